Context: an optimization exercise on an open-source flow, tuned for small area and a short achievable clock period. The choices shown serve that exercise and are no tape-out recipe. RTL that was checked went through simulation tests only; none was proved equivalent to the original. The runs stand in the order in which they began. Some may have run side by side, so a run need not build on the results above it, and the first need not be the original design. The series may have gaps, and a smaller design here may also do less where the tests do not look. No functional check of the RTL was part of run 3. Power figures rest on the tool's default switching activity, not on a simulated workload.

### design/flow/run.sh
#!/bin/bash
# synth_recipe.tcl (not shown) runs the flow's synth.tcl, then flattens the netlist and writes it again
# the make line also repeats each setting of config.mk as NAME=value (left out here)
make -C /OpenROAD-flow-scripts/flow DESIGN_CONFIG=/design/flow/config.mk WORK_HOME=/design/flow/orfs CLKGATE_MAP_FILE= SYNTH_SCRIPT=/design/flow/synth_recipe.tcl finish
### design/flow/config.mk
export PLATFORM = sky130hd
export DESIGN_NAME = cpu
export DESIGN_NICKNAME = cpu
export VERILOG_FILES = /design/flow/design.v
export SDC_FILE = /design/flow/constraint.sdc
export NUM_CORES = 4
export LEC_CHECK = 0
export CAP_MARGIN = 20
export CORE_MARGIN = 2
export CORE_UTILIZATION = 40
export SLEW_MARGIN = 20
### design/flow/constraint.sdc
create_clock -name core_clock -period 11.0 [get_ports {clk}]
set_input_delay 2.2000 -clock core_clock [delete_from_list [all_inputs] [get_ports {clk}]]
set_output_delay 2.2000 -clock core_clock [all_outputs]
set_load 0.01 [all_outputs]
### design/flow/design.v
`timescale 1ns / 1ps
module TwoToOneMux(a,b,sel_mux,out);
    input logic sel_mux;
    input logic [15:0] a;
    input logic [15:0] b;
    output logic [15:0] out;
    always_comb begin 
        case (sel_mux)
             1'b0 : out = a;
             1'b1 : out = b;
        endcase 
    end
endmodule
`timescale 1ns / 1ps
module alu(a, b, s, f, take_branch, ovf);
    input logic[15:0] a, b;
    input logic[3:0] s;
    output logic take_branch, ovf;
    output logic[15:0] f;
    always_comb begin
        case(s)
            4'b0000: begin
                f = a + b;
                ovf = (a[15] == b[15] && f[15] != a[15]);
                take_branch = 0;
            end
            4'b0001: begin
                f = ~b;
                ovf = 0;
                take_branch = 0;
            end
            4'b0010: begin
                f = a & b;
                ovf = 0;
                take_branch = 0;
            end                
            4'b0011: begin
                f = a | b;
                ovf = 0;
                take_branch = 0;
            end
            4'b0100: begin
                f = $signed (a) >>> b;
                ovf = 0;
                take_branch = 0;
            end
            4'b0101: begin
                f = a << b;
                ovf = 0;
                take_branch = 0;
            end 
            4'b0110: begin
                f = 0;
                ovf = 0;
                take_branch = (a == 0);
            end 
            4'b0111: begin
                f = 0;
                ovf = 0;
                take_branch = (a != 0);
            end  
            4'b1000: begin
                f = a ^ b;
                ovf = 0;
                take_branch = 0;
            end  
            default: begin
                f = 0;
                ovf = 0;
                take_branch = 0; 
            end
        endcase
    end
endmodule
`timescale 1ns / 1ps
module instruction_decoder(rs1, rs2, rd, immediate, nzimm, offset, opcode, RegWrite, RegDst, instr_i, ALUSrc1, ALUSrc2, ALUOp, MemWrite, MemToReg, Regsrc);
    input logic [2:0] rs1, rs2, rd;
    input logic [6:0] immediate;
    input logic [5:0] nzimm;
    input logic [8:0] offset;
    input logic [3:0] opcode;
    output logic RegWrite, RegDst, ALUSrc1, ALUSrc2, MemWrite, MemToReg, Regsrc;
    output logic [15:0] instr_i;
    output logic [3:0] ALUOp;
    always_comb begin
        case(opcode)
            4'b0000: begin  
                RegWrite = 1;
                RegDst = 1;
                instr_i = {{9{immediate[6]}}, immediate[6:0]};
                ALUSrc1 = 0;
                ALUSrc2 = 1;
                ALUOp = 4'b0000;
                MemWrite = 0;
                MemToReg = 1;
                Regsrc = 0;
            end
            4'b0001: begin  
                RegWrite = 0;
                RegDst = 0;
                instr_i = {{9{immediate[6]}}, immediate[6:0]};
                ALUSrc1 = 0;
                ALUSrc2 = 1;
                ALUOp = 4'b0000;
                MemWrite = 1;
                MemToReg = 0;
                Regsrc = 0;
            end 
            4'b0010: begin  
                RegWrite = 1;
                RegDst = 1;
                instr_i = 16'h0000;
                ALUSrc1 = 0;
                ALUSrc2 = 0;
                ALUOp = 4'b0000;
                MemWrite = 0;
                MemToReg = 0;
                Regsrc = 1;
            end                
            4'b0011: begin  
                RegWrite = 1;
                RegDst = 1;
                instr_i = {{10{nzimm[5]}}, nzimm};
                ALUSrc1 = 0;
                ALUSrc2 = 1;
                ALUOp = 4'b0000;
                MemWrite = 0;
                MemToReg = 0;
                Regsrc = 1; 
            end
            4'b0100: begin  
                RegWrite = 1;
                RegDst = 1;
                instr_i = 16'h0000;
                ALUSrc1 = 0;
                ALUSrc2 = 0;
                ALUOp = 4'b0010;
                MemWrite = 0;
                MemToReg = 0;
                Regsrc = 1; 
            end
            4'b0101: begin  
                RegWrite = 1;
                RegDst = 1;
                instr_i = {{9{immediate[6]}}, immediate[6:0]};
                ALUSrc1 = 0;
                ALUSrc2 = 1;
                ALUOp = 4'b0010;
                MemWrite = 0;
                MemToReg = 0;
                Regsrc = 1; 
            end 
            4'b0110: begin  
                RegWrite = 1;
                RegDst = 1;
                instr_i = 16'h0000; 
                ALUSrc1 = 0;
                ALUSrc2 = 0;
                ALUOp = 4'b0011; 
                MemWrite = 0;
                MemToReg = 0;
                Regsrc = 1;  
            end 
            4'b0111: begin  
                RegWrite = 1;
                RegDst = 1;
                instr_i = 16'h0000;
                ALUSrc1 = 0;
                ALUSrc2 = 0;
                ALUOp = 4'b1000; 
                MemWrite = 0;
                MemToReg = 0;
                Regsrc = 1;  
            end  
            4'b1000: begin  
                RegWrite = 1;
                RegDst = 1;
                instr_i = {{10{nzimm[5]}}, nzimm}; 
                ALUSrc1 = 0;
                ALUSrc2 = 1;
                ALUOp = 4'b0100; 
                MemWrite = 0;
                MemToReg = 0;
                Regsrc = 1;  
            end  
            4'b1001: begin  
                RegWrite = 1;
                RegDst = 1;
                instr_i = {{10{nzimm[5]}}, nzimm};
                ALUSrc1 = 0;
                ALUSrc2 = 1;
                ALUOp = 4'b0101;
                MemWrite = 0;
                MemToReg = 0;
                Regsrc = 1;  
            end  
            4'b1010: begin  
                RegWrite = 0;
                RegDst = 0;
                instr_i = {{7{offset[8]}}, offset}; 
                ALUSrc1 = 0;
                ALUSrc2 = 0;
                ALUOp = 4'b0110; 
                MemWrite = 0;
                MemToReg = 0;
                Regsrc = 0;  
            end  
            4'b1011: begin  
                RegWrite = 0;
                RegDst = 0;
                instr_i = {{7{offset[8]}}, offset}; 
                ALUSrc1 = 0; 
                ALUSrc2 = 0;
                ALUOp = 4'b0111; 
                MemWrite = 0;
                MemToReg = 0;
                Regsrc = 0;  
            end              
            default: begin
                RegWrite = 0;
                RegDst = 0;
                instr_i = 16'h0000;
                ALUSrc1 = 0;
                ALUSrc2 = 0;
                ALUOp = 4'b0000;
                MemWrite = 0;
                MemToReg = 0;
                Regsrc = 0;
            end
        endcase
    end
endmodule
`timescale 1ns / 1ps
module mapper(instruction, rs1, rs2, rd, immediate, nzimm, offset, opcode);
	input [15:0] instruction;
	output logic [2:0] rs1, rs2, rd;
	output logic [6:0] immediate;
	output logic [5:0] nzimm;
	output logic [8:0] offset;
	output logic [3:0] opcode;
  	always_comb begin
		nzimm = 0;
		offset = 0;
		immediate = 0;
		rs1 = 0;
		rs2 = 0;
		rd = 0;
		opcode = 4'b1111;  
		case(instruction[15:13])
			3'b110: begin 
				case(instruction[1:0])
					2'b00: begin  
						immediate = {instruction[5], instruction[12], instruction[11:10], instruction[6], 2'b00};
						rs1 = instruction[9:7];
						rs2 = instruction[4:2];
						opcode = 4'b0001;
					end
					2'b01: begin  
						offset = {instruction[12], instruction[12], instruction[6:5], instruction[2], instruction[11:10], instruction[4:3]};
						rs1 = instruction[9:7];
						opcode = 4'b1010;
					end
					default: ;
				endcase
			end
			3'b010: begin  
				immediate = {instruction[5], instruction[12], instruction[11:10], instruction[6], 2'b00};
				rs1 = instruction[9:7];
				rd = instruction[4:2];
				opcode = 4'b0000;
			end
			3'b100: begin
				case(instruction[11:10])
					2'b01: begin
						case(instruction[1:0])
							2'b10: begin  
								rd = instruction[9:7];
								rs2 = instruction[4:2];
								opcode = 4'b0010;
							end
							2'b01: begin  
								nzimm  = {instruction[12], instruction[6:5], instruction[4:2]};
								rd = instruction[9:7];
								rs1 = instruction[9:7];
								opcode = 4'b1000;
							end
							default: ;
						endcase
					end
					2'b11: begin
						case(instruction[6:5])
							2'b11: begin  
								rs1 = instruction[9:7];
								rd = instruction[9:7];
								rs2 = instruction[4:2];
								opcode = 4'b0100;
							end
							2'b10: begin  
								rs1 = instruction[9:7];
								rd = instruction[9:7];
								rs2 = instruction[4:2];
								opcode = 4'b0110;
							end
							2'b01: begin  
								rs1 = instruction[9:7];
								rd = instruction[9:7];
								rs2 = instruction[4:2];
								opcode = 4'b0111;
							end
							default: ;
						endcase
					end
					2'b10: begin  
						immediate = {1'b0, instruction[12], instruction[6:5], instruction[4:2]};
						rs1 = instruction[9:7];
						rd = instruction[9:7];
						opcode = 4'b0101;
					end
					default: ;
				endcase
			end
			3'b000: begin
				case(instruction[1:0])
					2'b01: begin  
						nzimm = {instruction[12], instruction[6:5], instruction[4:2]};
						rs1 = instruction[9:7];
						rd = instruction[9:7];
						opcode = 4'b0011;
					end
					2'b10: begin  
						nzimm = {instruction[12], instruction[6:5], instruction[4:2]};
						rd = instruction[9:7];
						opcode = 4'b1001;
					end
					default: ;
				endcase
			end
			3'b111: begin  
				offset = {instruction[12], instruction[12], instruction[6:5], instruction[2], instruction[11:10], instruction[4:3]};
				rs1 = instruction[9:7];
				opcode = 4'b1011;
			end
			default: ;
		endcase
    end
endmodule
`timescale 1ns / 1ps
module program_counter(clk, rst, pc, take_branch, offset);
    input logic clk, rst, take_branch;
    input logic signed [8:0] offset;
    output logic [8:0] pc;
    always_ff @(posedge clk or posedge rst) begin
        if (rst)
            pc <= 9'b0;  
        else if (take_branch)
            pc <= pc + offset;  
        else
            pc <= pc + 1;  
    end
endmodule
`timescale 1ns / 1ps
module regfile(rst, clk, wr_en, rd0_addr, rd1_addr, wr_addr, wr_data, rd0_data, rd1_data);
    input logic rst, clk, wr_en;
    input logic [2:0] rd0_addr;
    input logic [2:0] rd1_addr;
    input logic [2:0] wr_addr;
    input logic [15:0] wr_data;
    output logic [15:0] rd1_data;
    output logic [15:0] rd0_data;
    logic [15:0] REG [0:7];
    always_comb begin
        rd0_data = REG[rd0_addr];
        rd1_data = REG[rd1_addr];
    end
    always_ff @(posedge clk or posedge rst) begin
        if (rst == 1'b1) begin 
            for (int i = 0; i < 8; i = i + 1) 
                REG[i] <= 16'b0;
        end 
        else if (wr_en == 1) begin
            REG[wr_addr] <= wr_data;
        end
    end 
endmodule
`timescale 1ns / 1ps
module cpu(clk, reset, pc_out, alu_out, instruction, DataMemOut, MemWrite, MemWriteData);
    input logic clk;    
    input logic reset;   
    output logic [8:0] pc_out;
    output logic [15:0] alu_out;
    input logic [15:0] instruction;    
    input logic [15:0] DataMemOut;     
    output logic MemWrite;             
    output logic [15:0] MemWriteData;  
    logic [15:0] alu_input1, alu_input2, alu_input2_instr_src;
    logic [3:0] ALUOp;
    logic RegWrite;
    logic alu_ovf_flag, alu_take_branch;
    logic [2:0] regfile_ReadAddress1;
    logic [2:0] regfile_ReadAddress2;
    logic [2:0] regfile_WriteAddress;
    logic [15:0] regfile_ReadAddress1_full, regfile_WriteAddress_full;
    logic [15:0] regfile_WriteData;
    logic [15:0] regfile_ReadData1;
    logic [15:0] regfile_ReadData2;
    logic ALUSrc1, ALUSrc2;
    logic [15:0] zero_register;
    logic Regdst, Regsrc;
    logic [2:0] rs1, rs2, rd;
    logic [6:0] immediate;
    logic [8:0] offset;
    logic [3:0] opcode;
    logic [5:0] nzimm;
    logic MemToReg;
    assign zero_register = 16'h0000;
    program_counter prog_count(
        .clk(clk),
        .rst(reset),
        .pc(pc_out),
        .take_branch(alu_take_branch),
        .offset(offset)
    );
    mapper map_inst(
        .instruction(instruction),
        .rs1(rs1),
        .rs2(rs2),
        .rd(rd),
        .immediate(immediate),
        .nzimm(nzimm),
        .offset(offset),
        .opcode(opcode)
    );
    instruction_decoder inst_dec(
        .rs1(rs1),
        .rs2(rs2),
        .rd(rd),
        .nzimm(nzimm),
        .opcode(opcode),
        .immediate(immediate),
        .offset(offset),
        .RegWrite(RegWrite),
        .RegDst(Regdst),
        .ALUSrc1(ALUSrc1),
        .ALUSrc2(ALUSrc2),
        .MemWrite(MemWrite),
        .MemToReg(MemToReg),
        .Regsrc(Regsrc),
        .instr_i(alu_input2_instr_src),
        .ALUOp(ALUOp)
    );
    regfile reg1(
        .rst(reset),
        .clk(clk),
        .wr_en(RegWrite),
        .rd0_addr(regfile_ReadAddress1),
        .rd1_addr(regfile_ReadAddress2),
        .wr_addr(regfile_WriteAddress),
        .wr_data(regfile_WriteData),
        .rd0_data(regfile_ReadData1),
        .rd1_data(regfile_ReadData2)
    );
    TwoToOneMux mux1(.a(regfile_ReadData1), .b(zero_register), .sel_mux(ALUSrc1), .out(alu_input1));
    TwoToOneMux mux2(.a(regfile_ReadData2), .b(alu_input2_instr_src), .sel_mux(ALUSrc2), .out(alu_input2));
    TwoToOneMux mux3(.a(alu_out), .b(DataMemOut), .sel_mux(MemToReg), .out(regfile_WriteData));
    TwoToOneMux mux4(.a({13'b0, rs1}), .b({13'b0, rd}), .sel_mux(Regsrc), .out(regfile_ReadAddress1_full));
    TwoToOneMux mux5(.a({13'b0, rs2}), .b({13'b0, rd}), .sel_mux(Regdst), .out(regfile_WriteAddress_full));
    assign regfile_ReadAddress1 = regfile_ReadAddress1_full[2:0];
    assign regfile_WriteAddress = regfile_WriteAddress_full[2:0];
    assign regfile_ReadAddress2 = rs2;
    alu sixteenbit_alu(
        .s(ALUOp),
        .a(alu_input1),
        .b(alu_input2),
        .f(alu_out),
        .ovf(alu_ovf_flag),
        .take_branch(alu_take_branch)
    );
    assign MemWriteData = regfile_ReadData2;
endmodule
==> run summary, run 1 <==
* CP endpoint kind: output pin
* Max Slew Vio Count at 0
* PortBufs at 75
* Status: finished clean
* Minimum clock period at 10,750 ps
* Die W at 187 um
* Crit path max fanout at 33
* Post-Syn Nets at 1,762
* Hold buffers post-CTS at 0
* Vias in the first global route at 14.6k
* RSZ-0062 raised after global routing: no
* Clk sinks at 137
* Clock Skew at 12.2 ps
* Clock slew at reported path FFs at 60 ps
* Syn avg cell area at 7.96 sq um
* Cell count after synthesis at 1,681
* GR Util All Layers at 38.2%
* Post-CTS Setup Inserts at 0
* First-pass GRT wire length at 99,400 um
* Critical Path RT at 8800 ps
* Post-Route WL at 68,300 um
* Synth cell types at 102
* GRT overflow at 0
* Worst min path class: reg2reg
* Detailed-router iteration count before antenna repair at 7
* Clk root buf: clkbuf_16
* Fraction of layout cells with a size suffix above 1 at 18.4%
* Simple-gate share of the synthesized area at 20.9%
* # H-tree levels at 4
* Final core occ at 49.3%
* Main combinational cell family by area after synthesis: compound AO/OA/AOI/OAI gates
* Crit Path Class: in2out
* Diode count at 0
* Clk buf depth at 2
* # rows at 66
* Slew HR at 25.9%
* Max cap viols at 0
* I/O Pins at 76
* Tightest Pin Transition at 1110 ps
* HPWL Detailed at 53,100 um
* EDFF count, synth at 0
* Worst Path Buf+Inv at 6
* Synth Area in Compound Gates at 28.7%
* CP startpoint kind: primary input
* PwrDens at 256 nW/um^2
* Fin Setup TNS at 0 ps
* Remaining DRCs at 0
* Mux cell area share after synthesis at 13.4%
* Die height at 187 um
* Asr flop ratio synth at 100%
* Initial core utilization at 40.8%
* TritonCTS clock tree: built
* Dominant cell type by area after synthesis: dfrtp_1
* Largest net degree at the start of global routing at 73
* Sequential element share of the synthesized area at 25.6%
* R2R Setup Slk at 4970 ps
* GP Congestion at 1.04
* Mapped Area at 13,400 sq um
* Final setup vio count at 0
* Synth area leaders: dfrtp_1, mux2_2, mux2i_1
* Worst-Skew Late Latency at 450 ps
* Top-area cell type share of the netlist area at 25.6%
* Crit path max-delay family: compound AO/OA/AOI/OAI gates
* Slowest cell on crit path: clkdlybuf4s50_1
* Via Count at 15.4k
* XOR/XNOR share of the synthesized area at 1.51%
* Final nets at 1,903
* Period utilization at 97.7%
* Worst vdd ir at 0.000160 V
* Final hold vios at 0
* Adder-cell share of the synthesized area at 4.58%
* WL per Instance at 30.0 um
* DIE AREA at 34,900 sq um
* Initial antenna violation count at 0
* FF+latch count, synth at 137
* FMAX at 0.0931 GHz
* Drt via density at 6.78
* Crit-path max cell delay at 550 ps
* Ys Warns at 7
* Detail Route Antenna Nets at 0
* Pleak at 6.91 nW
* Area delta synth->final at 20.7%
* Prevailing post-synth register cell: dfrtp_1
* Iter 0 DRT Violations at 1,804
* CP Data Arrival Time at 8550 ps
* Clock buffer count from CTS at 17
* Placeable Area at 32,800 sq um
-- power by group --
| group | total, mW | switching [mW] | leakage, nW | internal [mW] |
|---|---|---|---|---|
| sequential | 0.912 | 0.228 | 1.80 | 0.683 |
| clock | 0.548 | 0.254 | 0.250 | 0.294 |
| combinational | 2.67 | 1.65 | 4.85 | 1.03 |
| total | 4.13 | 2.13 | 6.91 | 2.00 |
-- logic make-up after synthesis --
| kind of cell | Yosys count |
|---|---|
| simple gates | 596 |
| compound gates | 546 |
| buf+inv | 169 |
| mux | 165 |
| flops | 137 |
| fa+ha+maj | 48 |
| xor+xnor | 20 |
-- cell usage in the layout, fill, tap and decap left out, drive strengths merged, types with 21 or more instances in the layout --
cell type and instances:
a211oi 22, a21oi 108, a221oi 32, a31oi 21, and3 26, buf 155
clkdlybuf4s50 71, dfrtp 137, ha 45, inv 66, mux2 88, mux2i 74
nand2 182, nand3 76, nand4 22, nor2 164, nor3 40, o211ai 21
o21ai 118, o31ai 28
-- synthesized netlist by cell type (6+ instances only) --
cell / instances
mux2i_1: 74
and3_1: 26
o21ai_0: 114
nand4_1: 21
clkbuf_1: 71
xnor2_1: 15
nor3b_1: 6
nand2_1: 181
and2_1: 15
or3_1: 10
a21oi_1: 106
ha_1: 45
a311oi_1: 9
a2bb2oi_1: 6
buf_2: 20
a221o_1: 10
a2111oi_0: 13
o21a_1: 7
a21o_1: 12
buf_1: 10
nor2b_1: 8
o22ai_1: 17
a221oi_1: 31
nand3_1: 76
nor3_1: 40
nand2b_1: 16
a211oi_1: 21
dfrtp_1: 137
a22o_1: 15
nand3b_1: 6
a31oi_1: 18
o2111ai_1: 6
o21bai_1: 10
or2_2: 6
o211ai_1: 20
o31ai_1: 27
o221ai_1: 6
nor2_1: 164
a32oi_1: 13
mux2_2: 83
inv_1: 54
-- worst paths after layout --
path / startpoint / endpoint / cells past startpoint
worst max register to register: reg1.REG[7][0] / reg1.REG[6][15] / 25
min in group asynchronous: reset / reg1.REG[1][3] / 2
worst max-delay path: instruction[1] / alu_out[12] / 26
worst min-delay path: reg1.REG[4][15] / reg1.REG[4][15] / 2
max in group asynchronous: reset / reg1.REG[5][5] / 3
worst min register to register: reg1.REG[4][15] / reg1.REG[4][15] / 2
-- through the flow --
stage | std cells | hold slack (ps) | worst slack (ps) | area (sq um) | power, mW
after global routing | 2277 | 509 | 17.3 | 16100 | 4.31
final | 2277 | 496 | 254 | 16100 | 4.13
after floorplan | 1681 | 450 | 935 | 13400 | 2.26
after CTS | 2276 | 494 | 32.2 | 16000 | 4.03
after detailed placement | 2244 | 479 | 19.3 | 15500 | 3.47
after global placement | 2244 | 468 | 81.5 | 15500 | 3.47
-- worst register-to-register path, cell delays in order (launching register included) --
cell and delay, ps:
dfrtp_1 450, mux2_2 290, a221oi_1 300, nor2_1 150, o32a_1 460, nand2_1 90, a21boi_2 180, clkinv_1 100
ha_1 210, a21o_1 200, a21oi_2 170, o21bai_1 130, a2111oi_2 380, buf_4 170, o21bai_1 110, a2111oi_2 370
buf_4 160, o31ai_1 80, a31oi_1 270, xnor2_1 110, a21oi_1 160, buf_4 160, o21ai_0 110, buf_4 170
mux2i_1 680, o21ai_0 230
-- repair_timing --
item	CTS	global route
pin swaps	1	1
endpoints found under the hold margin	0	0
setup endpoints to repair	1	7
resized for setup	2	21
-- cell type report --
class                   count  area (sq um)
clock buffers              19           433
repair buffers            229          1980
flip-flops and latches    137          3430
inverters                  62           238
well taps                 442           553
clock inverters            13           110
fillers                  3268         16600
multi-input cells        1375          9410
-- flip-flops by register name (all words and copies together) (netlist names) --
| signal | count |
|---|---|
| prog_count.pc | 9 |
| reg1.REG | 128 |
-- layer usage --
| layer | GRT usage [%] | wire [um] | vias to the layer above |
|---|---|---|---|
| met1 | 49.4 | 27600 | 7513 |
| met3 | 5.95 | 5650 | 232 |
| met2 | 61.8 | 31100 | 1043 |
| li1 | - | - | 6651 |
| met5 | 0 | 0 | - |
| met4 | 19.9 | 3970 | 0 |
==> run 2: changes to the inputs <==
==> design/flow/design.v (replaced) <==
`timescale 1ns / 1ps
module cpu(clk, reset, pc_out, alu_out, instruction, DataMemOut, MemWrite, MemWriteData);
    input  logic        clk;
    input  logic        reset;
    output logic [8:0]  pc_out;
    output logic [15:0] alu_out;
    input  logic [15:0] instruction;
    input  logic [15:0] DataMemOut;
    output logic        MemWrite;
    output logic [15:0] MemWriteData;
    logic [15:0] i;
    assign i = instruction;
    logic op000, op010, op100, op110, op111;
    logic is_lw, is_sw, is_beqz, is_bnez, is_add, is_srai, is_and, is_or, is_xor;
    logic is_andi, is_addi, is_slli, is_nop;
    assign op000 = i[15:13] == 3'b000;
    assign op010 = i[15:13] == 3'b010;
    assign op100 = i[15:13] == 3'b100;
    assign op110 = i[15:13] == 3'b110;
    assign op111 = i[15:13] == 3'b111;
    assign is_lw   = op010;
    assign is_sw   = op110 & (i[1:0] == 2'b00);
    assign is_beqz = op110 & (i[1:0] == 2'b01);
    assign is_bnez = op111;
    assign is_add  = op100 & (i[11:10] == 2'b01) & (i[1:0] == 2'b10);
    assign is_srai = op100 & (i[11:10] == 2'b01) & (i[1:0] == 2'b01);
    assign is_and  = op100 & (i[11:10] == 2'b11) & (i[6:5] == 2'b11);
    assign is_or   = op100 & (i[11:10] == 2'b11) & (i[6:5] == 2'b10);
    assign is_xor  = op100 & (i[11:10] == 2'b11) & (i[6:5] == 2'b01);
    assign is_andi = op100 & (i[11:10] == 2'b10);
    assign is_addi = op000 & (i[1:0] == 2'b01);
    assign is_slli = op000 & (i[1:0] == 2'b10);
    assign is_nop  = ~(is_lw | is_sw | is_beqz | is_bnez | is_add | is_srai | is_and |
                       is_or | is_xor | is_andi | is_addi | is_slli);
    logic [15:0] R [0:7];
    logic [15:0] A, B;
    assign A = R[i[9:7]];
    assign B = R[i[4:2]];
    logic [15:0] imm, bop;
    always_comb begin
        if (is_lw | is_sw)
            imm = {{9{i[5]}}, i[5], i[12], i[11:10], i[6], 2'b00};
        else if (is_andi)
            imm = {10'b0, i[12], i[6:5], i[4:2]};
        else
            imm = {{10{i[12]}}, i[12], i[6:5], i[4:2]};
    end
    assign bop = (is_add | is_and | is_or | is_xor) ? B : imm;
    logic [15:0] sum, andr, orr, xorr;
    assign sum  = A + bop;
    assign andr = A & bop;
    assign orr  = A | bop;
    assign xorr = A ^ bop;
    logic [15:0] arev, sx, shr, shrrev;
    logic        fill, big;
    always_comb for (int k = 0; k < 16; k++) arev[k] = A[15-k];
    assign sx   = is_slli ? arev : A;
    assign fill = is_srai & A[15];
    assign shr  = 16'({{16{fill}}, sx} >> i[5:2]);
    always_comb for (int k = 0; k < 16; k++) shrrev[k] = shr[15-k];
    assign big  = i[12] | i[6];
    always_comb begin
        alu_out = 16'b0;
        if (is_lw | is_sw | is_add | is_addi) alu_out = sum;
        if (is_and | is_andi) alu_out = andr;
        if (is_or)  alu_out = orr;
        if (is_xor) alu_out = xorr;
        if (is_srai) alu_out = big ? {16{A[15]}} : shr;
        if (is_slli) alu_out = big ? 16'b0 : shrrev;
        if (is_nop) alu_out = {R[0][14:0], 1'b0};
    end
    logic        we;
    logic [2:0]  wa;
    logic [15:0] wd;
    assign we = is_lw | is_add | is_addi | is_and | is_andi | is_or | is_xor | is_srai | is_slli;
    assign wa = is_lw ? i[4:2] : i[9:7];
    assign wd = is_lw ? DataMemOut : alu_out;
    always_ff @(posedge clk or posedge reset) begin
        if (reset) begin
            for (int k = 0; k < 8; k++) R[k] <= 16'b0;
        end else if (we) begin
            R[wa] <= wd;
        end
    end
    logic       take;
    logic [8:0] off;
    assign off  = {i[12], i[12], i[6:5], i[2], i[11:10], i[4:3]};
    assign take = (is_beqz & (A == 16'b0)) | (is_bnez & (A != 16'b0));
    always_ff @(posedge clk or posedge reset) begin
        if (reset)
            pc_out <= 9'b0;
        else
            pc_out <= pc_out + (take ? off : 9'd1);
    end
    assign MemWrite     = is_sw;
    assign MemWriteData = B;
endmodule
==> run 2 against run 1 <==
  * Still clean on timing, DRC and antenna
  * Global-route usage decreased by 1.7 points
  * Count of clock-buffer cells in the layout increased by 2
  * Synthesized area decreased by 10%
  * Hold slack improved by 5.8 ps
  * Clock power increased by 8.8%
  * Via count decreased by 15%
  * Combinational power decreased by 55%
  * Setup slack improved by 540 ps
  * Routed wire length decreased by 16%
  * Critical path depth decreased by 10
  * Non-clock buffer count decreased by 95
  * Die area decreased by 10%
  * Highest routed layer unchanged
==> run summary, run 2 <==
* DIE AREA at 31,500 sq um (was 34,900 sq um)
* Critical Path RT at 8800 ps (about the same)
* Status: finished clean (unchanged)
* FMAX at 0.0980 GHz (was 0.0931 GHz)
* Max Slew Vio Count at 0 (unchanged)
* Synth cell types at 92 (was 102)
* CP Launch Point: instruction[8] (was instruction[1])
* Post-synth top cells: nand2_1, nor2_1, o21ai_0 (was nand2_1, nor2_1, dfrtp_1)
* Hold_ws at 502 ps (was 496 ps)
* Pleak at 5.68 nW (was 6.91 nW)
* # rows at 63 (was 66)
* Crit Path Class: in2out (unchanged)
* Reg-to-reg endpoint: R[2][15] (was reg1.REG[6][15])
* Syn avg cell area at 7.94 sq um (was 7.96 sq um)
* GRT overflow at 0 (unchanged)
* GR Util All Layers at 36.5% (was 38.2%)
* Post-Place Cells at 1,934 (was 2,244)
* Worst hold path endpoint: R[3][11] (was reg1.REG[4][15])
* RSZ-0062 raised after global routing: no (unchanged)
* Max reg flops at 128 (unchanged)
* CP Data Arrival Time at 8000 ps (was 8550 ps)
* First-pass GRT wire length at 84,100 um (was 99,400 um)
* Detailed-router iteration count before antenna repair at 6 (was 7)
* Asr flop ratio synth at 100% (unchanged)
* Initial antenna violation count at 1 (was 0)
* Clk root buf: clkbuf_16 (unchanged)
* Die height at 177 um (was 187 um)
* Fin Setup TNS at 0 ps (unchanged)
* Ys Warns at 2 (was 7)
* Clock buffer count from CTS at 17 (unchanged)
* Worst-Skew Late Latency at 450 ps (about the same)
* Worst min path class: reg2reg (unchanged)
* Final nets at 1,640 (was 1,903)
* HPWL Detailed at 43,000 um (was 53,100 um)
* Clk buf depth at 2 (unchanged)
* Vias in the first global route at 12.6k (was 14.6k)
* Clock slew at reported path FFs at 60 ps (about the same)
* Minimum clock period at 10,200 ps (was 10,750 ps)
* Dpl ws at 1000 ps (was 19.3 ps)
* Post-CTS Resized at 0 (was 2)
* Max cap viols at 0 (unchanged)
* Via Count at 13.2k (was 15.4k)
* Post-Syn Nets at 1,591 (was 1,762)
* Remaining DRCs at 0 (unchanged)
* Fraction of layout cells with a size suffix above 1 at 10.7% (was 18.4%)
* Final setup vio count at 0 (unchanged)
* Die W at 177 um (was 187 um)
* Area delta synth->final at 15.2% (was 20.7%)
* Hold depth at 2 (unchanged)
* Worst R2R Path Depth at 16 (was 25)
* Drt via density at 6.69 (was 6.78)
* Initial core utilization at 40.6% (was 40.8%)
* Mapped Area at 12,000 sq um (was 13,400 sq um)
* Pwr Total at 2.69 mW (was 4.13 mW)
* Final hold vios at 0 (unchanged)
* Tightest Pin Transition at 1110 ps (about the same)
* Most instantiated library cell after synthesis: nand2_1 (unchanged)
* Commonest non-fill, non-tap cell in the layout: nand2_1 (unchanged)
* Most frequent cells in the layout: nand2_1, nor2_1, o21ai_0 (was nand2_1, nor2_1, buf_4)
* FF+latch count, synth at 137 (unchanged)
* Beginning of the worst hold path: R[3][11] (was reg1.REG[4][15])
* Sequential element share of the synthesized area at 28.5% (was 25.6%)
* WL per Instance at 29.0 um (was 30.0 um)
* Largest net degree at the start of global routing at 74 (was 73)
* TritonCTS clock tree: built (unchanged)
* GP Congestion at 1.04 (about the same)
* Setup WS post-layout at 799 ps (was 254 ps)
* R2r startpoint: R[7][6] (was reg1.REG[7][0])
* Crit path max fanout at 16 (was 33)
* Slew HR at 25.8% (was 25.9%)
* Cell count after synthesis at 1,514 (was 1,681)
* PwrDens at 194 nW/um^2 (was 256 nW/um^2)
* Top-area cell type share of the netlist area at 28.5% (was 25.6%)
* PortBufs at 75 (unchanged)
* Detail Route Antenna Nets at 0 (unchanged)
* EDFF count, synth at 0 (unchanged)
* I/O Pins at 76 (unchanged)
* CP startpoint kind: primary input (unchanged)
* # H-tree levels at 4 (unchanged)
* Post-CTS Setup Inserts at 0 (unchanged)
* Filler-free cell count of the finished design at 1,967 (was 2,277)
* Period utilization at 92.7% (was 97.7%)
* Placeable Area at 29,600 sq um (was 32,800 sq um)
* Clk sinks at 137 (unchanged)
* R2R Setup Slk at 5820 ps (was 4970 ps)
* Biggest regs: R (128), pc_out (9) (was reg1.REG (128), prog_count.pc (9))
* Post-Route WL at 57,100 um (was 68,300 um)
* Prevailing post-synth register cell: dfrtp_1 (unchanged)
* Dominant cell type by area after synthesis: dfrtp_1 (unchanged)
* Hold buffers post-CTS at 0 (unchanged)
* Largest Register: R (was reg1.REG)
* Worst vdd ir at 0.000129 V (was 0.000160 V)
* CP endpoint kind: output pin (unchanged)
* Clock Skew at 19.6 ps (was 12.2 ps)
* Iter 0 DRT Violations at 1,620 (was 1,804)
* Synth area leaders: dfrtp_1, o21ai_0, nand2_1 (was dfrtp_1, mux2_2, mux2i_1)
## run 2: cell types whose count changed in the layout (fill, tap and decap cells not counted), moves of 16 or more
cell,change
buf_4,-87
mux2_2,-68
nand3_1,-62
o21ai_0,+35
a31oi_1,+32
nor3_1,-25
and3_1,-23
a21oi_1,-22
o21ai_1,+19
o22ai_1,+16
## run 2: layout make-up
type | count | area (sq um)
Inverter | 62 | 238
Clock inverter | 11 | 134
Timing Repair Buffer | 134 | 1170
Tap cell | 390 | 488
Fill cell | 3036 | 15800
Sequential cell | 137 | 3430
Antenna cell | 1 | 2.50
Clock buffer | 21 | 460
Multi-Input combinational cell | 1211 | 7930
## run 2: where the power goes
part / leakage [nW] / total, mW / internal, mW / switching, mW
sequential: 1.73 / 0.878 / 0.685 / 0.193
clock: 0.278 / 0.596 / 0.349 / 0.247
combinational: 3.67 / 1.21 / 0.495 / 0.719
## run 2: kinds of logic after synthesis
logic type      Yosys count  share of synthesized area, %
compound gates          589                          33.5
xor+xnor                 12                         0.874
fa+ha+maj                43                          4.60
buf+inv                 166                          5.69
flops                   137                          28.5
mux                      85                          8.42
simple gates            482                          18.4
## run 2: critical path, stage by stage
cell and delay (ps):
clkdlybuf4s50_1 980, nor2b_1 680, a221oi_1 200, o221a_2 390, nor2_1 450, ha_1 420
nand3_1 170, nor2_1 50, a2111oi_0 660, a21oi_1 210, mux2i_1 160, and3_1 230
o21ai_0 420, nor2_1 100, nor2_1 120, clkdlybuf4s50_1 540
## run 2: worst max-delay path by stage
stage / to / slack, ps / cells after the start
5_1_grt: alu_out[10] / 590 / 19
3_3_place_gp: alu_out[10] / 1010 / 19
6_report: alu_out[15] / 800 / 16
2_1_floorplan: alu_out[10] / 2200 / 21
4_1_cts: alu_out[10] / 990 / 19
3_5_place_dp: alu_out[10] / 1000 / 19
## run 2: layer usage
| layer | global-route usage, % | vias to the layer above | share of wire (%) |
|---|---|---|---|
| met5 | 0 | - | 0 |
| met4 | 19.5 | 0 | 5.8 |
| met3 | 7.35 | 195 | 9.0 |
| met2 | 56.0 | 801 | 44 |
| met1 | 48.5 | 6382 | 41 |
| li1 | - | 5772 | - |
## run 2: stage by stage
stage,cell area [sq um],utilization [%]
after floorplan,12000,-
after global placement,13200,44.7
after detailed placement,13300,44.7
after CTS,13900,46.7
after global routing,13900,46.7
final,13900,46.7
==> run 3: changes to the inputs <==
--- a/design/flow/design.v
+++ b/design/flow/design.v
@@ -1 +1,63 @@
+`timescale 1ns / 1ps
+module alu_add(a, b, p, g, sum);
+    input  logic [15:0] a, b;
+    output logic [15:0] p, g, sum;
+    logic [15:0] G1, P1, G2, P2, G3, P3, G4;
+    assign p = a ^ b;
+    assign g = a & b;
+    always_comb begin
+        for (int k = 0; k < 16; k++) begin
+            if (k % 2 == 1) begin G1[k] = g[k] | (p[k] & g[k-1]); P1[k] = p[k] & p[k-1]; end
+            else            begin G1[k] = g[k];                    P1[k] = p[k]; end
+        end
+        for (int k = 0; k < 16; k++) begin
+            if (k % 4 >= 2) begin G2[k] = G1[k] | (P1[k] & G1[(k/4)*4+1]); P2[k] = P1[k] & P1[(k/4)*4+1]; end
+            else            begin G2[k] = G1[k];                           P2[k] = P1[k]; end
+        end
+        for (int k = 0; k < 16; k++) begin
+            if (k % 8 >= 4) begin G3[k] = G2[k] | (P2[k] & G2[(k/8)*8+3]); P3[k] = P2[k] & P2[(k/8)*8+3]; end
+            else            begin G3[k] = G2[k];                           P3[k] = P2[k]; end
+        end
+        for (int k = 0; k < 16; k++) begin
+            if (k >= 8) G4[k] = G3[k] | (P3[k] & G3[7]);
+            else        G4[k] = G3[k];
+        end
+        sum[0] = p[0];
+        for (int k = 1; k < 16; k++) sum[k] = p[k] ^ G4[k-1];
+    end
+endmodule
+module alu_shift(x, fill, amt, y);
+    input  logic [15:0] x;
+    input  logic        fill;
+    input  logic [3:0]  amt;
+    output logic [15:0] y;
+    assign y = 16'({{16{fill}}, x} >> amt);
+endmodule
+`timescale 1ns / 1ps
+module dec3to8(a, y);
+    input  logic [2:0] a;
+    output logic [7:0] y;
+    always_comb for (int k = 0; k < 8; k++) y[k] = (a == 3'(k));
+endmodule
+`timescale 1ns / 1ps
+module pc_next(pc, take, off, nxt);
+    input  logic [8:0] pc, off;
+    input  logic       take;
+    output logic [8:0] nxt;
+    assign nxt = pc + (take ? off : 9'd1);
+endmodule
+`timescale 1ns / 1ps
+module rf_wmux(sel, nsel, wd, q, d);
+    input  logic        sel, nsel;
+    input  logic [15:0] wd, q;
+    output logic [15:0] d;
+    assign d = ({16{sel}} & wd) | ({16{nsel}} & q);
+endmodule
+module rf_rdport(s, r0, r1, r2, r3, r4, r5, r6, r7, y);
+    input  logic [7:0]  s;
+    input  logic [15:0] r0, r1, r2, r3, r4, r5, r6, r7;
+    output logic [15:0] y;
+    assign y = ({16{s[0]}} & r0) | ({16{s[1]}} & r1) | ({16{s[2]}} & r2) | ({16{s[3]}} & r3) |
+               ({16{s[4]}} & r4) | ({16{s[5]}} & r5) | ({16{s[6]}} & r6) | ({16{s[7]}} & r7);
+endmodule
 `timescale 1ns / 1ps
@@ -36,4 +98,9 @@
     logic [15:0] A, B;
-    assign A = R[i[9:7]];
-    assign B = R[i[4:2]];
+    logic [7:0]  sa, sb;
+    dec3to8 deca(.a(i[9:7]), .y(sa));
+    dec3to8 decb(.a(i[4:2]), .y(sb));
+    rf_rdport rpa(.s(sa), .r0(R[0]), .r1(R[1]), .r2(R[2]), .r3(R[3]),
+                  .r4(R[4]), .r5(R[5]), .r6(R[6]), .r7(R[7]), .y(A));
+    rf_rdport rpb(.s(sb), .r0(R[0]), .r1(R[1]), .r2(R[2]), .r3(R[3]),
+                  .r4(R[4]), .r5(R[5]), .r6(R[6]), .r7(R[7]), .y(B));
     logic [15:0] imm, bop;
@@ -48,27 +115,25 @@
     assign bop = (is_add | is_and | is_or | is_xor) ? B : imm;
-    logic [15:0] sum, andr, orr, xorr;
-    assign sum  = A + bop;
-    assign andr = A & bop;
-    assign orr  = A | bop;
-    assign xorr = A ^ bop;
+    logic [15:0] p, g, sum;
+    alu_add adder(.a(A), .b(bop), .p(p), .g(g), .sum(sum));
     logic [15:0] arev, sx, shr, shrrev;
-    logic        fill, big;
+    logic        big;
     always_comb for (int k = 0; k < 16; k++) arev[k] = A[15-k];
-    assign sx   = is_slli ? arev : A;
-    assign fill = is_srai & A[15];
-    assign shr  = 16'({{16{fill}}, sx} >> i[5:2]);
+    assign sx  = is_slli ? arev : A;
+    alu_shift shifter(.x(sx), .fill(is_srai & A[15]), .amt(i[5:2]), .y(shr));
     always_comb for (int k = 0; k < 16; k++) shrrev[k] = shr[15-k];
-    assign big  = i[12] | i[6];
-    always_comb begin
-        alu_out = 16'b0;
-        if (is_lw | is_sw | is_add | is_addi) alu_out = sum;
-        if (is_and | is_andi) alu_out = andr;
-        if (is_or)  alu_out = orr;
-        if (is_xor) alu_out = xorr;
-        if (is_srai) alu_out = big ? {16{A[15]}} : shr;
-        if (is_slli) alu_out = big ? 16'b0 : shrrev;
-        if (is_nop) alu_out = {R[0][14:0], 1'b0};
-    end
+    assign big = i[12] | i[6];
+    logic s_sum, s_g, s_p, s_shr, s_shl, s_nop, fbig;
+    assign s_sum = is_lw | is_sw | is_add | is_addi;
+    assign s_g   = is_and | is_andi | is_or;
+    assign s_p   = is_xor | is_or;
+    assign s_shr = is_srai & ~big;
+    assign s_shl = is_slli & ~big;
+    assign s_nop = is_nop;
+    assign fbig  = is_srai & big & A[15];
+    assign alu_out = ({16{s_sum}} & sum) | ({16{s_g}} & g) | ({16{s_p}} & p) |
+                     ({16{s_shr}} & shr) | ({16{s_shl}} & shrrev) |
+                     ({16{s_nop}} & {R[0][14:0], 1'b0}) | {16{fbig}};
     logic        we;
     logic [2:0]  wa;
+    logic [7:0]  ws;
     logic [15:0] wd;
@@ -76,3 +141,8 @@
     assign wa = is_lw ? i[4:2] : i[9:7];
+    dec3to8 decw(.a(wa), .y(ws));
     assign wd = is_lw ? DataMemOut : alu_out;
+    logic [15:0] D [0:7];
+    for (genvar k = 0; k < 8; k++) begin : g_wr
+        rf_wmux wm(.sel(we & ws[k]), .nsel(~(we & ws[k])), .wd(wd), .q(R[k]), .d(D[k]));
+    end
     always_ff @(posedge clk or posedge reset) begin
@@ -80,4 +150,4 @@
             for (int k = 0; k < 8; k++) R[k] <= 16'b0;
-        end else if (we) begin
-            R[wa] <= wd;
+        end else begin
+            for (int k = 0; k < 8; k++) R[k] <= D[k];
         end
@@ -85,5 +155,6 @@
     logic       take;
-    logic [8:0] off;
+    logic [8:0] off, pcn;
     assign off  = {i[12], i[12], i[6:5], i[2], i[11:10], i[4:3]};
     assign take = (is_beqz & (A == 16'b0)) | (is_bnez & (A != 16'b0));
+    pc_next pcu(.pc(pc_out), .take(take), .off(off), .nxt(pcn));
     always_ff @(posedge clk or posedge reset) begin
@@ -92,3 +163,3 @@
         else
-            pc_out <= pc_out + (take ? off : 9'd1);
+            pc_out <= pcn;
     end
==> design/flow/flow/run.sh (new file) <==
#!/bin/bash
# Own layout flow: the standard ORFS flow with two changes:
#  - synthesis maps logic with an area-oriented ABC script (flow/abc.script)
#  - ports are buffered with a plain buffer cell instead of a delay buffer
set -euo pipefail
W=$PWD
rm -rf "$W/scripts_local"
cp -r "$FLOW_HOME/scripts" "$W/scripts_local"
cp "$W/flow/abc.script" "$W/scripts_local/abc_area.script"
cp "$W/flow/abc.script" "$W/scripts_local/abc_speed.script"
export BUFFER_PORTS_ARGS="-buffer_cell sky130_fd_sc_hd__buf_2"
bash "$W/standard.sh" SCRIPTS_DIR="$W/scripts_local" finish > "$W/make_finish.log" 2>&1
==> design/flow/flow/abc.script (new file) <==
strash
dch -f
map -a
topo
==> design/flow/standard.sh (new file) <==
#!/bin/bash
# synth_recipe.tcl (not shown) runs the flow's synth.tcl, then flattens the netlist and writes it again
# the make line also repeats each setting of config.mk as NAME=value (left out here)
make -C /OpenROAD-flow-scripts/flow DESIGN_CONFIG=/design/flow/config.mk WORK_HOME=/design/flow/orfs CLKGATE_MAP_FILE= SYNTH_SCRIPT=/design/flow/synth_recipe.tcl "${@:-finish}"
--- a/design/flow/config.mk
+++ b/design/flow/config.mk
@@ -7,2 +7,3 @@
 export LEC_CHECK = 0
+export ABC_AREA = 1
 export CAP_MARGIN = 20
removed: design/flow/run.sh
==> run 3 against run 2 <==
  * Sequential share of layout area increased by 7.6 points
  * Critical path type unchanged
  * Non-clock buffer count decreased by 22
  * Critical endpoint is now alu_out[10]
  * Largest cell class unchanged
  * Clock power decreased by 4.4%
==> run summary, run 3 <==
* Status: finished clean (unchanged)
* Top-area cell type share of the netlist area at 38.2% (was 28.5%)
* Critical Path RT at 8800 ps (about the same)
* Clk root buf: clkbuf_16 (unchanged)
* GRT overflow at 0 (unchanged)
* WL per Instance at 23.0 um (was 29.0 um)
* Clk buf depth at 2 (unchanged)
* TritonCTS clock tree: built (unchanged)
* PwrDens at 208 nW/um^2 (was 194 nW/um^2)
* GR Util All Layers at 32.0% (was 36.5%)
* Most frequent cells in the layout: nand2_1, o21ai_0, clkinv_1 (was nand2_1, nor2_1, o21ai_0)
* Clock slew at reported path FFs at 60 ps (about the same)
* Largest net degree at the start of global routing at 72 (was 74)
* Final hold vios at 0 (unchanged)
* Detail Route Antenna Nets at 0 (unchanged)
* Tightest Pin Transition at 1070 ps (was 1110 ps)
* Filler-free cell count of the finished design at 1,626 (was 1,967)
* DIE AREA at 23,700 sq um (was 31,500 sq um)
* Slowest cell on crit path: a221oi_1 (was clkdlybuf4s50_1)
* Placeable Area at 22,000 sq um (was 29,600 sq um)
* Crit-path max cell delay at 640 ps (was 980 ps)
* Synth cell types at 35 (was 92)
* Vias in the first global route at 9,252 (was 12.6k)
* M1 WL at 15,700 um (was 23,500 um)
* Prevailing post-synth register cell: dfrtp_1 (unchanged)
* Dominant cell type by area after synthesis: dfrtp_1 (unchanged)
* EDFF count, synth at 0 (unchanged)
* Initial antenna violation count at 0 (was 1)
* Reg power frac at 36.8% (was 32.7%)
* Detailed-router iteration count before antenna repair at 6 (unchanged)
* Clock network power share at 25.8% (was 22.2%)
* First-pass GRT wire length at 57,100 um (was 84,100 um)
* Max cap viols at 0 (unchanged)
* Post-Route WL at 37,300 um (was 57,100 um)
* Synth area leaders: dfrtp_1, nand2_1, o21ai_0 (was dfrtp_1, o21ai_0, nand2_1)
* PortBufs at 75 (unchanged)
* Die height at 154 um (was 177 um)
* Remaining DRCs at 0 (unchanged)
* GP Congestion at 1.01 (was 1.04)
* # rows at 54 (was 63)
* Post-CTS Resized at 0 (unchanged)
* HPWL Detailed at 26,900 um (was 43,000 um)
* Slew HR at 28.0% (was 25.8%)
* Asr flop ratio synth at 100% (unchanged)
* Crit-path most repeated cell: clkinv_1 (was nor2_1)
* Period utilization at 88.3% (was 92.7%)
* Crit Path Class: in2out (unchanged)
* Iter 0 DRT Violations at 1,103 (was 1,620)
* Fraction of layout cells with a size suffix above 1 at 12.1% (was 10.7%)
* FF+latch count, synth at 137 (unchanged)
* Area delta synth->final at 18.2% (was 15.2%)
* CP Data Arrival Time at 7510 ps (was 8000 ps)
* # H-tree levels at 4 (unchanged)
* FMAX at 0.103 GHz (was 0.0980 GHz)
* Top Metal Used: met4 (unchanged)
* CP startpoint kind: primary input (unchanged)
* Syn avg cell area at 7.47 sq um (was 7.94 sq um)
* Fin area at 10,600 sq um (was 13,900 sq um)
* Via Count at 9,909 (was 13.2k)
* Hold buffers post-CTS at 0 (unchanged)
* Drt via density at 6.09 (was 6.69)
* Post-CTS Setup Inserts at 0 (unchanged)
* RSZ-0062 raised after global routing: no (unchanged)
* Worst vdd ir at 0.000105 V (was 0.000129 V)
* Comb power frac at 37.4% (was 45.2%)
* CP endpoint kind: output pin (unchanged)
* Sw power at 0.945 mW (was 1.16 mW)
* Crit path max fanout at 18 (was 16)
* Clk sinks at 137 (unchanged)
* Post-Syn Nets at 1,265 (was 1,591)
* Fin Setup TNS at 0 ps (unchanged)
* Die W at 154 um (was 177 um)
* Commonest non-fill, non-tap cell in the layout: nand2_1 (unchanged)
* Clock Skew at 12.6 ps (was 19.6 ps)
* Diode count at 0 (was 1)
* Internal Pwr Total at 1.26 mW (was 1.53 mW)
* Post-synth top cells: nand2_1, o21ai_0, clkinv_1 (was nand2_1, nor2_1, o21ai_0)
* Post-DP Area at 10,000 sq um (was 13,300 sq um)
* Sequential element share of the synthesized area at 38.2% (was 28.5%)
* Final core occ at 48.3% (was 46.7%)
* Post-Place Cells at 1,594 (was 1,934)
* Minimum clock period at 9710 ps (was 10,200 ps)
* Met2 routed wirelength at 16,100 um (was 25,200 um)
* Mapped Area at 8980 sq um (was 12,000 sq um)
* I/O Pins at 76 (unchanged)
* Initial core utilization at 40.9% (was 40.6%)
* Pleak at 4.51 nW (was 5.68 nW)
* Switching share of power at 42.8% (was 43.1%)
* Cell count after synthesis at 1,202 (was 1,514)
* Ys Warns at 6 (was 2)
* Clock buffer count from CTS at 17 (unchanged)
* Max Slew Vio Count at 0 (unchanged)
* Final nets at 1,396 (was 1,640)
* Most instantiated library cell after synthesis: nand2_1 (unchanged)
* Worst-Skew Late Latency at 440 ps (was 450 ps)
* Worst min path class: reg2reg (unchanged)
* Final setup vio count at 0 (unchanged)
* Routed wl met3 at 3630 um (was 5150 um)
==> run 3: cell count changes in the layout (fill, tap and decap cells not counted), sizes merged, moves of 32 or more <==
cell / before / now
a22oi: 12 / 58
inv: 67 / 9
buf: 63 / 112
clkinv: 0 / 155
o21ai: 171 / 206
mux2i: 58 / 22
nand2: 182 / 279
a31oi: 48 / 3
nor2: 153 / 90
a21oi: 82 / 50
clkdlybuf4s50: 71 / 0
==> run 3: final cells by class <==
type,count,area [sq um]
Clock inverter,14,131
Fill cell,2219,11300
Sequential cell,137,3430
Clock buffer,18,439
Multi-Input combinational cell,912,5030
Tap cell,280,350
Inverter,153,579
Timing Repair Buffer,112,657
==> run 3: kinds of logic (layout without fill, tap and decap cells) <==
family / after synthesis / after routing / synth area share, %
AO/OA/AOI/OAI: 402 / 402 / 26.9
adder cells (fa/ha/maj): 29 / 29 / 4.46
multiplexers: 22 / 22 / 2.45
AND/OR/NAND/NOR: 448 / 448 / 20.5
buffers and inverters: 153 / 297 / 6.39
flip-flops: 137 / 137 / 38.2
XOR/XNOR: 11 / 11 / 1.07
==> run 3: power groups by stage <==
stage | combinational, mW | sequential [mW] | clock (mW)
2_1_floorplan | 0.523 | 0.781 | 0
3_3_place_gp | 0.815 | 0.814 | 0
3_5_place_dp | 0.815 | 0.816 | 0
4_1_cts | 0.818 | 0.810 | 0.575
5_1_grt | 0.922 | 0.833 | 0.595
6_report | 0.827 | 0.812 | 0.570
==> run 3: routing by layer <==
layer	vias up	global-route usage, %
li1	4523	-
met4	0	16.1
met5	-	0
met2	608	48.1
met3	114	7.38
met1	4664	43.5
==> run 3: metrics by stage <==
step	total power, mW	hold slack (ps)	worst slack [ps]
finish	2.21	494	1290
global route	2.35	517	903
CTS	2.20	498	1490
detailed placement	1.63	483	1540
global placement	1.63	475	1540
floorplan	1.30	461	2440
==> run 3: worst paths after layout <==
kind,depth (start not counted),slack (ps),to,from
max,25,1290,alu_out[10],instruction[3]
min,2,490,flop,flop
max reg2reg,24,6150,flop,flop
min reg2reg,2,490,flop,flop
max in group asynchronous,3,7780,async pin,reset
min in group asynchronous,2,1860,async pin,reset
==> run 3: worst max-delay path: cells and delay by family <==
kind | cells | cell delay [ps]
compound gates | 8 | 2020
buf+inv | 7 | 1420
simple gates | 8 | 1380
fa+ha+maj | 2 | 460
==> run 4: changes to the inputs <==
--- a/design/flow/design.v
+++ b/design/flow/design.v
@@ -28,8 +28,15 @@
 endmodule
-module alu_shift(x, fill, amt, y);
+module alu_shift(x, fill, l, h, y);
     input  logic [15:0] x;
     input  logic        fill;
-    input  logic [3:0]  amt;
+    input  logic [3:0]  l, h;
     output logic [15:0] y;
-    assign y = 16'({{16{fill}}, x} >> amt);
+    logic [31:0] xe, te;
+    logic [15:0] t;
+    assign xe = {{16{fill}}, x};
+    always_comb for (int k = 0; k < 16; k++)
+        t[k] = (l[0] & xe[k]) | (l[1] & xe[k+1]) | (l[2] & xe[k+2]) | (l[3] & xe[k+3]);
+    assign te = {{16{fill}}, t};
+    always_comb for (int k = 0; k < 16; k++)
+        y[k] = (h[0] & te[k]) | (h[1] & te[k+4]) | (h[2] & te[k+8]) | (h[3] & te[k+12]);
 endmodule
@@ -40,2 +47,7 @@
     always_comb for (int k = 0; k < 8; k++) y[k] = (a == 3'(k));
+endmodule
+module dec2to4(a, y);
+    input  logic [1:0] a;
+    output logic [3:0] y;
+    always_comb for (int k = 0; k < 4; k++) y[k] = (a == 2'(k));
 endmodule
@@ -121,3 +133,6 @@
     assign sx  = is_slli ? arev : A;
-    alu_shift shifter(.x(sx), .fill(is_srai & A[15]), .amt(i[5:2]), .y(shr));
+    logic [3:0] shl4, shh4;
+    dec2to4 dsl(.a(i[3:2]), .y(shl4));
+    dec2to4 dsh(.a(i[5:4]), .y(shh4));
+    alu_shift shifter(.x(sx), .fill(is_srai & A[15]), .l(shl4), .h(shh4), .y(shr));
     always_comb for (int k = 0; k < 16; k++) shrrev[k] = shr[15-k];
==> design/flow/flow/run.sh (replaced) <==
#!/bin/bash
# Own layout flow: the standard ORFS flow with these changes:
#  - synthesis maps logic with flow/abc.script, and does not pull out full/half adders
#  - ports are buffered with a plain buffer cell instead of a delay buffer
set -euo pipefail
W=$PWD
rm -rf "$W/scripts_local"
cp -r "$FLOW_HOME/scripts" "$W/scripts_local"
cp "$W/flow/abc.script" "$W/scripts_local/abc_area.script"
cp "$W/flow/abc.script" "$W/scripts_local/abc_speed.script"
export BUFFER_PORTS_ARGS="-buffer_cell sky130_fd_sc_hd__buf_2"
bash "$W/standard.sh" SCRIPTS_DIR="$W/scripts_local" ADDER_MAP_FILE= ${LFLOW_TARGET:-finish} > "$W/make_finish.log" 2>&1
==> design/flow/flow/abc.script (replaced) <==
strash
&get -n
&nf
&put
topo
--- a/design/flow/config.mk
+++ b/design/flow/config.mk
@@ -11,2 +11,5 @@
 export CORE_UTILIZATION = 40
+export SETUP_SLACK_MARGIN = 3
 export SLEW_MARGIN = 20
+export SYNTH_HIERARCHICAL = 1
+export SYNTH_MINIMUM_KEEP_SIZE = 0
==> run 4 against run 3 <==
  * Global-route usage is 2.2 points lower
  * Die area increased by 0.64%
  * Count of clock-buffer cells in the layout unchanged
  * Routed wire length fell by 3.8%
  * Design area increased by 5.8%
  * Critical endpoint is now alu_out[6]
==> run summary, run 4 <==
* Via Count at 9,592 (was 9,909)
* Most instantiated library cell after synthesis: nand2_1 (unchanged)
* Dpl ws at 1890 ps (was 1540 ps)
* Largest Register: R
* Ys Warns at 14 (was 6)
* Final hold vios at 0 (unchanged)
* Area delta synth->final at 24.3% (was 18.2%)
* Clk root buf: clkbuf_16 (unchanged)
* Synth cell types at 45 (was 35)
* Die height at 154 um (about the same)
* Crit Path Class: in2out (unchanged)
* Worst R2R Path Depth at 17 (was 24)
* Final setup vio count at 0 (unchanged)
* Top-area cell type share of the netlist area at 37.9% (was 38.2%)
* Comb power frac at 42.0% (was 37.4%)
* Filler-free cell count of the finished design at 1,389 (was 1,626)
* Hold buffers post-CTS at 0 (unchanged)
* Fraction of layout cells with a size suffix above 1 at 21.8% (was 12.1%)
* Status: finished clean (unchanged)
* Final core occ at 50.1% (was 48.3%)
* TritonCTS clock tree: built (unchanged)
* Sequential Area at 3430 sq um (unchanged)
* CP Cell Sequence: buf_12 > nor3b_4 > clkbuf_4 > a222oi_1 > nand4_1 > a221o_1 > nand2_1 > o21ai_2 > a31o_1 > a311oi_4 > buf_6 > nor2_4 > nor2_2 > xnor2_1 > a222oi_1 > nand3_1 > a211o_1 > buf_2
* R2r startpoint: R[0][3]
* # fillers at 2,053 (was 2,219)
* Worst hold path endpoint: R[4][6]
* Drt via density at 6.91 (was 6.09)
* Max reg flops at 128
* Dominant cell type by area after synthesis: dfrtp_1 (unchanged)
* RSZ-0062 raised after global routing: yes (was no)
* Met2 Usage GRT at 49.2% (was 48.1%)
* Pleak at 5.28 nW (was 4.51 nW)
* DIE AREA at 23,800 sq um (was 23,700 sq um)
* Vias in the first global route at 8,942 (was 9,252)
* Clk sinks at 137 (unchanged)
* Clock buffer count from CTS at 17 (unchanged)
* Minimum clock period at 8170 ps (was 9710 ps)
* Slowest cell on crit path: a311oi_4 (was a221oi_1)
* Biggest regs: R (128), pc_out (9)
* Initial antenna violation count at 0 (unchanged)
* Hold_ws at 522 ps (was 494 ps)
* GR Util All Layers at 29.8% (was 32.0%)
* Crit-path max cell delay at 470 ps (was 640 ps)
* Post-synth top cells: nand2_1, dfrtp_1, a22o_1 (was nand2_1, o21ai_0, clkinv_1)
* Diode count at 0 (unchanged)
* HPWL Detailed at 23,600 um (was 26,900 um)
* Slew HR at 26.2% (was 28.0%)
* Crit path max-delay family: compound AO/OA/AOI/OAI gates (unchanged)
* Worst vdd ir at 0.000102 V (was 0.000105 V)
* Crit-path most repeated cell: a222oi_1 (was clkinv_1)
* Beginning of the worst hold path: R[4][6]
* Post-DP Area at 9920 sq um (was 10,000 sq um)
* Largest net degree at the start of global routing at 73 (was 72)
* Internal Pwr Total at 1.39 mW (was 1.26 mW)
* Worst Path Buf+Inv at 4 (was 7)
* Detail Route Antenna Nets at 0 (unchanged)
* Placeable Area at 22,400 sq um (was 22,000 sq um)
* # rows at 55 (was 54)
* CP startpoint kind: primary input (unchanged)
* Reg power frac at 35.5% (was 36.8%)
* Post-Syn Nets at 967 (was 1,265)
* FMAX at 0.122 GHz (was 0.103 GHz)
* Clock slew at reported path FFs at 60 ps (about the same)
* Clk buf depth at 2 (unchanged)
* Sequential element share of the synthesized area at 37.9% (was 38.2%)
* Worst-Skew Late Latency at 430 ps (was 440 ps)
* Global-route track usage on met3 at 5.07% (was 7.38%)
* Remaining DRCs at 0 (unchanged)
* First-pass GRT wire length at 54,700 um (was 57,100 um)
* Iter 0 DRT Violations at 1,604 (was 1,103)
* Synth area leaders: dfrtp_1, a22o_1, nand2_1 (was dfrtp_1, nand2_1, o21ai_0)
* Most frequent cells in the layout: nand2_1, dfrtp_1, a22o_1 (was nand2_1, o21ai_0, clkinv_1)
* Setup WS post-layout at 2830 ps (was 1290 ps)
* Clock network power share at 22.5% (was 25.8%)
* Syn avg cell area at 9.69 sq um (was 7.47 sq um)
* R2R Setup Slk at 6390 ps (was 6150 ps)
* Crit path max fanout at 15 (was 18)
* # H-tree levels at 4 (unchanged)
* FF+latch count, synth at 137 (unchanged)
* Switching share of power at 40.6% (was 42.8%)
* I/O Pins at 76 (unchanged)
* CP endpoint kind: output pin (unchanged)
* Reg-to-reg endpoint: R[7][6]
* Met1 Use GR at 39.4% (was 43.5%)
* Post-Route WL at 35,900 um (was 37,300 um)
* EDFF count, synth at 0 (unchanged)
* Asr flop ratio synth at 100% (unchanged)
* Die W at 154 um (about the same)
* Final nets at 1,126 (was 1,396)
* Critical Path RT at 8800 ps (about the same)
* Max Slew Vio Count at 0 (unchanged)
* Worst min path class: reg2reg (unchanged)
* Fin area at 11,200 sq um (was 10,600 sq um)
* Pwr Total at 2.34 mW (was 2.21 mW)
* Max cap viols at 0 (unchanged)
* Fin Setup TNS at 0 ps (unchanged)
* Initial core utilization at 40.3% (was 40.9%)
* Commonest non-fill, non-tap cell in the layout: nand2_1 (unchanged)
* CP Data Arrival Time at 5970 ps (was 7510 ps)
* Most used routing layer: met2 (unchanged)
* GRT overflow at 0 (unchanged)
* Area of the multi-input gates at 5900 sq um (was 5030 sq um)
* Period utilization at 74.3% (was 88.3%)
* Cell count after synthesis at 933 (was 1,202)
* Sw power at 0.949 mW (was 0.945 mW)
* Hold depth at 1 (was 2)
* PortBufs at 75 (unchanged)
* Post-Place Cells at 1,306 (was 1,594)
* Clock Skew at 16.0 ps (was 12.6 ps)
* Detailed-router iteration count before antenna repair at 12 (was 6)
* Prevailing post-synth register cell: dfrtp_1 (unchanged)
* PwrDens at 208 nW/um^2 (about the same)
* GP Congestion at 0.939 (was 1.01)
* WL per Instance at 25.9 um (was 23.0 um)
* Mapped Area at 9040 sq um (was 8980 sq um)
* Tightest Pin Transition at 1100 ps (was 1070 ps)
-- run 4: kinds of logic (layout without fill, tap and decap cells) --
logic type / after synthesis / after routing / synth area share, %
AO/OA/AOI/OAI: 343 / 346 / 33.2
AND/OR/NAND/NOR: 354 / 354 / 19.2
multiplexers: 37 / 37 / 4.55
XOR/XNOR: 40 / 40 / 3.87
buffers and inverters: 17 / 185 / 0.747
adder cells (fa/ha/maj): 5 / 5 / 0.554
flip-flops: 137 / 137 / 37.9
-- run 4: power groups by stage --
stage / Combinational (mW) / Sequential (mW) / Clock, mW
global placement: 0.829 / 0.829 / 0
detailed placement: 0.837 / 0.832 / 0
finish: 0.983 / 0.830 / 0.527
CTS: 0.912 / 0.825 / 0.533
global route: 1.05 / 0.853 / 0.558
floorplan: 0.578 / 0.789 / 0
-- run 4: how the worst max path moves through the flow --
stage / startpoint / end / cells after the start
floorplan: instruction[9] / alu_out[14] / 13
finish: instruction[3] / alu_out[6] / 18
global route: instruction[3] / alu_out[11] / 17
CTS: instruction[2] / alu_out[14] / 18
detailed placement: instruction[13] / alu_out[14] / 16
global placement: instruction[13] / alu_out[14] / 16
-- run 4: modules after synthesis, one instance, submodules excluded --
module / flops+latches / times used / cell area [sq um]
cpu: 137 / 1 / 4850
alu_add: 0 / 1 / 617
alu_shift: 0 / 1 / 608
pc_next: 0 / 1 / 417
rf_rdport: 0 / 2 / 601
dec3to8: 0 / 3 / 60.1
dec2to4: 0 / 2 / 22.5
rf_wmux: 0 / 8 / 140
-- run 4: metal layers --
metal  wire length [um]  part of all wire, %
met5                  0                    0
met3               3010                  8.4
met2              16800                   47
met4               1690                  4.7
met1              14400                   40
-- run 4: final cells by class --
type,count,area share (%)
inverters,16,0.579
multi-input cells,782,52.5
flip-flops and latches,137,30.5
well taps,285,3.17
clock inverters,13,0.869
clock buffers,18,3.91
repair buffers,138,8.41
-- run 4: what timing repair did --
action | 4_1_cts | 5_1_grt
setup endpoints to repair | 15 | 16
setup buffers | 29 | 16
gates resized for setup | 73 | 61
cloned | 5 | 2
pin swaps | 43 | 74
==> run 5: changes to the inputs <==
--- a/design/flow/design.v
+++ b/design/flow/design.v
@@ -1,12 +1,15 @@
 `timescale 1ns / 1ps
-module alu_add(a, b, p, g, sum);
+module alu_add(a, b, arith, selp, selg, y);
     input  logic [15:0] a, b;
-    output logic [15:0] p, g, sum;
-    logic [15:0] G1, P1, G2, P2, G3, P3, G4;
-    assign p = a ^ b;
-    assign g = a & b;
+    input  logic        arith, selp, selg;
+    output logic [15:0] y;
+    logic [15:0] p, g, ga, x, G1, P1, G2, P2, G3, P3, G4;
+    assign p  = a ^ b;
+    assign g  = a & b;
+    assign ga = g & {16{arith}};
+    assign x  = (p & {16{selp}}) | (g & {16{selg}});
     always_comb begin
         for (int k = 0; k < 16; k++) begin
-            if (k % 2 == 1) begin G1[k] = g[k] | (p[k] & g[k-1]); P1[k] = p[k] & p[k-1]; end
-            else            begin G1[k] = g[k];                    P1[k] = p[k]; end
+            if (k % 2 == 1) begin G1[k] = ga[k] | (p[k] & ga[k-1]); P1[k] = p[k] & p[k-1]; end
+            else            begin G1[k] = ga[k];                     P1[k] = p[k]; end
         end
@@ -24,7 +27,7 @@
         end
-        sum[0] = p[0];
-        for (int k = 1; k < 16; k++) sum[k] = p[k] ^ G4[k-1];
+        y[0] = x[0];
+        for (int k = 1; k < 16; k++) y[k] = x[k] ^ G4[k-1];
     end
 endmodule
-module alu_shift(x, fill, l, h, y);
+module alu_shift(x, fill, l, h, hbig, y);
     input  logic [15:0] x;
@@ -32,2 +35,3 @@
     input  logic [3:0]  l, h;
+    input  logic        hbig;
     output logic [15:0] y;
@@ -40,3 +44,12 @@
     always_comb for (int k = 0; k < 16; k++)
-        y[k] = (h[0] & te[k]) | (h[1] & te[k+4]) | (h[2] & te[k+8]) | (h[3] & te[k+12]);
+        y[k] = (h[0] & te[k]) | (h[1] & te[k+4]) | (h[2] & te[k+8]) | (h[3] & te[k+12]) | (hbig & fill);
+endmodule
+module alu_result(alin, salu, shr, srai, slli, r0, nop, y);
+    input  logic [15:0] alin, shr, r0;
+    input  logic        salu, srai, slli, nop;
+    output logic [15:0] y;
+    logic [15:0] shrrev;
+    always_comb for (int k = 0; k < 16; k++) shrrev[k] = shr[15-k];
+    assign y = ({16{salu}} & alin) | ({16{srai}} & shr) | ({16{slli}} & shrrev) |
+               ({16{nop}} & {r0[14:0], 1'b0});
 endmodule
@@ -117,35 +130,28 @@
                   .r4(R[4]), .r5(R[5]), .r6(R[6]), .r7(R[7]), .y(B));
+    logic        regb, arith, selp, selg, ext;
     logic [15:0] imm, bop;
-    always_comb begin
-        if (is_lw | is_sw)
-            imm = {{9{i[5]}}, i[5], i[12], i[11:10], i[6], 2'b00};
-        else if (is_andi)
-            imm = {10'b0, i[12], i[6:5], i[4:2]};
-        else
-            imm = {{10{i[12]}}, i[12], i[6:5], i[4:2]};
-    end
-    assign bop = (is_add | is_and | is_or | is_xor) ? B : imm;
-    logic [15:0] p, g, sum;
-    alu_add adder(.a(A), .b(bop), .p(p), .g(g), .sum(sum));
-    logic [15:0] arev, sx, shr, shrrev;
-    logic        big;
+    assign regb  = i[15] & ~i[14] & i[10];         
+    assign arith = ~(i[15] & ~i[14] & i[11]);      
+    assign selp  = arith | (i[10] & (i[6] ^ i[5]));
+    assign selg  = ~arith & (~i[10] | i[6]);
+    assign ext   = i[12] & ~i[15];                 
+    assign imm   = i[14] ? {{9{i[5]}}, i[5], i[12], i[11:10], i[6], 2'b00}
+                         : {{10{ext}}, i[12], i[6:5], i[4:2]};
+    assign bop   = regb ? B : imm;
+    logic [15:0] alin;
+    alu_add adder(.a(A), .b(bop), .arith(arith), .selp(selp), .selg(selg), .y(alin));
+    logic [15:0] arev, sx, shr;
+    logic [3:0]  shl4, shh4;
+    logic        big, fill;
     always_comb for (int k = 0; k < 16; k++) arev[k] = A[15-k];
-    assign sx  = is_slli ? arev : A;
-    logic [3:0] shl4, shh4;
+    assign sx   = i[15] ? A : arev;                 
+    assign big  = i[12] | i[6];
+    assign fill = i[15] & A[15];
     dec2to4 dsl(.a(i[3:2]), .y(shl4));
     dec2to4 dsh(.a(i[5:4]), .y(shh4));
-    alu_shift shifter(.x(sx), .fill(is_srai & A[15]), .l(shl4), .h(shh4), .y(shr));
-    always_comb for (int k = 0; k < 16; k++) shrrev[k] = shr[15-k];
-    assign big = i[12] | i[6];
-    logic s_sum, s_g, s_p, s_shr, s_shl, s_nop, fbig;
-    assign s_sum = is_lw | is_sw | is_add | is_addi;
-    assign s_g   = is_and | is_andi | is_or;
-    assign s_p   = is_xor | is_or;
-    assign s_shr = is_srai & ~big;
-    assign s_shl = is_slli & ~big;
-    assign s_nop = is_nop;
-    assign fbig  = is_srai & big & A[15];
-    assign alu_out = ({16{s_sum}} & sum) | ({16{s_g}} & g) | ({16{s_p}} & p) |
-                     ({16{s_shr}} & shr) | ({16{s_shl}} & shrrev) |
-                     ({16{s_nop}} & {R[0][14:0], 1'b0}) | {16{fbig}};
+    alu_shift shifter(.x(sx), .fill(fill), .l(shl4), .h(shh4 & {4{~big}}), .hbig(big), .y(shr));
+    logic s_alu;
+    assign s_alu = is_lw | is_sw | is_add | is_addi | is_and | is_andi | is_or | is_xor;
+    alu_result resmux(.alin(alin), .salu(s_alu), .shr(shr), .srai(is_srai), .slli(is_slli),
+                      .r0(R[0]), .nop(is_nop), .y(alu_out));
     logic        we;
==> design/flow/flow/abc.script (replaced) <==
strash
&get -n
&st
&dch
&nf
&put
topo
==> run 5 against run 4 <==
  * Power shrank 5.7%
  * Critical path depth shrank 4
  * Synthesized cell count shrank 3.1%
  * Sequential power shrank 4.5%
  * Routed wire length grew 5.4%
  * Synthesized area shrank 2.8%
==> run summary, run 5 <==
* Largest Register: R (unchanged)
* Worst-Skew Late Latency at 430 ps (about the same)
* Most frequent cells in the layout: dfrtp_1, a22oi_1, a22o_1 (was nand2_1, dfrtp_1, a22o_1)
* Top-area cell type share of the netlist area at 39.0% (was 37.9%)
* Beginning of the worst hold path: R[4][15] (was R[4][6])
* Critical Path RT at 8800 ps (about the same)
* Remaining DRCs at 0 (unchanged)
* RSZ-0062 raised after global routing: yes (unchanged)
* Initial antenna violation count at 0 (unchanged)
* Clock slew at reported path FFs at 60 ps (about the same)
* Period utilization at 72.5% (was 74.3%)
* Die W at 152 um (was 154 um)
* Initial core utilization at 40.5% (was 40.3%)
* Fin Setup TNS at 0 ps (unchanged)
* Final setup vio count at 0 (unchanged)
* Final hold vios at 0 (unchanged)
* Dominant cell type by area after synthesis: dfrtp_1 (unchanged)
* Max Slew Vio Count at 0 (unchanged)
* Die height at 152 um (was 154 um)
* Pwr Total at 2.21 mW (was 2.34 mW)
* Crit-path most repeated cell: a222oi_1 (unchanged)
* CP Cell Sequence: buf_6 > and3_4 > buf_8 > a22oi_2 > nand4_1 > buf_4 > mux2_2 > a222oi_1 > nand2_1 > a222oi_1 > nand3_1 > a222oi_1 > nand2_1 > buf_2 (was buf_12 > nor3b_4 > clkbuf_4 > a222oi_1 > nand4_1 > a221o_1 > nand2_1 > o21ai_2 > a31o_1 > a311oi_4 > buf_6 > nor2_4 > nor2_2 > xnor2_1 > a222oi_1 > nand3_1 > a211o_1 > buf_2)
* Switching share of power at 38.9% (was 40.6%)
* Worst vdd ir at 0.000130 V (was 0.000102 V)
* Slew HR at 24.0% (was 26.2%)
* Drt via density at 7.12 (was 6.91)
* Crit-path max cell delay at 680 ps (was 470 ps)
* Worst min path class: reg2reg (unchanged)
* Clock network power share at 26.6% (was 22.5%)
* # rows at 54 (was 55)
* CP Launch Point: instruction[7] (was instruction[3])
* CP Data Arrival Time at 5780 ps (was 5970 ps)
* Post-DP Area at 9810 sq um (was 9920 sq um)
* Post-Place Cells at 1,284 (was 1,306)
* Mapped Area at 8790 sq um (was 9040 sq um)
* CP endpoint kind: output pin (unchanged)
* TritonCTS clock tree: built (unchanged)
* Post-Route WL at 37,900 um (was 35,900 um)
* Crit Path Class: in2out (unchanged)
* PwrDens at 199 nW/um^2 (was 208 nW/um^2)
* Max reg flops at 128 (unchanged)
* FF+latch count, synth at 137 (unchanged)
* Iter 0 DRT Violations at 1,363 (was 1,604)
* Detailed-router iteration count before antenna repair at 10 (was 12)
* Tightest Pin Transition at 1140 ps (was 1100 ps)
* Filler-free cell count of the finished design at 1,363 (was 1,389)
* Most instantiated library cell after synthesis: a22oi_1 (was nand2_1)
* GP Congestion at 0.902 (was 0.939)
* Syn avg cell area at 9.72 sq um (was 9.69 sq um)
* Comb power frac at 37.5% (was 42.0%)
* First-pass GRT wire length at 53,500 um (was 54,700 um)
* Fin area at 11,100 sq um (was 11,200 sq um)
* Status: finished clean (unchanged)
* Synth area leaders: dfrtp_1, a22o_1, a22oi_1 (was dfrtp_1, a22o_1, nand2_1)
* Slowest cell on crit path: a222oi_1 (was a311oi_4)
* # fillers at 2,002 (was 2,053)
* CP startpoint kind: primary input (unchanged)
* Synth cell types at 41 (was 45)
* Prevailing post-synth register cell: dfrtp_1 (unchanged)
* Clk buf depth at 2 (unchanged)
* DIE AREA at 23,200 sq um (was 23,800 sq um)
* PortBufs at 75 (unchanged)
* Clk sinks at 137 (unchanged)
* Post-Syn Nets at 938 (was 967)
* FMAX at 0.125 GHz (was 0.122 GHz)
* Reg power frac at 35.9% (was 35.5%)
* Minimum clock period at 7980 ps (was 8170 ps)
* GR Util All Layers at 29.8% (about the same)
* Diode count at 0 (unchanged)
* EDFF count, synth at 0 (unchanged)
* Crit path max fanout at 16 (was 15)
* Max cap viols at 0 (unchanged)
* WL per Instance at 27.8 um (was 25.9 um)
* Cell count after synthesis at 904 (was 933)
* # H-tree levels at 4 (unchanged)
* Final nets at 1,105 (was 1,126)
* Largest net degree at the start of global routing at 74 (was 73)
* GRT overflow at 0 (unchanged)
* Internal Pwr Total at 1.35 mW (was 1.39 mW)
* Pleak at 4.97 nW (was 5.28 nW)
* Clock buffer count from CTS at 17 (unchanged)
* Post-synth top cells: a22oi_1, dfrtp_1, a22o_1 (was nand2_1, dfrtp_1, a22o_1)
* Clock Skew at 8.68 ps (was 16.0 ps)
* Sw power at 0.857 mW (was 0.949 mW)
* Area delta synth->final at 26.2% (was 24.3%)
* Fraction of layout cells with a size suffix above 1 at 21.8% (about the same)
* Placeable Area at 21,700 sq um (was 22,400 sq um)
* Sequential element share of the synthesized area at 39.0% (was 37.9%)
* Asr flop ratio synth at 100% (unchanged)
* Via Count at 9,711 (was 9,592)
* Commonest non-fill, non-tap cell in the layout: dfrtp_1 (was nand2_1)
* Detail Route Antenna Nets at 0 (unchanged)
* R2r startpoint: R[6][2] (was R[0][3])
* Ys Warns at 15 (was 14)
* Biggest regs: R (128), pc_out (9) (unchanged)
* I/O Pins at 76 (unchanged)
* Clk root buf: clkbuf_16 (unchanged)
* Vias in the first global route at 8,788 (was 8,942)
* HPWL Detailed at 23,000 um (was 23,600 um)
run 5: cell count changes after synthesis, sizes merged, moves of 9 or more:
cell    before  now
a2111o      16    0
a211o       16    0
a21boi      26    0
a21oi       11   20
a221o       32    0
a222oi      62   35
a22oi        2  143
nand2      181  108
nor2        20   31
o21ai       14   23
o31ai        0   11
run 5: power by group through the flow:
stage | Sequential, mW | Clock (mW) | Combinational [mW]
4_1_cts | 0.783 | 0.590 | 0.748
2_1_floorplan | 0.761 | 0 | 0.481
6_report | 0.793 | 0.587 | 0.827
5_1_grt | 0.812 | 0.609 | 0.883
3_3_place_gp | 0.790 | 0 | 0.716
3_5_place_dp | 0.789 | 0 | 0.722
run 5: worst max-delay path, delay by kind of cell:
kind,cells,cell delay [ps]
AOI/OAI and AO/OA,4,1450
buffers and inverters,4,740
and+or+nand+nor,5,1070
muxes,1,290
run 5: area by class of cell:
| class | instances | area (sq um) | share of cell area, % |
|---|---|---|---|
| tap | 280 | 350 | 3.16 |
| clock inverter | 11 | 149 | 1.34 |
| clock buffer | 20 | 437 | 3.94 |
| timing repair buffer | 143 | 992 | 8.94 |
| sequential | 137 | 3430 | 30.9 |
| inverter | 9 | 38.8 | 0.350 |
| multi-input combinational | 763 | 5700 | 51.4 |
run 5: routing by layer:
metal | up-vias | share of wire, % | global-route usage (%)
li1 | 4114 | - | -
met3 | 186 | 12 | 8.65
met2 | 745 | 43 | 45.0
met5 | - | 0 | 0
met4 | 0 | 6.3 | 16.0
met1 | 4666 | 38 | 38.8
run 5: what timing repair did:
action | CTS | global route
pin swaps | 13 | 48
buffers inserted | 11 | 28
hold endpoints to repair | 0 | 0
hold buffers | 0 | 0
gates cloned | 0 | 8
gates resized for setup | 16 | 85
setup endpoints to repair | 14 | 11
run 5: final timing paths:
check / end / slack [ps] / cells past startpoint
hold reg to reg: R[4][15] / 520 / 1
max in group asynchronous: pc_out[1] / 7800 / 3
hold / removal: R[4][15] / 520 / 1
setup / recovery: alu_out[3] / 3020 / 14
min in group asynchronous: R[0][7] / 1870 / 2
setup reg to reg: R[3][3] / 6800 / 12
run 5: cells by family after synthesis:
logic type / share of synthesized area [%]
xor+xnor: 3.09
flops: 39.0
fa+ha+maj: 0.114
mux: 4.94
buf+inv: 0.384
simple gates: 16.8
compound gates: 35.7
run 5: per-stage QoR:
| stage | hold WS, ps | util (%) | worst slack, ps |
|---|---|---|---|
| 2_1_floorplan | 487 | - | 3310 |
| 3_3_place_gp | 504 | 45.2 | 2500 |
| 3_5_place_dp | 506 | 45.2 | 2430 |
| 4_1_cts | 525 | 48.5 | 3000 |
| 5_1_grt | 541 | 51.2 | 2970 |
| 6_report | 523 | 51.2 | 3020 |
run 5: Yosys stat by module (local to each module, per instance):
module,cells,flip-flops and latches,area [sq um]
cpu,263,137,4400
alu_add,122,0,742
rf_rdport,80,0,581
alu_shift,95,0,518
pc_next,57,0,345
alu_result,47,0,277
rf_wmux,16,0,140
dec3to8,8,0,60.1
dec2to4,4,0,22.5
==> run 6: changes to the inputs <==
--- a/design/flow/design.v
+++ b/design/flow/design.v
@@ -31,3 +31,3 @@
 endmodule
-module alu_shift(x, fill, l, h, hbig, y);
+module alu_shift(x, fill, l, h, hbig, r, lf, dir, y);
     input  logic [15:0] x;
@@ -35,21 +35,28 @@
     input  logic [3:0]  l, h;
-    input  logic        hbig;
+    input  logic        hbig, r, lf, dir;
     output logic [15:0] y;
-    logic [31:0] xe, te;
+    logic [3:0]  sr, sl;
     logic [15:0] t;
-    assign xe = {{16{fill}}, x};
-    always_comb for (int k = 0; k < 16; k++)
-        t[k] = (l[0] & xe[k]) | (l[1] & xe[k+1]) | (l[2] & xe[k+2]) | (l[3] & xe[k+3]);
-    assign te = {{16{fill}}, t};
-    always_comb for (int k = 0; k < 16; k++)
-        y[k] = (h[0] & te[k]) | (h[1] & te[k+4]) | (h[2] & te[k+8]) | (h[3] & te[k+12]) | (hbig & fill);
+    assign sr = l & {4{r}};
+    assign sl = l & {4{lf}};
+    always_comb for (int k = 0; k < 16; k++) begin
+        t[k] = (sr[0] | sl[0]) & x[k];
+        for (int j = 1; j < 4; j++) begin
+            t[k] = t[k] | (sr[j] & ((k + j <= 15) ? x[(k + j) % 16] : fill));
+            if (k - j >= 0) t[k] = t[k] | (sl[j] & x[(k - j + 16) % 16]);
+        end
+    end
+    always_comb for (int k = 0; k < 16; k++) begin
+        y[k] = (h[0] & t[k]) | (hbig & fill);
+        for (int j = 1; j < 4; j++) begin
+            y[k] = y[k] | (h[j] & dir & ((k + 4*j <= 15) ? t[(k + 4*j) % 16] : fill));
+            if (k - 4*j >= 0) y[k] = y[k] | (h[j] & ~dir & t[(k - 4*j + 16) % 16]);
+        end
+    end
 endmodule
-module alu_result(alin, salu, shr, srai, slli, r0, nop, y);
-    input  logic [15:0] alin, shr, r0;
-    input  logic        salu, srai, slli, nop;
+module alu_result(alin, salu, shout, r0, nop, y);
+    input  logic [15:0] alin, shout, r0;
+    input  logic        salu, nop;
     output logic [15:0] y;
-    logic [15:0] shrrev;
-    always_comb for (int k = 0; k < 16; k++) shrrev[k] = shr[15-k];
-    assign y = ({16{salu}} & alin) | ({16{srai}} & shr) | ({16{slli}} & shrrev) |
-               ({16{nop}} & {r0[14:0], 1'b0});
+    assign y = ({16{salu}} & alin) | shout | ({16{nop}} & {r0[14:0], 1'b0});
 endmodule
@@ -142,16 +149,15 @@
     alu_add adder(.a(A), .b(bop), .arith(arith), .selp(selp), .selg(selg), .y(alin));
-    logic [15:0] arev, sx, shr;
+    logic [15:0] shout;
     logic [3:0]  shl4, shh4;
     logic        big, fill;
-    always_comb for (int k = 0; k < 16; k++) arev[k] = A[15-k];
-    assign sx   = i[15] ? A : arev;                 
     assign big  = i[12] | i[6];
-    assign fill = i[15] & A[15];
+    assign fill = is_srai & A[15];
     dec2to4 dsl(.a(i[3:2]), .y(shl4));
     dec2to4 dsh(.a(i[5:4]), .y(shh4));
-    alu_shift shifter(.x(sx), .fill(fill), .l(shl4), .h(shh4 & {4{~big}}), .hbig(big), .y(shr));
+    alu_shift shifter(.x(A), .fill(fill), .l(shl4), .h(shh4 & {4{~big}}), .hbig(big),
+                      .r(is_srai), .lf(is_slli), .dir(i[15]), .y(shout));
     logic s_alu;
     assign s_alu = is_lw | is_sw | is_add | is_addi | is_and | is_andi | is_or | is_xor;
-    alu_result resmux(.alin(alin), .salu(s_alu), .shr(shr), .srai(is_srai), .slli(is_slli),
-                      .r0(R[0]), .nop(is_nop), .y(alu_out));
+    alu_result resmux(.alin(alin), .salu(s_alu), .shout(shout), .r0(R[0]), .nop(is_nop),
+                      .y(alu_out));
     logic        we;
==> design/flow/flow/abc.script (replaced) <==
strash
&get -n
&st
&dch
&nf
&put
topo
stime -c
upsize -c
dnsize -c
--- a/design/flow/config.mk
+++ b/design/flow/config.mk
@@ -8,2 +8,3 @@
 export ABC_AREA = 1
+export ABC_CLOCK_PERIOD_IN_PS = 700
 export CAP_MARGIN = 20
@@ -11,3 +12,4 @@
 export CORE_UTILIZATION = 40
-export SETUP_SLACK_MARGIN = 3
+export CTS_BUF_LIST = sky130_fd_sc_hd__clkbuf_8
+export SETUP_SLACK_MARGIN = 3.5
 export SLEW_MARGIN = 20
==> run 6 against run 5 <==
  * Still clean on timing, DRC and antenna
  * Combinational power down 8.1%
  * Sequential power down 0.6%
  * Maximum frequency up 7.3%
  * Largest cell class unchanged
==> run summary, run 6 <==
* GP Congestion at 0.906 (was 0.902)
* Top-area cell type share of the netlist area at 38.4% (was 39.0%)
* Slowest cell on crit path: a221o_1 (was a222oi_1)
* Remaining DRCs at 0 (unchanged)
* Clock Skew at 17.1 ps (was 8.68 ps)
* GRT overflow at 0 (unchanged)
* FMAX at 0.135 GHz (was 0.125 GHz)
* Period utilization at 67.6% (was 72.5%)
* Final nets at 1,088 (was 1,105)
* Biggest regs: R (128), pc_out (9) (unchanged)
* Cell count after synthesis at 890 (was 904)
* Mux cell area share after synthesis at 2.73% (was 4.94%)
* Synth Area in Compound Gates at 39.9% (was 35.7%)
* FF+latch count, synth at 137 (unchanged)
* Syn avg cell area at 10.0 sq um (was 9.72 sq um)
* Ys Warns at 14 (was 15)
* Sequential element share of the synthesized area at 38.4% (was 39.0%)
* Mapped Area at 8930 sq um (was 8790 sq um)
* Post-Syn Nets at 924 (was 938)
* Largest net degree at the start of global routing at 78 (was 74)
* Vias in the first global route at 9,119 (was 8,788)
* Max cap viols at 0 (unchanged)
* # H-tree levels at 4 (unchanged)
* TritonCTS clock tree: built (unchanged)
* Clk root buf: clkbuf_8 (was clkbuf_16)
* Slew HR at 34.1% (was 24.0%)
* Most instantiated library cell after synthesis: a22oi_1 (unchanged)
* Critical Path RT at 8800 ps (about the same)
* Commonest non-fill, non-tap cell in the layout: a22oi_1 (was dfrtp_1)
* Clock buffer count from CTS at 17 (unchanged)
* Detail Route Antenna Nets at 0 (unchanged)
* Final setup vio count at 0 (unchanged)
* Most frequent cells in the layout: a22oi_1, dfrtp_1, a22o_1 (was dfrtp_1, a22oi_1, a22o_1)
* WL per Instance at 28.4 um (was 27.8 um)
* CP endpoint kind: output pin (unchanged)
* HPWL Detailed at 23,900 um (was 23,000 um)
* Adder-cell share of the synthesized area at 0.126% (was 0.114%)
* Detailed-router iteration count before antenna repair at 8 (was 10)
* Prevailing post-synth register cell: dfrtp_1 (unchanged)
* First-pass GRT wire length at 56,200 um (was 53,500 um)
* Initial core utilization at 40.8% (was 40.5%)
* GR Util All Layers at 31.1% (was 29.8%)
* CP Cell Sequence: buf_6 > and3b_4 > a22oi_1 > nand4_1 > nand2_1 > o21ai_0 > and2_4 > maj3_2 > o2bb2ai_1 > o2bb2ai_4 > a221oi_2 > xnor2_1 > a221o_1 > buf_2 (was buf_6 > and3_4 > buf_8 > a22oi_2 > nand4_1 > buf_4 > mux2_2 > a222oi_1 > nand2_1 > a222oi_1 > nand3_1 > a222oi_1 > nand2_1 > buf_2)
* Post-Route WL at 38,300 um (was 37,900 um)
* Area delta synth->final at 21.2% (was 26.2%)
* Tightest Pin Transition at 980 ps (was 1140 ps)
* Simple-gate share of the synthesized area at 15.6% (was 16.8%)
* Synth area leaders: dfrtp_1, a22oi_1, a22o_1 (was dfrtp_1, a22o_1, a22oi_1)
* Crit path max fanout at 16 (unchanged)
* Worst vdd ir at 0.0000764 V (was 0.000130 V)
* Final hold vios at 0 (unchanged)
* Post-synth top cells: a22oi_1, dfrtp_1, a22o_1 (unchanged)
* Initial antenna violation count at 2 (was 0)
* Pleak at 4.76 nW (was 4.97 nW)
* Minimum clock period at 7430 ps (was 7980 ps)
* Dominant cell type by area after synthesis: dfrtp_1 (unchanged)
* # rows at 54 (unchanged)
* Clk sinks at 137 (unchanged)
* Fin Setup TNS at 0 ps (unchanged)
* Clock slew at reported path FFs at 80 ps (was 60 ps)
* Main combinational cell family by area after synthesis: compound AO/OA/AOI/OAI gates (unchanged)
* I/O Pins at 76 (unchanged)
* Fraction of layout cells with a size suffix above 1 at 21.5% (was 21.8%)
* EDFF count, synth at 0 (unchanged)
* CP startpoint kind: primary input (unchanged)
* CP Data Arrival Time at 5230 ps (was 5780 ps)
* Largest Register: R (unchanged)
* XOR/XNOR share of the synthesized area at 2.94% (was 3.09%)
* Asr flop ratio synth at 100% (unchanged)
* PortBufs at 75 (unchanged)
* Die height at 153 um (was 152 um)
* Max Slew Vio Count at 0 (unchanged)
* Crit-path max cell delay at 420 ps (was 680 ps)
* PwrDens at 181 nW/um^2 (was 199 nW/um^2)
* Crit path max-delay family: compound AO/OA/AOI/OAI gates (unchanged)
* Worst Path Buf+Inv at 2 (was 4)
* Worst-Skew Late Latency at 470 ps (was 430 ps)
* RSZ-0062 raised after global routing: no (was yes)
* Iter 0 DRT Violations at 1,764 (was 1,363)
* DIE AREA at 23,500 sq um (was 23,200 sq um)
* Fin area at 10,800 sq um (was 11,100 sq um)
* Synth cell types at 57 (was 41)
* Placeable Area at 21,900 sq um (was 21,700 sq um)
* Die W at 153 um (was 152 um)
* Clk buf depth at 2 (unchanged)
* Hold buffers post-CTS at 0 (unchanged)
* Worst min path class: reg2reg (unchanged)
* Drt via density at 7.27 (was 7.12)
* Crit Path Class: in2out (unchanged)
* Via Count at 9,791 (was 9,711)
* Max reg flops at 128 (unchanged)
* Status: finished clean (unchanged)
* Post-DP Area at 9930 sq um (was 9810 sq um)
## run 6: cell types whose count changed in the layout (fill, tap and decap cells not counted), sizes merged, moves of 5 or more
cell,previous run,this run
a21oi,20,32
o31ai,11,2
mux2,35,19
a22oi,143,163
o21ai,23,30
o31a,9,0
and2,17,27
nand3,27,32
a21boi,0,8
nand2,108,47
a221o,0,15
nor4,8,13
## run 6: worst register-to-register path: stages (launching register included)
cell     delay (ps)
dfrtp_1         430
a22oi_1         240
nand4_1         230
buf_4           240
buf_4           150
nor4_1          350
nand2_1         130
or4_1           480
nand2_1         460
a21oi_2         190
nor4_1          310
a21oi_1         200
o21ai_0         260
xor2_1          170
## run 6: Yosys stat by module, one instance, submodules excluded
module	cells	area, sq um	flops+latches
dec3to8	8	60.1	0
cpu	247	4210	137
alu_result	16	158	0
dec2to4	4	22.5	0
rf_rdport	80	581	0
alu_shift	127	882	0
alu_add	122	787	0
pc_next	58	382	0
rf_wmux	16	140	0
## run 6: kinds of logic (layout without fill, tap and decap cells)
kind of cell	Yosys count	count (layout)
adders and majority gates	1	1
and+or+nand+nor	247	248
DFF	137	137
AOI/OAI and AO/OA	446	446
buffers and inverters	7	181
muxes	22	22
xor gates and xnor gates	30	30
other	0	1
## run 6: where the power goes
group          internal (mW)  total [mW]  switching (mW)
registers              0.648       0.788           0.140
clock network          0.204       0.417           0.214
logic                  0.317       0.760           0.443
total                   1.17        1.96           0.796
## run 6: per-stage QoR
step | util, % | power (mW) | setup WS [ps] | cells | hold slack, ps
after CTS | 48.0 | 1.91 | 3520 | 1326 | 526
after floorplan | - | 1.21 | 3550 | 890 | 487
final | 49.5 | 1.96 | 3570 | 1346 | 530
after global routing | 49.4 | 2.06 | 3510 | 1345 | 541
after detailed placement | 45.3 | 1.46 | 3030 | 1275 | 506
after global placement | 45.3 | 1.45 | 3050 | 1275 | 498
## run 6: worst paths after layout
check	start	to	slack, ps	cells after the start
max in group asynchronous	reset	R[7][12]	8020	4
worst min register to register	R[5][11]	R[5][11]	530	1
worst max register to register	R[0][8]	pc_out[7]	7110	13
worst max-delay path	instruction[3]	alu_out[15]	3570	14
min in group asynchronous	reset	R[7][5]	1800	2
worst min-delay path	R[5][11]	R[5][11]	530	1
## run 6: layout make-up
type	count	area [sq um]
diodes	1	2.50
clock buffers	18	248
clock inverters	12	128
fillers	2047	11100
inverters	7	31.3
multi-input cells	747	5690
flip-flops and latches	137	3430
well taps	280	350
repair buffers	144	953
## run 6: routing by layer
metal / wire, um / part of all wire [%] / global-route usage (%)
met4: 1480 / 3.9 / 12.6
met2: 16800 / 44 / 45.4
met3: 4680 / 12 / 9.72
met5: 0 / 0 / 0
met1: 15300 / 40 / 42.8
## run 6: what timing repair did
item,in CTS,in global routing
setup endpoints to repair,15,15
buffers inserted,21,16
pin swaps,14,15
gates cloned,0,2
resized for setup,22,33
==> run 7: changes to the inputs <==
--- a/design/flow/flow/run.sh
+++ b/design/flow/flow/run.sh
@@ -11,2 +11,3 @@
 export BUFFER_PORTS_ARGS="-buffer_cell sky130_fd_sc_hd__buf_2"
+export CTS_ARGS="-sink_clustering_enable -repair_clock_nets -buf_list sky130_fd_sc_hd__clkbuf_8 -dont_use_dummy_load"
 bash "$W/standard.sh" SCRIPTS_DIR="$W/scripts_local" ADDER_MAP_FILE= ${LFLOW_TARGET:-finish} > "$W/make_finish.log" 2>&1
==> run 7 against run 6 <==
  * Combinational power down 0.7%
  * Count of clock-buffer cells in the layout down 1
  * Clock power down 24%
  * Via count up 0.28%
  * Power down 5.2%
  * Final cell count down 0.97%
  * Highest routed layer unchanged
  * Hold slack worse by 5.5 ps
  * Largest cell class unchanged
  * Critical path depth unchanged
==> run summary, run 7 <==
* Sequential Area at 3430 sq um (unchanged)
* Worst R2R Path Depth at 13 (unchanged)
* Clock buffer count from CTS at 17 (unchanged)
* EDFF count, synth at 0 (unchanged)
* Prevailing post-synth register cell: dfrtp_1 (unchanged)
* Detail Route Antenna Nets at 0 (unchanged)
* CP Launch Point: instruction[2] (was instruction[3])
* DIE AREA at 23,500 sq um (unchanged)
* Asr flop ratio synth at 100% (unchanged)
* Worst vdd ir at 0.0000736 V (was 0.0000764 V)
* GR Util All Layers at 31.1% (about the same)
* WL per Instance at 28.7 um (was 28.4 um)
* Final nets at 1,087 (was 1,088)
* Commonest non-fill, non-tap cell in the layout: a22oi_1 (unchanged)
* Hold depth at 1 (unchanged)
* Post-synth top cells: a22oi_1, dfrtp_1, a22o_1 (unchanged)
* Dpl ws at 3030 ps (unchanged)
* PortBufs at 75 (unchanged)
* Drt via density at 7.37 (was 7.27)
* Max cap viols at 0 (unchanged)
* Most instantiated library cell after synthesis: a22oi_1 (unchanged)
* R2r startpoint: R[0][8] (unchanged)
* Vias in the first global route at 9,088 (was 9,119)
* Period utilization at 67.7% (was 67.6%)
* Worst-Skew Late Latency at 480 ps (was 470 ps)
* Ys Warns at 14 (unchanged)
* Cell count after synthesis at 890 (unchanged)
* Clock slew at reported path FFs at 60 ps (was 80 ps)
* Hold buffers post-CTS at 0 (unchanged)
* Setup WS post-layout at 3550 ps (was 3570 ps)
* Pleak at 4.68 nW (was 4.76 nW)
* Synth area leaders: dfrtp_1, a22oi_1, a22o_1 (unchanged)
* Minimum clock period at 7450 ps (was 7430 ps)
* Area of the multi-input gates at 5670 sq um (was 5690 sq um)
* CP startpoint kind: primary input (unchanged)
* FF+latch count, synth at 137 (unchanged)
* Critical Path RT at 8800 ps (about the same)
* Most frequent cells in the layout: a22oi_1, dfrtp_1, a22o_1 (unchanged)
* Detailed-router iteration count before antenna repair at 14 (was 8)
* Die W at 153 um (unchanged)
* Biggest regs: R (128), pc_out (9) (unchanged)
* # rows at 54 (unchanged)
* Max Slew Vio Count at 0 (unchanged)
* Remaining DRCs at 0 (unchanged)
* # H-tree levels at 4 (unchanged)
* GRT overflow at 0 (unchanged)
* Hold_ws at 525 ps (was 530 ps)
* Initial antenna violation count at 1 (was 2)
* Final setup vio count at 0 (unchanged)
* Synth cell types at 57 (unchanged)
* # fillers at 2,066 (was 2,047)
* Clk sinks at 137 (unchanged)
* Slew HR at 31.3% (was 34.1%)
* Tightest Pin Transition at 1020 ps (was 980 ps)
* Max reg flops at 128 (unchanged)
* Clock Skew at 29.2 ps (was 17.1 ps)
* CP Data Arrival Time at 5250 ps (was 5230 ps)
* I/O Pins at 76 (unchanged)
* Initial core utilization at 40.8% (unchanged)
* Pwr Total at 1.86 mW (was 1.96 mW)
* Largest net degree at the start of global routing at 78 (unchanged)
* Final core occ at 48.7% (was 49.5%)
* Clk buf depth at 2 (unchanged)
* Largest Register: R (unchanged)
* Clk root buf: clkbuf_8 (unchanged)
* Sequential element share of the synthesized area at 38.4% (unchanged)
* Crit Path Class: in2out (unchanged)
* HPWL Detailed at 23,900 um (unchanged)
* First-pass GRT wire length at 56,300 um (was 56,200 um)
* Worst min path class: reg2reg (unchanged)
* Crit path capture: alu_out[8] (was alu_out[15])
* Fraction of layout cells with a size suffix above 1 at 20.4% (was 21.5%)
* Final hold vios at 0 (unchanged)
* Dominant cell type by area after synthesis: dfrtp_1 (unchanged)
* Top-area cell type share of the netlist area at 38.4% (unchanged)
* RSZ-0062 raised after global routing: no (unchanged)
* Reg-to-reg endpoint: pc_out[7] (unchanged)
* Status: finished clean (unchanged)
* Iter 0 DRT Violations at 1,821 (was 1,764)
* Post-Syn Nets at 924 (unchanged)
* Mapped Area at 8930 sq um (unchanged)
* Placeable Area at 21,900 sq um (unchanged)
* Post-Route WL at 38,300 um (about the same)
* Syn avg cell area at 10.0 sq um (unchanged)
* FMAX at 0.134 GHz (was 0.135 GHz)
* TritonCTS clock tree: built (unchanged)
* CP endpoint kind: output pin (unchanged)
* Via Count at 9,818 (was 9,791)
* R2R Setup Slk at 7120 ps (was 7110 ps)
* Fin Setup TNS at 0 ps (unchanged)
* Area delta synth->final at 19.4% (was 21.2%)
* PwrDens at 175 nW/um^2 (was 181 nW/um^2)
* Crit path max fanout at 18 (was 16)
* GP Congestion at 0.906 (unchanged)
* Die height at 153 um (unchanged)
==> run 7: cell counts after synthesis <==
Identical to the previous run, type by type.
==> run 7: stage by stage <==
step           std cells  instance area, sq um
6_report            1333                 10700
3_3_place_gp        1275                  9930
4_1_cts             1311                 10400
3_5_place_dp        1275                  9930
2_1_floorplan        890                  8940
5_1_grt             1331                 10700
==> run 7: Yosys stat by module (local to each module, per instance) <==
module	times used	cells
alu_add	1	122
alu_result	1	16
dec2to4	2	4
alu_shift	1	127
cpu	1	247
dec3to8	3	8
rf_wmux	8	16
rf_rdport	2	80
pc_next	1	58
==> run 7: repair_timing <==
action                                 CTS  global route
resized for setup                       25            28
endpoints found under the hold margin    0             0
buffers inserted                        19            17
pin swaps                               13            15
gates cloned                             0             2
setup endpoints to repair               15            15
==> run 7: worst min path at each step <==
stage	to	from
6_report	R[7][13]	R[7][13]
2_1_floorplan	R[1][0]	R[1][0]
4_1_cts	R[7][13]	R[7][13]
5_1_grt	R[7][13]	R[7][13]
3_5_place_dp	R[4][1]	R[4][1]
3_3_place_gp	pc_out[0]	pc_out[0]
==> run 7: cell type report <==
cell class,instances,area share [%]
timing repair buffer,143,8.87
tap,280,3.28
sequential,137,32.1
clock buffer,17,2.19
multi-input combinational,747,53.2
inverter,7,0.293
antenna,2,0.0469
==> run 7: kinds of logic (layout without fill, tap and decap cells) <==
| family | after synthesis | count (layout) | share of synthesized area (%) |
|---|---|---|---|
| simple gates | 247 | 248 | 15.6 |
| mux | 22 | 22 | 2.73 |
| xor+xnor | 30 | 30 | 2.94 |
| buf+inv | 7 | 167 | 0.294 |
| other cells | 0 | 2 | 0 |
| flops | 137 | 137 | 38.4 |
| compound gates | 446 | 446 | 39.9 |
| fa+ha+maj | 1 | 1 | 0.126 |
==> run 7: layer usage <==
metal / routed length, um / part of all wire [%] / vias up / GRT usage, %
li1: - / - / 4109 / -
met4: 1690 / 4.4 / 0 / 11.8
met2: 16500 / 43 / 782 / 45.5
met5: 0 / 0 / - / 0
met3: 5080 / 13 / 155 / 10.0
met1: 15000 / 39 / 4772 / 43.0
==> run 7: power breakdown <==
part / internal [mW] / total, mW / switching (mW)
Sequential: 0.649 / 0.789 / 0.140
Combinational: 0.314 / 0.755 / 0.440
Clock: 0.136 / 0.319 / 0.183
==> run 7: worst max-delay path, stage by stage <==
cell	delay, ps
buf_8	150
nor3b_4	340
buf_2	360
a22oi_1	130
nand4_1	180
a21o_1	160
and2_0	280
nor2_1	100
o2bb2ai_1	240
o2bb2ai_4	220
buf_4	170
xnor2_1	70
a221o_1	450
buf_2	180
==> run 8: changes to the inputs <==
--- a/design/flow/flow/run.sh
+++ b/design/flow/flow/run.sh
@@ -10,3 +10,3 @@
 cp "$W/flow/abc.script" "$W/scripts_local/abc_speed.script"
-export BUFFER_PORTS_ARGS="-buffer_cell sky130_fd_sc_hd__buf_2"
+export BUFFER_PORTS_ARGS="-buffer_cell sky130_fd_sc_hd__buf_1"
 export CTS_ARGS="-sink_clustering_enable -repair_clock_nets -buf_list sky130_fd_sc_hd__clkbuf_8 -dont_use_dummy_load"
==> run 8 against run 7 <==
  * Utilization shrank 0.21 points
  * Global-route usage grew 0.38 points
  * Sequential share of layout area grew 0.14 points
  * Clock skew grew 0.60 ps
  * Die area is the same
  * Synthesized cell count is the same
  * Design area shrank 0.42%
  * Power shrank 0.49%
  * Largest cell class unchanged
  * Clock power is essentially flat
  * Synthesized area is the same
  * Sequential power is essentially flat
  * Maximum frequency grew 0.58%
==> run summary, run 8 <==
* Status: finished clean (unchanged)
* Slowest cell on crit path: a221o_1 (unchanged)
* CP Cell Sequence: buf_6 > and3b_4 > buf_12 > a22oi_1 > nand4_1 > a21o_1 > and2_0 > nor2_1 > nand2_1 > nor4_4 > a221oi_4 > xnor2_1 > a221o_1 > buf_1 (was buf_8 > nor3b_4 > buf_2 > a22oi_1 > nand4_1 > a21o_1 > and2_0 > nor2_1 > o2bb2ai_1 > o2bb2ai_4 > buf_4 > xnor2_1 > a221o_1 > buf_2)
* Crit-path max cell delay at 400 ps (was 450 ps)
* HPWL Detailed at 24,100 um (was 23,900 um)
* I/O Pins at 76 (unchanged)
* EDFF count, synth at 0 (unchanged)
* Iter 0 DRT Violations at 1,832 (was 1,821)
* Die W at 153 um (unchanged)
* Prevailing post-synth register cell: dfrtp_1 (unchanged)
* Detailed-router iteration count before antenna repair at 9 (was 14)
* Final nets at 1,095 (was 1,087)
* Max reg flops at 128 (unchanged)
* CP Data Arrival Time at 5210 ps (was 5250 ps)
* Final hold vios at 0 (unchanged)
* Largest Register: R (unchanged)
* Mapped Area at 8930 sq um (unchanged)
* GR Util All Layers at 31.5% (was 31.1%)
* Max Slew Vio Count at 0 (unchanged)
* Sequential element share of the synthesized area at 38.4% (unchanged)
* PortBufs at 75 (unchanged)
* First-pass GRT wire length at 57,000 um (was 56,300 um)
* CP startpoint kind: primary input (unchanged)
* Hold depth at 1 (unchanged)
* Clock Skew at 29.8 ps (was 29.2 ps)
* Post-Syn Nets at 924 (unchanged)
* GP Congestion at 0.902 (was 0.906)
* DIE AREA at 23,500 sq um (unchanged)
* Fin Setup TNS at 0 ps (unchanged)
* Crit Path Class: in2out (unchanged)
* Clk sinks at 137 (unchanged)
* Top-area cell type share of the netlist area at 38.4% (unchanged)
* Ys Warns at 14 (unchanged)
* FMAX at 0.135 GHz (was 0.134 GHz)
* TritonCTS clock tree: built (unchanged)
* Clock slew at reported path FFs at 80 ps (was 60 ps)
* R2r startpoint: R[0][8] (unchanged)
* Syn avg cell area at 10.0 sq um (unchanged)
* Hold_ws at 513 ps (was 525 ps)
* Pwr Total at 1.85 mW (was 1.86 mW)
* Clk root buf: clkbuf_8 (unchanged)
* Placeable Area at 21,900 sq um (unchanged)
* CP endpoint kind: output pin (unchanged)
* Cell count after synthesis at 890 (unchanged)
* Remaining DRCs at 0 (unchanged)
* Most frequent cells in the layout: a22oi_1, dfrtp_1, a22o_1 (unchanged)
* Synth area leaders: dfrtp_1, a22oi_1, a22o_1 (unchanged)
* Period utilization at 67.3% (was 67.7%)
* Reg-to-reg endpoint: pc_out[7] (unchanged)
* Initial core utilization at 40.8% (unchanged)
* Beginning of the worst hold path: pc_out[0] (was R[7][13])
* Diode count at 0 (was 2)
* Post-DP Area at 9840 sq um (was 9930 sq um)
* Max cap viols at 0 (unchanged)
* Fin area at 10,600 sq um (was 10,700 sq um)
* Final setup vio count at 0 (unchanged)
* Die height at 153 um (unchanged)
* Worst vdd ir at 0.0000756 V (was 0.0000736 V)
* Most instantiated library cell after synthesis: a22oi_1 (unchanged)
* PwrDens at 174 nW/um^2 (was 175 nW/um^2)
* Post-Route WL at 38,400 um (was 38,300 um)
* Post-Place Cells at 1,275 (unchanged)
* Fraction of layout cells with a size suffix above 1 at 14.7% (was 20.4%)
* Pleak at 4.49 nW (was 4.68 nW)
* Critical Path RT at 8800 ps (about the same)
* Via Count at 9,730 (was 9,818)
* # H-tree levels at 4 (unchanged)
* Synth cell types at 57 (unchanged)
* Worst R2R Path Depth at 13 (unchanged)
* Area delta synth->final at 18.9% (was 19.4%)
* Crit path max fanout at 19 (was 18)
* Clk buf depth at 2 (unchanged)
* Initial antenna violation count at 0 (was 1)
* FF+latch count, synth at 137 (unchanged)
* Worst min path class: reg2reg (unchanged)
* R2R Setup Slk at 7160 ps (was 7120 ps)
* Commonest non-fill, non-tap cell in the layout: a22oi_1 (unchanged)
* Worst-Skew Late Latency at 470 ps (was 480 ps)
* Filler-free cell count of the finished design at 1,339 (was 1,333)
* Clock buffer count from CTS at 17 (unchanged)
* RSZ-0062 raised after global routing: no (unchanged)
* Drt via density at 7.27 (was 7.37)
* Asr flop ratio synth at 100% (unchanged)
* Detail Route Antenna Nets at 0 (unchanged)
* Largest net degree at the start of global routing at 72 (was 78)
* GRT overflow at 0 (unchanged)
* Minimum clock period at 7410 ps (was 7450 ps)
* Worst hold path endpoint: pc_out[0] (was R[7][13])
* # rows at 54 (unchanged)
* Dominant cell type by area after synthesis: dfrtp_1 (unchanged)
* Vias in the first global route at 9,277 (was 9,088)
* Biggest regs: R (128), pc_out (9) (unchanged)
* Tightest Pin Transition at 944 ps (was 1020 ps)
* Slew HR at 36.5% (was 31.3%)
* Post-synth top cells: a22oi_1, dfrtp_1, a22o_1 (unchanged)
* WL per Instance at 28.7 um (about the same)
## run 8: cell type report
cell class | count | area [sq um]
Multi-Input combinational cell | 748 | 5680
Fill cell | 2102 | 11300
Timing Repair Buffer | 150 | 895
Tap cell | 280 | 350
Clock buffer | 17 | 234
Sequential cell | 137 | 3430
Inverter | 7 | 31.3
## run 8: cells by family after synthesis
logic type               count (synthesis)  share of synthesized area (%)
buffers and inverters                    7                          0.294
multiplexers                            22                           2.73
flip-flops                             137                           38.4
XOR/XNOR                                30                           2.94
adder cells (fa/ha/maj)                  1                          0.126
AND/OR/NAND/NOR                        247                           15.6
AO/OA/AOI/OAI                          446                           39.9
## run 8: worst max-delay path by stage
stage / slack (ps) / end / startpoint / depth (start not counted)
after global routing: 3490 / alu_out[13] / instruction[4] / 15
after detailed placement: 2650 / alu_out[15] / instruction[4] / 14
after CTS: 3490 / alu_out[15] / instruction[15] / 11
final: 3590 / alu_out[15] / instruction[2] / 14
after floorplan: 3550 / alu_out[13] / instruction[4] / 12
after global placement: 2790 / alu_out[15] / instruction[4] / 14
## run 8: power breakdown
part | total, mW | switching [mW] | internal [mW]
sequential | 0.790 | 0.141 | 0.649
clock | 0.319 | 0.182 | 0.136
combinational | 0.745 | 0.440 | 0.305
total | 1.85 | 0.763 | 1.09
## run 8: through the flow
stage,setup slack [ps],utilization (%)
2_1_floorplan,3550,-
3_3_place_gp,2790,44.9
3_5_place_dp,2650,44.9
4_1_cts,3490,47.5
5_1_grt,3490,48.5
6_report,3590,48.5
## run 8: per-module statistics from Yosys, one instance, submodules excluded
module	copies in the design	flip-flops and latches	cells inside
alu_result	1	0	16
cpu	1	137	247
alu_shift	1	0	127
rf_rdport	2	0	80
rf_wmux	8	0	16
alu_add	1	0	122
pc_next	1	0	58
dec2to4	2	0	4
dec3to8	3	0	8
## run 8: repair_timing
action                                 CTS  global route
gates resized for setup                 25            34
buffers inserted                        36             8
pin swaps                               18             8
endpoints found under the hold margin    0             0
cloned                                   0             3
hold buffers                             0             0
setup endpoints to repair               16            16
## run 8: worst max-delay path, delay by kind of cell
family / cells / cell delay, ps
buffers and inverters: 3 / 490
AOI/OAI and AO/OA: 4 / 920
and+or+nand+nor: 6 / 1420
xor gates and xnor gates: 1 / 150
## run 8: routing by layer
layer / share of wire (%) / global-route usage (%) / routed length, um
met5: 0.22 / 2.69 / 83
met4: 4.3 / 12.6 / 1650
met3: 12 / 9.55 / 4470
met2: 43 / 46.0 / 16500
met1: 41 / 43.4 / 15700

[static timing again, ports no longer ideal]
No port has a modelled driver above. Below, the same layouts with a new extraction and two added sets of constraints.
Step 1: set_driving_cell puts a clkbuf_16 on clk and a buf_2 on each other input, an assumption about the parent block.
Step 2 adds t to the input delays and takes it off the output delays; t is the mean of the earliest and latest rising clock arrival at the registers after step 1. Input paths then give back, and output paths get back, about the clock's delay inside the block.
Slacks: ideal / step 1 / step 2; pairs: ideal / step 1.
| run | t (ns) | setup slack, ns | worst slew at a driven data input, ns | pins driven straight from the clock port |
|---|---|---|---|---|
| run 1 | 0.501 | 0.254 / 0.232 / 0.232 | 0.05 | 1 |
| run 2 | 0.490 | 0.799 / 0.774 / 0.774 | 0.05 | 1 |
| run 3 | 0.481 | 1.289 / 1.256 / 1.256 | 0.04 | 1 |
| run 4 | 0.472 | 2.830 / 2.782 / 2.782 | 0.06 | 1 |
| run 5 | 0.473 | 3.024 / 2.992 / 2.992 | 0.05 | 1 |
| run 6 | 0.498 | 3.569 / 3.520 / 3.520 | 0.05 | 1 |
| run 7 | 0.502 | 3.551 / 3.501 / 3.501 | 0.05 | 1 |
| run 8 | 0.489 | 3.594 / 3.550 / 3.550 | 0.04 | 1 |
After both steps setup and hold are still met in every run listed. For run 7, which loses most, drivers alone change the setup slack by -0.050 ns; drivers and shift together by -0.050 ns.
